Background: an optimization exercise with open tools, aiming at small area, a short achievable clock period and few clock cycles. Do not read the settings as production practice.
The RTL was checked by simulation tests, not by an equivalence proof against the original design.
The runs stand in the order in which they began. Some may have run side by side, so a run need not build on the results above it, and the first need not be the original design.
The series may have gaps, and a smaller design here may also do less where the tests do not look.

## flow/constraint.sdc

```tcl
create_clock -name core_clock -period 7.0 [get_ports {clk}]
set_input_delay 1.4000 -clock core_clock [delete_from_list [all_inputs] [get_ports {clk}]]
set_output_delay 1.4000 -clock core_clock [all_outputs]
set_load 0.01 [all_outputs]
```

## flow/design.v

```verilog
module rbot_solver (
    input clk,
    input reset,
    input start,
    input [161:0] cube_in,
    output moves_valid,
    output [199:0] moves,
    output done
);
    localparam IDLE = 2'd0;
    localparam FIND_SOLUTION = 2'd1;
    localparam CALCULATE_NEW_STATE = 2'd2;
    localparam DONE_PLANNING_SOLUTION = 2'd3;
    reg [1:0] state;
    reg [161:0] cubestate_for_solving_algorithm;
    wire [161:0] cubestate_updated;
    wire state_updated;
    wire cube_solution_finished;
    wire new_moves_ready;
    wire [199:0] next_moves;
    wire load = start && (state == IDLE || state == DONE_PLANNING_SOLUTION);
    always @(posedge clk) begin
        if (reset) begin
            state <= IDLE;
        end else begin
            case (state)
                IDLE, DONE_PLANNING_SOLUTION: begin
                    if (start) begin
                        cubestate_for_solving_algorithm <= cube_in;
                        state <= FIND_SOLUTION;
                    end
                end
                FIND_SOLUTION: begin
                    if (cube_solution_finished) state <= DONE_PLANNING_SOLUTION;
                    else if (new_moves_ready) state <= CALCULATE_NEW_STATE;
                end
                CALCULATE_NEW_STATE: begin
                    cubestate_for_solving_algorithm <= cubestate_updated;
                    if (state_updated) state <= FIND_SOLUTION;
                end
            endcase
        end
    end
    solving_algorithm sa (
        .start(state == FIND_SOLUTION),
        .clock(clk),
        .reset(reset | load),
        .cubestate(cubestate_for_solving_algorithm),
        .state_updated(state_updated),
        .next_moves(next_moves),
        .cube_solved(cube_solution_finished),
        .new_moves_ready(new_moves_ready),
        .step_stuff(),
        .state_stuff(),
        .fucked(),
        .piece_counter_stuff()
    );
    update_state us (
        .clock(clk),
        .reset(reset),
        .moves_input(next_moves),
        .new_moves_ready(new_moves_ready),
        .cubestate_input(cubestate_for_solving_algorithm),
        .cubestate_updated(cubestate_updated),
        .state_updated(state_updated),
        .state_stuff()
    );
    assign moves_valid = new_moves_ready;
    assign moves = next_moves;
    assign done = (state == DONE_PLANNING_SOLUTION);
endmodule
module solving_algorithm(input start, input clock, input reset, input [161:0] cubestate, input state_updated,
                        output reg [199:0] next_moves, output reg cube_solved, output reg new_moves_ready, output [2:0] step_stuff, output [1:0] state_stuff, output reg fucked, output [1:0] piece_counter_stuff);
    parameter W = 3'd0;
    parameter O = 3'd1;
    parameter G = 3'd2;
    parameter Red = 3'd3;
    parameter Blue = 3'd4;
    parameter Y = 3'd5;
    parameter R = 4'd2;
    parameter Ri = 4'd3;
    parameter U = 4'd4;
    parameter Ui = 4'd5;
    parameter F = 4'd6;
    parameter Fi = 4'd7;
    parameter L = 4'd8;
    parameter Li = 4'd9;
    parameter B = 4'd10;
    parameter Bi = 4'd11;
    parameter D = 4'd12;
    parameter Di = 4'd13;
    parameter CROSS = 0;
    parameter BOTTOM_CORNERS = 1;
    parameter MIDDLE_LAYER = 2;
    parameter OLL_EDGES = 3;
    parameter OLL_CORNERS = 4;
    parameter PLL_EDGES = 5;
    parameter PLL_CORNERS = 6;
    parameter SOLVED = 7;
    parameter MOVE = 0;  
    parameter UPDATE_STATE = 1;  
    parameter WAIT = 2;
    parameter SETUP = 3;
    reg[2:0] step;
    assign step_stuff = step;
    reg [1:0] state;
    assign state_stuff = state;
    reg [5:0] counter;
    reg[1:0] piece_counter;
    assign piece_counter_stuff = piece_counter;
    always @(posedge clock) begin
        if(reset)begin
            state <= SETUP;
            step <= CROSS;  
            piece_counter <= 0;
            cube_solved <= 0;
            next_moves <= 0;
            new_moves_ready <= 0;
            fucked <= 0;
        end else begin
            case (state)
                SETUP:begin
                    if(start)begin
                        state <= MOVE;
                    end
                end
                MOVE:begin
                    case (step)
                        CROSS: begin
                            case (piece_counter)
                                0: begin
                                    if (cubestate[101:99] == G && cubestate[140:138] == Y) piece_counter <= 1;
                                    else if (cubestate[101:99] == Y && cubestate[140:138] == G) begin
                                        next_moves <= next_moves | {Fi,Ri,Di};
                                        new_moves_ready <= 1;
                                        state <= UPDATE_STATE;
                                        piece_counter <= 0;
                                    end
                                    else if (cubestate[137:135] == Y && cubestate[86:84] == G) begin
                                        next_moves <= next_moves | {D};
                                        new_moves_ready <= 1;
                                        state <= UPDATE_STATE;
                                        piece_counter <= 0;
                                    end
                                    else if (cubestate[137:135] == G && cubestate[86:84] == Y) begin
                                        next_moves <= next_moves | {Li,Fi};
                                        new_moves_ready <= 1;
                                        state <= UPDATE_STATE;
                                        piece_counter <= 0;
                                    end
                                    else if (cubestate[134:132] == Y && cubestate[125:123] == G) begin
                                        next_moves <= next_moves | {D,D};
                                        new_moves_ready <= 1;
                                        state <= UPDATE_STATE;
                                        piece_counter <= 0;
                                    end
                                    else if (cubestate[134:132] == G && cubestate[125:123] == Y) begin
                                        next_moves <= next_moves | {B,R,Di};
                                        new_moves_ready <= 1;
                                        state <= UPDATE_STATE;
                                        piece_counter <= 0;
                                    end
                                    else if (cubestate[143:141] == Y && cubestate[116:114] == G) begin
                                        next_moves <= next_moves | {Di};
                                        new_moves_ready <= 1;
                                        state <= UPDATE_STATE;
                                        piece_counter <= 0;
                                    end
                                    else if (cubestate[143:141] == G && cubestate[116:114] == Y) begin
                                        next_moves <= next_moves | {R,F};
                                        new_moves_ready <= 1;
                                        state <= UPDATE_STATE;
                                        piece_counter <= 0;
                                    end
                                    else if (cubestate[98:96] == Y && cubestate[113:111] == G) begin
                                        next_moves <= next_moves | {Ri,Di};
                                        new_moves_ready <= 1;
                                        state <= UPDATE_STATE;
                                        piece_counter <= 0;
                                    end
                                    else if (cubestate[98:96] == G && cubestate[113:111] == Y) begin
                                        next_moves <= next_moves | {F};
                                        new_moves_ready <= 1;
                                        state <= UPDATE_STATE;
                                        piece_counter <= 0;
                                    end
                                    else if (cubestate[104:102] == Y && cubestate[89:87] == G) begin
                                        next_moves <= next_moves | {L,D};
                                        new_moves_ready <= 1;
                                        state <= UPDATE_STATE;
                                        piece_counter <= 0;
                                    end
                                    else if (cubestate[104:102] == G && cubestate[89:87] == Y) begin
                                        next_moves <= next_moves | {Fi};
                                        new_moves_ready <= 1;
                                        state <= UPDATE_STATE;
                                        piece_counter <= 0;
                                    end
                                    else if (cubestate[128:126] == Y && cubestate[119:117] == G) begin
                                        next_moves <= next_moves | {R,Di};
                                        new_moves_ready <= 1;
                                        state <= UPDATE_STATE;
                                        piece_counter <= 0;
                                    end
                                    else if (cubestate[128:126] == G && cubestate[119:117] == Y) begin
                                        next_moves <= next_moves | {Bi,D,D};
                                        new_moves_ready <= 1;
                                        state <= UPDATE_STATE;
                                        piece_counter <= 0;
                                    end
                                    else if (cubestate[122:120] == Y && cubestate[95:93] == G) begin
                                        next_moves <= next_moves | {Li,D};
                                        new_moves_ready <= 1;
                                        state <= UPDATE_STATE;
                                        piece_counter <= 0;
                                    end
                                    else if (cubestate[122:120] == G && cubestate[95:93] == Y) begin
                                        next_moves <= next_moves | {B,D,D};
                                        new_moves_ready <= 1;
                                        state <= UPDATE_STATE;
                                        piece_counter <= 0;
                                    end
                                    else if (cubestate[80:78] == Y && cubestate[107:105] == G) begin
                                        next_moves <= next_moves | {F,F};
                                        new_moves_ready <= 1;
                                        state <= UPDATE_STATE;
                                        piece_counter <= 0;
                                    end
                                    else if (cubestate[80:78] == G && cubestate[107:105] == Y) begin
                                        next_moves <= next_moves | {U,L,Fi};
                                        new_moves_ready <= 1;
                                        state <= UPDATE_STATE;
                                        piece_counter <= 0;
                                    end
                                    else begin
                                        next_moves <= next_moves | {U};
                                        new_moves_ready <= 1;
                                        state <= UPDATE_STATE;
                                        piece_counter <= 0;
                                    end
                                end
                                1: begin
                                    if (cubestate[137:135] == Y && cubestate[86:84] == O) piece_counter <= 2;       
                                    else if (cubestate[137:135] == O && cubestate[86:84] == Y) begin
                                        next_moves <= next_moves | {Li,D,Fi,Di};
                                        new_moves_ready <= 1;
                                        state <= UPDATE_STATE;
                                        piece_counter <= 1;
                                    end
                                    else if (cubestate[134:132] == Y && cubestate[125:123] == O) begin
                                        next_moves <= next_moves | {F,D,Fi};
                                        new_moves_ready <= 1;
                                        state <= UPDATE_STATE;
                                        piece_counter <= 1;
                                    end
                                    else if (cubestate[134:132] == O && cubestate[125:123] == Y) begin
                                        next_moves <= next_moves | {Bi,Li};
                                        new_moves_ready <= 1;
                                        state <= UPDATE_STATE;
                                        piece_counter <= 1;
                                    end
                                    else if (cubestate[143:141] == Y && cubestate[116:114] == O) begin
                                        next_moves <= next_moves | {R,D,D,Ri,D,D};
                                        new_moves_ready <= 1;
                                        state <= UPDATE_STATE;
                                        piece_counter <= 1;
                                    end
                                    else if (cubestate[143:141] == O && cubestate[116:114] == Y) begin
                                        next_moves <= next_moves | {Ri,Di,Bi,D};
                                        new_moves_ready <= 1;
                                        state <= UPDATE_STATE;
                                        piece_counter <= 1;
                                    end
                                    else if (cubestate[98:96] == Y && cubestate[113:111] == O) begin
                                        next_moves <= next_moves | {D,D,Ri,D,D};
                                        new_moves_ready <= 1;
                                        state <= UPDATE_STATE;
                                        piece_counter <= 1;
                                    end
                                    else if (cubestate[98:96] == O && cubestate[113:111] == Y) begin
                                        next_moves <= next_moves | {D,F,Di};
                                        new_moves_ready <= 1;
                                        state <= UPDATE_STATE;
                                        piece_counter <= 1;
                                    end
                                    else if (cubestate[104:102] == Y && cubestate[89:87] == O) begin
                                        next_moves <= next_moves | {L};
                                        new_moves_ready <= 1;
                                        state <= UPDATE_STATE;
                                        piece_counter <= 1;
                                    end
                                    else if (cubestate[104:102] == O && cubestate[89:87] == Y) begin
                                        next_moves <= next_moves | {D,Fi,Di};
                                        new_moves_ready <= 1;
                                        state <= UPDATE_STATE;
                                        piece_counter <= 1;
                                    end
                                    else if (cubestate[128:126] == Y && cubestate[119:117] == O) begin
                                        next_moves <= next_moves | {D,D,R,D,D};
                                        new_moves_ready <= 1;
                                        state <= UPDATE_STATE;
                                        piece_counter <= 1;
                                    end
                                    else if (cubestate[128:126] == O && cubestate[119:117] == Y) begin
                                        next_moves <= next_moves | {Di,Bi,D};
                                        new_moves_ready <= 1;
                                        state <= UPDATE_STATE;
                                        piece_counter <= 1;
                                    end
                                    else if (cubestate[122:120] == Y && cubestate[95:93] == O) begin
                                        next_moves <= next_moves | {Li};
                                        new_moves_ready <= 1;
                                        state <= UPDATE_STATE;
                                        piece_counter <= 1;
                                    end
                                    else if (cubestate[122:120] == O && cubestate[95:93] == Y) begin
                                        next_moves <= next_moves | {Di,B,D};
                                        new_moves_ready <= 1;
                                        state <= UPDATE_STATE;
                                        piece_counter <= 1;
                                    end
                                    else if (cubestate[80:78] == Y && cubestate[107:105] == O) begin
                                        next_moves <= next_moves | {U,L,L};
                                        new_moves_ready <= 1;
                                        state <= UPDATE_STATE;
                                        piece_counter <= 1;
                                    end
                                    else if (cubestate[80:78] == O && cubestate[107:105] == Y) begin
                                        next_moves <= next_moves | {Fi,L,F};
                                        new_moves_ready <= 1;
                                        state <= UPDATE_STATE;
                                        piece_counter <= 1;
                                    end
                                    else begin
                                        next_moves <= next_moves | {U};
                                        new_moves_ready <= 1;
                                        state <= UPDATE_STATE;
                                        piece_counter <= 1;
                                    end              
                                end
                                2: begin
                                    if (cubestate[134:132] == Y && cubestate[125:123] == Blue) piece_counter <= 3;
                                    else if (cubestate[134:132] == Blue && cubestate[125:123] == Y) begin
                                        next_moves <= next_moves | {B,Di,R,D};
                                        new_moves_ready <= 1;
                                        state <= UPDATE_STATE;
                                        piece_counter <= 2;
                                    end
                                    else if (cubestate[143:141] == Y && cubestate[116:114] == Blue) begin
                                        next_moves <= next_moves | {R,Di,Ri,D};
                                        new_moves_ready <= 1;
                                        state <= UPDATE_STATE;
                                        piece_counter <= 2;
                                    end
                                    else if (cubestate[143:141] == Blue && cubestate[116:114] == Y) begin
                                        next_moves <= next_moves | {Ri,Bi};
                                        new_moves_ready <= 1;
                                        state <= UPDATE_STATE;
                                        piece_counter <= 2;
                                    end 
                                    else if (cubestate[98:96] == Y && cubestate[113:111] == Blue) begin
                                        next_moves <= next_moves | {Di,Ri,D};
                                        new_moves_ready <= 1;
                                        state <= UPDATE_STATE;
                                        piece_counter <= 2;
                                    end
                                    else if (cubestate[98:96] == Blue && cubestate[113:111] == Y) begin
                                        next_moves <= next_moves | {D,D,F,D,D};
                                        new_moves_ready <= 1;
                                        state <= UPDATE_STATE;
                                        piece_counter <= 2;
                                    end
                                    else if (cubestate[104:102] == Y && cubestate[89:87] == Blue) begin
                                        next_moves <= next_moves | {D,L,Di};
                                        new_moves_ready <= 1;
                                        state <= UPDATE_STATE;
                                        piece_counter <= 2;
                                    end
                                    else if (cubestate[104:102] == Blue && cubestate[89:87] == Y) begin
                                        next_moves <= next_moves | {D,D,Fi,D,D};
                                        new_moves_ready <= 1;
                                        state <= UPDATE_STATE;
                                        piece_counter <= 2;
                                    end
                                    else if (cubestate[128:126] == Y && cubestate[119:117] == Blue) begin
                                        next_moves <= next_moves | {Di,R,D};
                                        new_moves_ready <= 1;
                                        state <= UPDATE_STATE;
                                        piece_counter <= 2;
                                    end
                                    else if (cubestate[128:126] == Blue && cubestate[119:117] == Y) begin
                                        next_moves <= next_moves | {Bi};
                                        new_moves_ready <= 1;
                                        state <= UPDATE_STATE;
                                        piece_counter <= 2;
                                    end
                                    else if (cubestate[122:120] == Y && cubestate[95:93] == Blue) begin
                                        next_moves <= next_moves | {D,Li,Di};
                                        new_moves_ready <= 1;
                                        state <= UPDATE_STATE;
                                        piece_counter <= 2;
                                    end
                                    else if (cubestate[122:120] == Blue && cubestate[95:93] == Y) begin
                                        next_moves <= next_moves | {B};
                                        new_moves_ready <= 1;
                                        state <= UPDATE_STATE;
                                        piece_counter <= 2;
                                    end
                                    else if (cubestate[80:78] == Y && cubestate[107:105] == Blue) begin
                                        next_moves <= next_moves | {U,U,B,B};
                                        new_moves_ready <= 1;
                                        state <= UPDATE_STATE;
                                        piece_counter <= 2;
                                    end
                                    else if (cubestate[80:78] == Blue && cubestate[107:105] == Y) begin
                                        next_moves <= next_moves | {Ui,R,Bi};
                                        new_moves_ready <= 1;
                                        state <= UPDATE_STATE;
                                        piece_counter <= 2;
                                    end
                                    else begin
                                        next_moves <= next_moves | {U};
                                        new_moves_ready <= 1;
                                        state <= UPDATE_STATE;
                                        piece_counter <= 2;
                                    end             
                                end
                                3: begin
                                    if (cubestate[116:114] == Red && cubestate[143:141] == Y) begin
                                        piece_counter <= 0;
                                        step <= BOTTOM_CORNERS;
                                    end
                                    else if (cubestate[116:114] == Y && cubestate[143:141] == Red) begin
                                        next_moves <= next_moves | {R,Di,F,D};
                                        new_moves_ready <= 1;
                                        state <= UPDATE_STATE;
                                        piece_counter <= 3;
                                    end
                                    else if (cubestate[98:96] == Y && cubestate[113:111] == Red) begin
                                        next_moves <= next_moves | {Ri};
                                        new_moves_ready <= 1;
                                        state <= UPDATE_STATE;
                                        piece_counter <= 3;
                                    end
                                    else if (cubestate[98:96] == Red && cubestate[113:111] == Y) begin
                                        next_moves <= next_moves | {Di,F,D};
                                        new_moves_ready <= 1;
                                        state <= UPDATE_STATE;
                                        piece_counter <= 3;
                                    end
                                    else if (cubestate[104:102] == Y && cubestate[89:87] == Red) begin
                                        next_moves <= next_moves | {D,D,L,D,D};
                                        new_moves_ready <= 1;
                                        state <= UPDATE_STATE;
                                        piece_counter <= 3;
                                    end
                                    else if (cubestate[104:102] == Red && cubestate[89:87] == Y) begin
                                        next_moves <= next_moves | {Di,Fi,D};
                                        new_moves_ready <= 1;
                                        state <= UPDATE_STATE;
                                        piece_counter <= 3;
                                    end
                                    else if (cubestate[128:126] == Y && cubestate[119:117] == Red) begin
                                        next_moves <= next_moves | {R};
                                        new_moves_ready <= 1;
                                        state <= UPDATE_STATE;
                                        piece_counter <= 3;
                                    end
                                    else if (cubestate[128:126] == Red && cubestate[119:117] == Y) begin
                                        next_moves <= next_moves | {D,Bi,Di};
                                        new_moves_ready <= 1;
                                        state <= UPDATE_STATE;
                                        piece_counter <= 3;
                                    end
                                    else if (cubestate[122:120] == Y && cubestate[95:93] == Red) begin
                                        next_moves <= next_moves | {D,D,Li,D,D};
                                        new_moves_ready <= 1;
                                        state <= UPDATE_STATE;
                                        piece_counter <= 3;
                                    end
                                    else if (cubestate[122:120] == Red && cubestate[95:93] == Y) begin
                                        next_moves <= next_moves | {D,B,Di};
                                        new_moves_ready <= 1;
                                        state <= UPDATE_STATE;
                                        piece_counter <= 3;
                                    end
                                    else if (cubestate[80:78] == Y && cubestate[107:105] == Red) begin
                                        next_moves <= next_moves | {Ui,R,R};
                                        new_moves_ready <= 1;
                                        state <= UPDATE_STATE;
                                        piece_counter <= 3;
                                    end
                                    else if (cubestate[80:78] == Red && cubestate[107:105] == Y) begin
                                        next_moves <= next_moves | {F,Ri,Fi};
                                        new_moves_ready <= 1;
                                        state <= UPDATE_STATE;
                                        piece_counter <= 3;
                                    end
                                    else begin
                                        next_moves <= next_moves | {U};
                                        new_moves_ready <= 1;
                                        state <= UPDATE_STATE;
                                        piece_counter <= 3;
                                    end
                                end
                                default : piece_counter <= 0;
                            endcase
                        end
                        BOTTOM_CORNERS: begin
                            case (piece_counter)
                                0: begin
                                    if (cubestate[17:15] == O && cubestate[29:27] == G && cubestate[62:60] == Y) piece_counter <= 1;
                                    else if (cubestate[17:15] == Y && cubestate[29:27] == O && cubestate[62:60] == G) begin
                                        next_moves <= next_moves | {Li,Ui,L,U,Li,Ui,L};
                                        new_moves_ready <= 1;
                                        state <= UPDATE_STATE;
                                        piece_counter <= 0;
                                    end
                                    else if (cubestate[17:15] == G && cubestate[29:27] == Y && cubestate[62:60] == O) begin
                                        next_moves <= next_moves | {Li,U,L,Ui,Li,U,L};
                                        new_moves_ready <= 1;
                                        state <= UPDATE_STATE;
                                        piece_counter <= 0;
                                    end
                                    else if (cubestate[32:30] == G && cubestate[44:42] == Y && cubestate[71:69] == O) begin
                                        next_moves <= next_moves | {R,Li,U,L,Ri};
                                        new_moves_ready <= 1;
                                        state <= UPDATE_STATE;
                                        piece_counter <= 0;
                                    end
                                    else if (cubestate[32:30] == O && cubestate[44:42] == G && cubestate[71:69] == Y) begin
                                        next_moves <= next_moves | {R,U,Ri,Li,Ui,L};
                                        new_moves_ready <= 1;
                                        state <= UPDATE_STATE;
                                        piece_counter <= 0;
                                    end
                                    else if (cubestate[32:30] == Y && cubestate[44:42] == O && cubestate[71:69] == G) begin
                                        next_moves <= next_moves | {Fi,Ui,F,F,U,U,Fi};
                                        new_moves_ready <= 1;
                                        state <= UPDATE_STATE;
                                        piece_counter <= 0;
                                    end
                                    else if (cubestate[14:12] == G && cubestate[50:48] == O && cubestate[65:63] == Y) begin
                                        next_moves <= next_moves | {L,U,U,Li,U,Li,Ui,L};
                                        new_moves_ready <= 1;
                                        state <= UPDATE_STATE;
                                        piece_counter <= 0;
                                    end
                                    else if (cubestate[14:12] == Y && cubestate[50:48] == G && cubestate[65:63] == O) begin
                                        next_moves <= next_moves | {L,U,U,Li,Li,U,L};
                                        new_moves_ready <= 1;
                                        state <= UPDATE_STATE;
                                        piece_counter <= 0;
                                    end
                                    else if (cubestate[14:12] == O && cubestate[50:48] == Y && cubestate[65:63] == G) begin
                                        next_moves <= next_moves | {F,Bi,Ui,Fi,B};
                                        new_moves_ready <= 1;
                                        state <= UPDATE_STATE;
                                        piece_counter <= 0;
                                    end
                                    else if (cubestate[47:45] == G && cubestate[59:57] == Y && cubestate[68:66] == O) begin
                                        next_moves <= next_moves | {B,Li,U,U,L,Bi};
                                        new_moves_ready <= 1;
                                        state <= UPDATE_STATE;
                                        piece_counter <= 0;
                                    end
                                    else if (cubestate[47:45] == O && cubestate[59:57] == G && cubestate[68:66] == Y) begin
                                        next_moves <= next_moves | {Ri,Li,U,U,L,R};
                                        new_moves_ready <= 1;
                                        state <= UPDATE_STATE;
                                        piece_counter <= 0;
                                    end
                                    else if (cubestate[47:45] == Y && cubestate[59:57] == O && cubestate[68:66] == G) begin
                                        next_moves <= next_moves | {Ri,F,U,U,Fi,R};
                                        new_moves_ready <= 1;
                                        state <= UPDATE_STATE;
                                        piece_counter <= 0;
                                    end
                                    else if (cubestate[5:3] == G && cubestate[26:24] == Y && cubestate[20:18] == O) begin
                                        next_moves <= next_moves | {Ui,Li,U,L};
                                        new_moves_ready <= 1;
                                        state <= UPDATE_STATE;
                                        piece_counter <= 0;
                                    end
                                    else if (cubestate[5:3] == O && cubestate[26:24] == G && cubestate[20:18] == Y) begin
                                        next_moves <= next_moves | {Li,Ui,L};
                                        new_moves_ready <= 1;
                                        state <= UPDATE_STATE;
                                        piece_counter <= 0;
                                    end
                                    else if (cubestate[5:3] == Y && cubestate[26:24] == O && cubestate[20:18] == G) begin
                                        next_moves <= next_moves | {Li,U,U,L,U,Li,Ui,L};
                                        new_moves_ready <= 1;
                                        state <= UPDATE_STATE;
                                        piece_counter <= 0;
                                    end
                                    else begin
                                        next_moves <= next_moves | {U};
                                        new_moves_ready <= 1;
                                        state <= UPDATE_STATE;
                                        piece_counter <= 0;
                                    end
                                end
                                1: begin
                                    if (cubestate[32:30] == G && cubestate[44:42] == Red && cubestate[71:69] == Y) piece_counter <= 2;
                                    else if (cubestate[32:30] == Y && cubestate[44:42] == G && cubestate[71:69] == Red) begin
                                        next_moves <= next_moves | {R,Ui,Ri,U,R,Ui,Ri};
                                        new_moves_ready <= 1;
                                        state <= UPDATE_STATE;
                                        piece_counter <= 1;
                                    end
                                    else if (cubestate[32:30] == Red && cubestate[44:42] == Y && cubestate[71:69] == G) begin
                                        next_moves <= next_moves | {R,U,Ri,Ui,R,U,Ri};
                                        new_moves_ready <= 1;
                                        state <= UPDATE_STATE;
                                        piece_counter <= 1;
                                    end
                                    else if (cubestate[14:12] == G && cubestate[50:48] == Y && cubestate[65:63] == Red) begin
                                        next_moves <= next_moves | {Bi,R,U,U,Ri,B};
                                        new_moves_ready <= 1;
                                        state <= UPDATE_STATE;
                                        piece_counter <= 1;
                                    end
                                    else if (cubestate[14:12] == Red && cubestate[50:48] == G && cubestate[65:63] == Y) begin
                                        next_moves <= next_moves | {L,U,U,Li,U,R,Ui,Ri};
                                        new_moves_ready <= 1;
                                        state <= UPDATE_STATE;
                                        piece_counter <= 1;
                                    end
                                    else if (cubestate[14:12] == Y && cubestate[50:48] == Red && cubestate[65:63] == G) begin
                                        next_moves <= next_moves | {L,U,U,R,U,Ri,Li};
                                        new_moves_ready <= 1;
                                        state <= UPDATE_STATE;
                                        piece_counter <= 1;
                                    end
                                    else if (cubestate[47:45] == G && cubestate[59:57] == Red && cubestate[68:66] == Y) begin
                                        next_moves <= next_moves | {Ri,U,U,R,Ui,R,U,Ri};
                                        new_moves_ready <= 1;
                                        state <= UPDATE_STATE;
                                        piece_counter <= 1;
                                    end
                                    else if (cubestate[47:45] == Y && cubestate[59:57] == G && cubestate[68:66] == Red) begin
                                        next_moves <= next_moves | {Ri,U,U,R,R,Ui,Ri};
                                        new_moves_ready <= 1;
                                        state <= UPDATE_STATE;
                                        piece_counter <= 1;
                                    end
                                    else if (cubestate[47:45] == Red && cubestate[59:57] == Y && cubestate[68:66] == G) begin
                                        next_moves <= next_moves | {Fi,B,U,Bi,F};
                                        new_moves_ready <= 1;
                                        state <= UPDATE_STATE;
                                        piece_counter <= 1;
                                    end
                                    else if (cubestate[5:3] == G && cubestate[26:24] == Red && cubestate[20:18] == Y) begin
                                        next_moves <= next_moves | {R,Ui,Ri};
                                        new_moves_ready <= 1;
                                        state <= UPDATE_STATE;
                                        piece_counter <= 1;
                                    end
                                    else if (cubestate[5:3] == Y && cubestate[26:24] == G && cubestate[20:18] == Red) begin
                                        next_moves <= next_moves | {R,U,U,Ri,U,R,Ui,Ri};
                                        new_moves_ready <= 1;
                                        state <= UPDATE_STATE;
                                        piece_counter <= 1;
                                    end
                                    else if (cubestate[5:3] == Red && cubestate[26:24] == Y && cubestate[20:18] == G) begin
                                        next_moves <= next_moves | {Ui,R,U,Ri};
                                        new_moves_ready <= 1;
                                        state <= UPDATE_STATE;
                                        piece_counter <= 1;
                                    end
                                    else begin
                                        next_moves <= next_moves | {U};
                                        new_moves_ready <= 1;
                                        state <= UPDATE_STATE;
                                        piece_counter <= 1;
                                    end
                                end
                                2: begin
                                    if (cubestate[14:12] == O && cubestate[50:48] == Blue && cubestate[65:63] == Y) piece_counter <= 3;
                                    else if (cubestate[14:12] == Y && cubestate[50:48] == O && cubestate[65:63] == Blue) begin
                                        next_moves <= next_moves | {L,U,Li,Ui,L,U,Li};
                                        new_moves_ready <= 1;
                                        state <= UPDATE_STATE;
                                        piece_counter <= 2;
                                    end
                                    else if (cubestate[14:12] == Blue && cubestate[50:48] == Y && cubestate[65:63] == O) begin
                                        next_moves <= next_moves | {Bi,Ui,B,U,Bi,Ui,B};
                                        new_moves_ready <= 1;
                                        state <= UPDATE_STATE;
                                        piece_counter <= 2;
                                    end
                                    else if (cubestate[47:45] == Blue && cubestate[59:57] == O && cubestate[68:66] == Y) begin
                                        next_moves <= next_moves | {Ri,U,U,R,Bi,U,B};
                                        new_moves_ready <= 1;
                                        state <= UPDATE_STATE;
                                        piece_counter <= 2;
                                    end
                                    else if (cubestate[47:45] == Y && cubestate[59:57] == Blue && cubestate[68:66] == O) begin
                                        next_moves <= next_moves | {Ri,L,Ui,R,Li};
                                        new_moves_ready <= 1;
                                        state <= UPDATE_STATE;
                                        piece_counter <= 2;
                                    end
                                    else if (cubestate[47:45] == O && cubestate[59:57] == Y && cubestate[68:66] == Blue) begin
                                        next_moves <= next_moves | {B, U, Bi, U, Bi, U, B};
                                        new_moves_ready <= 1;
                                        state <= UPDATE_STATE;
                                        piece_counter <= 2;
                                    end
                                    else if (cubestate[5:3] == Blue && cubestate[26:24] == O && cubestate[20:18] == Y) begin
                                        next_moves <= next_moves | {U,U,L,Ui,Li};
                                        new_moves_ready <= 1;
                                        state <= UPDATE_STATE;
                                        piece_counter <= 2;
                                    end
                                    else if (cubestate[5:3] == Y && cubestate[26:24] == Blue && cubestate[20:18] == O) begin
                                        next_moves <= next_moves | {U,L,U,U,Li,Ui,Li,U,L};
                                        new_moves_ready <= 1;
                                        state <= UPDATE_STATE;
                                        piece_counter <= 2;
                                    end
                                    else if (cubestate[5:3] == O && cubestate[26:24] == Y && cubestate[20:18] == Blue) begin
                                        next_moves <= next_moves | {Bi,U,B};
                                        new_moves_ready <= 1;
                                        state <= UPDATE_STATE;
                                        piece_counter <= 2;
                                    end
                                    else begin
                                        next_moves <= next_moves | {U};
                                        new_moves_ready <= 1;
                                        state <= UPDATE_STATE;
                                        piece_counter <= 2;
                                    end
                                end
                                3: begin
                                    if (cubestate[47:45] == Red && cubestate[59:57] == Blue && cubestate[68:66] == Y) begin
                                        piece_counter <= 0;
                                        step <= MIDDLE_LAYER;
                                    end
                                    else if (cubestate[47:45] == Blue && cubestate[59:57] == Y && cubestate[68:66] == Red) begin
                                        next_moves <= next_moves | {Ri,U,R,Ui,Ri,U,R};
                                        new_moves_ready <= 1;
                                        state <= UPDATE_STATE;
                                        piece_counter <= 3;
                                    end
                                    else if (cubestate[47:45] == Y && cubestate[59:57] == Red && cubestate[68:66] == Blue) begin
                                        next_moves <= next_moves | {Ri,Ui,R,U,Ri,Ui,R};
                                        new_moves_ready <= 1;
                                        state <= UPDATE_STATE;
                                        piece_counter <= 3;
                                    end
                                    else if (cubestate[5:3] == Blue && cubestate[26:24] == Y && cubestate[20:18] == Red) begin
                                        next_moves <= next_moves | {Ri,U,U,R};
                                        new_moves_ready <= 1;
                                        state <= UPDATE_STATE;
                                        piece_counter <= 3;
                                    end
                                    else if (cubestate[5:3] == Red && cubestate[26:24] == Blue && cubestate[20:18] == Y) begin
                                        next_moves <= next_moves | {B,U,U,Bi};
                                        new_moves_ready <= 1;
                                        state <= UPDATE_STATE;
                                        piece_counter <= 3;
                                    end
                                    else if (cubestate[5:3] == Y && cubestate[26:24] == Red && cubestate[20:18] == Blue) begin
                                        next_moves <= next_moves | {Ri,Ui,R,Ui,Ri,U,R};
                                        new_moves_ready <= 1;
                                        state <= UPDATE_STATE;
                                        piece_counter <= 3;
                                    end
                                    else begin
                                        next_moves <= next_moves | {U};
                                        new_moves_ready <= 1;
                                        state <= UPDATE_STATE;
                                        piece_counter <= 3;
                                    end
                                end
                                default : piece_counter <= 0;
                            endcase
                        end
                        MIDDLE_LAYER: begin
                            case (piece_counter)
                                0: begin
                                    if (cubestate[89:87] == O && cubestate[104:102] == G) piece_counter <= 1;
                                    else if (cubestate[89:87] == G && cubestate[104:102] == O) begin
                                        next_moves <= next_moves | {Li,U,L,Ui,F,U,U,Fi,U,U,F,Ui,Fi};
                                        new_moves_ready <= 1;
                                        state <= UPDATE_STATE;
                                        piece_counter <= 0;
                                    end
                                    else if (cubestate[98:96] == G && cubestate[113:111] == O) begin
                                        next_moves <= next_moves | {B,B,D,D,F,F,D,D,B,B};
                                        new_moves_ready <= 1;
                                        state <= UPDATE_STATE;
                                        piece_counter <= 0;
                                    end
                                    else if( cubestate[98:96] == O && cubestate[113:111] == G) begin
                                        next_moves <= next_moves | {D,R,U,Ri,Di,U,F,Ui,Fi};
                                        new_moves_ready <= 1;
                                        state <= UPDATE_STATE;
                                        piece_counter <= 0;
                                    end
                                    else if (cubestate[128:126] == G && cubestate[119:117] == O) begin
                                        next_moves <= next_moves | {D,D,Ri,U,R,D,D,U,U,Li,Ui,L};
                                        new_moves_ready <= 1;
                                        state <= UPDATE_STATE;
                                        piece_counter <= 0;
                                    end
                                    else if( cubestate[128:126] == O && cubestate[119:117] == G) begin
                                        next_moves <= next_moves | {Ri,U,R,Ui,Li,U,L,U,F,Ui,Fi,U,Ri,Ui,R};
                                        new_moves_ready <= 1;
                                        state <= UPDATE_STATE;
                                        piece_counter <= 0;
                                    end
                                    else if (cubestate[95:93] == G && cubestate[122:120] == O) begin
                                        next_moves <= next_moves | {Di,L,U,Li,D,Ui,F,Ui,Fi};
                                        new_moves_ready <= 1;
                                        state <= UPDATE_STATE;
                                        piece_counter <= 0;
                                    end
                                    else if( cubestate[95:93] == O && cubestate[122:120] == G) begin
                                        next_moves <= next_moves | {R,R,D,D,L,L,D,D,R,R};
                                        new_moves_ready <= 1;
                                        state <= UPDATE_STATE;
                                        piece_counter <= 0;
                                    end
                                    else if (cubestate[80:78] == G && cubestate[107:105] == O) begin
                                        next_moves <= next_moves | {U,U,F,Ui,Fi,Ui,Li,U,L};
                                        new_moves_ready <= 1;
                                        state <= UPDATE_STATE;
                                        piece_counter <= 0;
                                    end
                                    else if(cubestate[80:78] == O && cubestate[107:105] == G) begin
                                        next_moves <= next_moves | {Ui,Li,U,L,U,F,Ui,Fi};
                                        new_moves_ready <= 1;
                                        state <= UPDATE_STATE;
                                        piece_counter <= 0;
                                    end
                                    else begin
                                        next_moves <= next_moves | {U};
                                        new_moves_ready <= 1;
                                        state <= UPDATE_STATE;
                                        piece_counter <= 0;
                                    end
                                end
                                1: begin
                                    if (cubestate[98:96] == G && cubestate[113:111] == Red) piece_counter <= 2;
                                    else if (cubestate[98:96] == Red && cubestate[113:111] == G) begin
                                        next_moves <= next_moves | {R,Ui,Ri,U,Fi,U,U,F,U,U,Fi,U,F};
                                        new_moves_ready <= 1;
                                        state <= UPDATE_STATE;
                                        piece_counter <= 1;
                                    end
                                    else if (cubestate[128:126] == G && cubestate[119:117] == Red) begin
                                        next_moves <= next_moves | {L,L,D,D,R,R,D,D,L,L};
                                        new_moves_ready <= 1;
                                        state <= UPDATE_STATE;
                                        piece_counter <= 1;
                                    end
                                    else if (cubestate[128:126] == Red && cubestate[119:117] == G) begin
                                        next_moves <= next_moves | {D,Ri,Ui,R,Di,Fi,U,U,F};
                                        new_moves_ready <= 1;
                                        state <= UPDATE_STATE;
                                        piece_counter <= 1;
                                    end
                                    else if (cubestate[122:120] == G && cubestate[95:93] == Red) begin
                                        next_moves <= next_moves | {D,D,L,U,Li,D,D,U,U,R,Ui,Ri};
                                        new_moves_ready <= 1;
                                        state <= UPDATE_STATE;
                                        piece_counter <= 1;
                                    end
                                    else if (cubestate[122:120] == Red && cubestate[95:93] == G) begin
                                        next_moves <= next_moves | {L,U,Li,Ui,Bi,Ui,B,U,R,Ui,Ri,Ui,Fi,U,F};
                                        new_moves_ready <= 1;
                                        state <= UPDATE_STATE;
                                        piece_counter <= 1;
                                    end
                                    else if (cubestate[80:78] == G && cubestate[107:105] == Red) begin
                                        next_moves <= next_moves | {U,U,Fi,U,F,U,R,Ui,Ri};
                                        new_moves_ready <= 1;
                                        state <= UPDATE_STATE;
                                        piece_counter <= 1;
                                    end
                                    else if (cubestate[80:78] == Red && cubestate[107:105] == G) begin
                                        next_moves <= next_moves | {U,R,Ui,Ri,Ui,Fi,U,F};
                                        new_moves_ready <= 1;
                                        state <= UPDATE_STATE;
                                        piece_counter <= 1;
                                    end
                                    else begin
                                        next_moves <= next_moves | {U};
                                        new_moves_ready <= 1;
                                        state <= UPDATE_STATE;
                                        piece_counter <= 1;
                                    end
                                end
                                2: begin
                                    if (cubestate[119:117] == Red && cubestate[128:126] == Blue) piece_counter <= 3;
                                    else if (cubestate[119:117] == Blue && cubestate[128:126] == Red) begin
                                        next_moves <= next_moves | {Ri,U,R,Ui,B,U,U,Bi,U,U,B,Ui,Bi};
                                        new_moves_ready <= 1;
                                        state <= UPDATE_STATE;
                                        piece_counter <= 2;
                                    end
                                    else if (cubestate[95:93] == Blue && cubestate[122:120] == Red) begin
                                        next_moves <= next_moves | {D,L,U,Li,Di,U,B,Ui,Bi};
                                        new_moves_ready <= 1;
                                        state <= UPDATE_STATE;
                                        piece_counter <= 2;
                                    end
                                    else if (cubestate[95:93] == Red && cubestate[122:120] == Blue) begin
                                        next_moves <= next_moves | {F,F,D,D,B,B,D,D,F,F};
                                        new_moves_ready <= 1;
                                        state <= UPDATE_STATE;
                                        piece_counter <= 2;
                                    end
                                    else if (cubestate[80:78] == Blue && cubestate[107:105] == Red) begin
                                        next_moves <= next_moves | {B,Ui,Bi,Ui,Ri,U,R};
                                        new_moves_ready <= 1;
                                        state <= UPDATE_STATE;
                                        piece_counter <= 2;
                                    end
                                    else if (cubestate[80:78] == Red && cubestate[107:105] == Blue) begin
                                        next_moves <= next_moves | {U,Ri,U,R,U,B,Ui,Bi};
                                        new_moves_ready <= 1;
                                        state <= UPDATE_STATE;
                                        piece_counter <= 2;
                                    end
                                    else begin
                                        next_moves <= next_moves | {U};
                                        new_moves_ready <= 1;
                                        state <= UPDATE_STATE;
                                        piece_counter <= 2;
                                    end
                                end
                                3: begin
                                    if (cubestate[95:93] == O && cubestate[122:120] == Blue) begin
                                        piece_counter <= 0;
                                        step <= OLL_EDGES;
                                    end
                                    else if (cubestate[95:93] == Blue && cubestate[122:120] == O) begin
                                        next_moves <= next_moves | {L,Ui,Li,U,Bi,U,U,B,U,U,Bi,U,B};
                                        new_moves_ready <= 1;
                                        state <= UPDATE_STATE;
                                        piece_counter <= 3;
                                    end
                                    else if (cubestate[80:78] == Blue && cubestate[107:105] == O) begin
                                        next_moves <= next_moves | {Bi,U,B,U,L,Ui,Li};
                                        new_moves_ready <= 1;
                                        state <= UPDATE_STATE;
                                        piece_counter <= 3;
                                    end
                                    else if (cubestate[80:78] == O && cubestate[107:105] == Blue) begin
                                        next_moves <= next_moves | {Ui,L,Ui,Li,Ui,Bi,U,B};
                                        new_moves_ready <= 1;
                                        state <= UPDATE_STATE;
                                        piece_counter <= 3;
                                    end
                                    else begin
                                        next_moves <= next_moves | {U};
                                        new_moves_ready <= 1;
                                        state <= UPDATE_STATE;
                                        piece_counter <= 3;
                                    end
                                end
                                default: piece_counter <= 0;
                            endcase
                        end
                        OLL_EDGES: begin
                            if(cubestate[83:81] == W && cubestate[80:78] == W && cubestate[77:75] == W && cubestate[74:72] == W) step <= OLL_CORNERS;
                            else if(cubestate[92:90] == W && cubestate[107:105] == W && cubestate[110:108] == W && cubestate[131:129] == W) begin
                                next_moves <= next_moves | {F,U,R,Ui,Ri,Fi,U,F,R,U,Ri,Ui,Fi};
                                new_moves_ready <= 1;
                                state <= UPDATE_STATE;
                            end
                            else if(cubestate[77:75] == W && cubestate[74:72] == W) begin
                                next_moves <= next_moves | {F,U,R,Ui,Ri,Fi};
                                new_moves_ready <= 1;
                                state <= UPDATE_STATE;
                            end
                            else if(cubestate[77:75] == W && cubestate[83:81] == W) begin
                                next_moves <= next_moves | {F,R,U,Ri,Ui,Fi};
                                new_moves_ready <= 1;
                                state <= UPDATE_STATE;
                            end
                            else begin
                                next_moves <= next_moves | {U};
                                new_moves_ready <= 1;
                                state <= UPDATE_STATE;
                            end
                        end
                        OLL_CORNERS: begin
                            if (cubestate[11:9] == W && cubestate[8:6] == W && cubestate[5:3] == W && cubestate[2:0] == W) step <= PLL_EDGES;
                            else if (cubestate[41:39] == W && cubestate[38:36] == W && cubestate[20:18] == W && cubestate[23:21] == W) begin
                                next_moves <= next_moves | {R,U,Ri,U,R,Ui,Ri,U,R,U,U,Ri};
                                new_moves_ready <= 1;
                                step <= OLL_CORNERS;
                                state <= UPDATE_STATE;
                            end
                            else if (cubestate[26:24] == W && cubestate[35:33] == W && cubestate[11:9] == W && cubestate[2:0] == W) begin
                                next_moves <= next_moves | {R,R,D,Ri,U,U,R,Di,Ri,U,U,Ri};
                                new_moves_ready <= 1;
                                step <= OLL_CORNERS;
                                state <= UPDATE_STATE;
                            end
                            else if (cubestate[26:24] == W && cubestate[53:51] == W && cubestate[11:9] == W && cubestate[8:6] == W) begin
                                next_moves <= next_moves | {L,F,Ri,Fi,Li,F,R,Fi};
                                new_moves_ready <= 1;
                                step <= OLL_CORNERS;
                                state <= UPDATE_STATE;
                            end
                            else if (cubestate[41:39] == W && cubestate[53:51] == W && cubestate[11:9] == W && cubestate[5:3] == W) begin
                                next_moves <= next_moves | {R,U,Ri,Ui,Ri,F,R,U,R,Ui,Ri,Fi};
                                new_moves_ready <= 1;
                                step <= OLL_CORNERS;
                                state <= UPDATE_STATE;
                            end
                            else if (cubestate[35:33] == W && cubestate[57:54] == W && cubestate[20:18] == W && cubestate[23:21] == W) begin
                                next_moves <= next_moves | {R,U,U,R,R,Ui,R,R,Ui,R,R,U,U,R};
                                new_moves_ready <= 1;
                                step <= OLL_CORNERS;
                                state <= UPDATE_STATE;
                            end
                            else if (cubestate[35:33] == W && cubestate[38:36] == W && cubestate[53:51] == W && cubestate[5:3] == W) begin
                                next_moves <= next_moves | {R,U,Ri,U,R,U,U,Ri};
                                new_moves_ready <= 1;
                                step <= OLL_CORNERS;
                                state <= UPDATE_STATE;
                            end
                            else if (cubestate[41:39] == W && cubestate[26:24] == W && cubestate[23:21] == W && cubestate[11:9] == W) begin
                                next_moves <= next_moves | {R,U,U,Ri,Ui,R,Ui,Ri};
                                new_moves_ready <= 1;
                                step <= OLL_CORNERS;
                                state <= UPDATE_STATE;
                            end
                            else begin
                                next_moves <= next_moves | {U};
                                new_moves_ready <= 1;
                                state <= UPDATE_STATE;
                            end
                        end
                        PLL_EDGES: begin
                            if (cubestate[92:90] == O && cubestate[107:105] == G && cubestate[110:108] == Red && cubestate[131:129] == Blue) step <= PLL_CORNERS;
                            else if (cubestate[92:90] == Red && cubestate[107:105] == O && cubestate[110:108] == G) begin
                                next_moves <= next_moves | {R,R,U,R,U,Ri,Ui,Ri,Ui,Ri,U,Ri};
                                new_moves_ready <= 1;
                                step <= PLL_CORNERS;
                                state <= UPDATE_STATE;
                            end
                            else if (cubestate[92:90] == G && cubestate[107:105] == Red && cubestate[110:108] == O) begin
                                next_moves <= next_moves | {R,Ui,R,U,R,U,R,Ui,Ri,Ui,R,R};
                                new_moves_ready <= 1;
                                step <= PLL_CORNERS;
                                state <= UPDATE_STATE;
                            end
                            else if (cubestate[131:129] == G && cubestate[107:105] == Red && cubestate[110:108] == Blue) begin
                                next_moves <= next_moves | {U,R,Ui,R,U,R,U,R,Ui,Ri,Ui,R,R,Ui};
                                new_moves_ready <= 1;
                                step <= PLL_CORNERS;
                                state <= UPDATE_STATE;
                            end
                            else if (cubestate[131:129] == Red && cubestate[107:105] == Blue && cubestate[110:108] == G) begin
                                next_moves <= next_moves | {U,R,R,U,R,U,Ri,Ui,Ri,Ui,Ri,U,Ri,Ui};
                                new_moves_ready <= 1;
                                step <= PLL_CORNERS;
                                state <= UPDATE_STATE;
                            end
                            else if (cubestate[131:129] == Red && cubestate[92:90] == Blue && cubestate[110:108] == O) begin
                                next_moves <= next_moves | {U,U,R,R,U,R,U,Ri,Ui,Ri,Ui,Ri,U,Ri,U,U};
                                new_moves_ready <= 1;
                                step <= PLL_CORNERS;
                                state <= UPDATE_STATE;
                            end
                            else if (cubestate[131:129] == O && cubestate[92:90] == Red && cubestate[110:108] == Blue) begin
                                next_moves <= next_moves | {U,U,R,Ui,R,U,R,U,R,Ui,Ri,Ui,R,R,U,U};
                                new_moves_ready <= 1;
                                step <= PLL_CORNERS;
                                state <= UPDATE_STATE;
                            end
                            else if (cubestate[131:129] == G && cubestate[107:105] == O && cubestate[92:90] == Blue) begin
                                next_moves <= next_moves | {Ui,R,R,U,R,U,Ri,Ui,Ri,Ui,Ri,U,Ri,U};
                                new_moves_ready <= 1;
                                step <= PLL_CORNERS;
                                state <= UPDATE_STATE;
                            end
                            else if (cubestate[131:129] == O && cubestate[107:105] == Blue && cubestate[92:90] == G) begin
                                next_moves <= next_moves | {Ui,R,Ui,R,U,R,U,R,Ui,Ri,Ui,R,R,U};
                                new_moves_ready <= 1;
                                step <= PLL_CORNERS;
                                state <= UPDATE_STATE;
                            end
                            else if (cubestate[107:105] == Red && cubestate[110:108] == G && cubestate[92:90] == Blue && cubestate[131:129] == O) begin
                                next_moves <= next_moves | {R,R,U,R,U,Ri,Ui,Ri,Ui,Ri,U,Ri};
                                new_moves_ready <= 1;
                                state <= UPDATE_STATE;
                            end
                            else if (cubestate[107:105] == O && cubestate[110:108] == Blue && cubestate[92:90] == G && cubestate[131:129] == Red) begin
                                next_moves <= next_moves | {R,R,U,R,U,Ri,Ui,Ri,Ui,Ri,U,Ri};
                                new_moves_ready <= 1;
                                state <= UPDATE_STATE;
                            end
                            else if (cubestate[92:90] == O && cubestate[110:108] == Red && cubestate[107:105] == Blue && cubestate[131:129] == G) begin
                                next_moves <= next_moves | {Ui,R,U,Ri,Ui,Ri,F,R,R,Ui,Ri,Ui,R,U,Ri,Fi,U};
                                new_moves_ready <= 1;
                                state <= UPDATE_STATE;
                            end
                            else if (cubestate[92:90] == Red && cubestate[110:108] == O && cubestate[107:105] == G && cubestate[131:129] == Blue) begin
                                next_moves <= next_moves | {Ui,R,U,Ri,Ui,Ri,F,R,R,Ui,Ri,Ui,R,U,Ri,Fi,U};
                                new_moves_ready <= 1;
                                state <= UPDATE_STATE;
                            end
                            else begin
                                next_moves <= next_moves | {U};
                                new_moves_ready <= 1;
                                state <= UPDATE_STATE;
                            end
                        end
                        PLL_CORNERS: begin
                            if (cubestate[26:24] == G && cubestate[35:33] == G && cubestate[56:54] == Blue && cubestate[53:51] == Blue) step <= SOLVED;
                            else if (cubestate[35:33] == Blue && cubestate[38:36] == G && cubestate[53:51] == Red) begin
                                next_moves <= next_moves | {Ri,F,Ri,B,B,R,Fi,Ri,B,B,R,R};
                                new_moves_ready <= 1;
                                state <= UPDATE_STATE;
                                step <= SOLVED;
                            end
                            else if (cubestate[35:33] == Red && cubestate[38:36] == Blue && cubestate[53:51] == G) begin
                                next_moves <= next_moves | {R,R,B,B,R,F,Ri,B,B,R,Fi,R};
                                new_moves_ready <= 1;
                                state <= UPDATE_STATE;
                                step <= SOLVED;
                            end
                            else if (cubestate[38:36] == O && cubestate[53:51] == Red && cubestate[20:18] == Blue) begin
                                next_moves <= next_moves | {U,Ri,F,Ri,B,B,R,Fi,Ri,B,B,R,R,Ui};
                                new_moves_ready <= 1;
                                state <= UPDATE_STATE;
                                step <= SOLVED;
                            end
                            else if (cubestate[38:36] == Blue && cubestate[53:51] == O && cubestate[20:18] == Red) begin
                                next_moves <= next_moves | {U,R,R,B,B,R,F,Ri,B,B,R,Fi,R,Ui};
                                new_moves_ready <= 1;
                                state <= UPDATE_STATE;
                                step <= SOLVED;
                            end
                            else if (cubestate[35:33] == Blue && cubestate[53:51] == O && cubestate[20:18] == G) begin
                                next_moves <= next_moves | {U,U,R,R,B,B,R,F,Ri,B,B,R,Fi,R,Ui,Ui};
                                new_moves_ready <= 1;
                                state <= UPDATE_STATE;
                                step <= SOLVED;
                            end
                            else if (cubestate[35:33] == O && cubestate[53:51] == G && cubestate[20:18] == Blue) begin
                                next_moves <= next_moves | {U,U,Ri,F,Ri,B,B,R,Fi,Ri,B,B,R,R,Ui,Ui};
                                new_moves_ready <= 1;
                                state <= UPDATE_STATE;
                                step <= SOLVED;
                            end
                            else if (cubestate[35:33] == Red && cubestate[38:36] == O && cubestate[20:18] == G) begin
                                next_moves <= next_moves | {Ui,R,R,B,B,R,F,Ri,B,B,R,Fi,R,U};
                                new_moves_ready <= 1;
                                state <= UPDATE_STATE;
                                step <= SOLVED;
                            end
                            else if (cubestate[35:33] == O && cubestate[38:36] == G && cubestate[20:18] == Red) begin
                                next_moves <= next_moves | {Ui,Ri,F,Ri,B,B,R,Fi,Ri,B,B,R,R,U};
                                new_moves_ready <= 1;
                                state <= UPDATE_STATE;
                                step <= SOLVED;
                            end
                            else if (cubestate[26:24] == O && cubestate[35:33] == Red && cubestate[23:21] == G && cubestate[38:36] == G) begin
                                next_moves <= next_moves | {R,Bi,Ri,F,R,B,Ri,Fi,R,B,Ri,F,R,Bi,Ri,Fi};
                                new_moves_ready <= 1;
                                state <= UPDATE_STATE;
                                step <= SOLVED;
                            end
                            else if (cubestate[26:24] == Red && cubestate[35:33] == O && cubestate[23:21] == Blue && cubestate[38:36] == Blue) begin
                                next_moves <= next_moves | {U,R,Bi,Ri,F,R,B,Ri,Fi,R,B,Ri,F,R,Bi,Ri,Fi,Ui};
                                new_moves_ready <= 1;
                                state <= UPDATE_STATE;
                                step <= SOLVED;
                            end
                            else if (cubestate[26:24] == Blue && cubestate[35:33] == Blue && cubestate[56:54] == G && cubestate[53:51] == G) begin
                                next_moves <= next_moves | {R,R,U,U,R,R,U,U,R,R,U,R,R,U,U,R,R,U,U,R,R,U};
                                new_moves_ready <= 1;
                                state <= UPDATE_STATE;
                                step <= SOLVED;
                            end
                            else begin
                                next_moves <= next_moves | U;
                                new_moves_ready <= 1;
                                state <= UPDATE_STATE;
                                fucked <= 1;
                            end
                        end
                        SOLVED: cube_solved <= 1;
                        default : step <= CROSS;
                    endcase
                end
                WAIT: begin
                    counter <= counter + 1;
                    state <= (counter == 60) ? MOVE : WAIT;
                end
                UPDATE_STATE:begin
                    next_moves <= 0;
                    new_moves_ready <= 0;
                    counter <= 0;
                    if (state_updated) begin
                        state <= WAIT;
                    end
                end
                default : state <= UPDATE_STATE;  
            endcase
        end
    end
endmodule
module update_state (
    input clock, input reset, input [199:0] moves_input, input new_moves_ready, input [161:0] cubestate_input,
    output reg [161:0] cubestate_updated, output reg state_updated, output [1:0] state_stuff
);
    parameter R = 4'd2;
    parameter Ri = 4'd3;
    parameter U = 4'd4;
    parameter Ui = 4'd5;
    parameter F = 4'd6;
    parameter Fi = 4'd7;
    parameter L = 4'd8;
    parameter Li = 4'd9;
    parameter B = 4'd10;
    parameter Bi = 4'd11;
    parameter D = 4'd12;
    parameter Di = 4'd13;
    parameter IDLE = 0;
    parameter MOVING = 1;
    parameter DONE = 2;
    reg [1:0] state;
    assign state_stuff = state;
    reg [5:0] counter;
    reg [161:0] cubestate;
    reg [199:0] moves;
    reg [3:0] next_move;
    always @(posedge clock) begin
        if (reset) begin
            state <= IDLE;
            state_updated <= 0;
        end else
        case (state)
            MOVING: begin
                case (next_move)
                    R: begin  
                        cubestate[8:6] <= cubestate[32:30];
                        cubestate[11:9] <= cubestate[35:33];
                        cubestate[56:54] <= cubestate[8:6];
                        cubestate[59:57] <= cubestate[11:9];
                        cubestate[68:66] <= cubestate[56:54];
                        cubestate[71:69] <= cubestate[59:57];
                        cubestate[32:30] <= cubestate[68:66];
                        cubestate[35:33] <= cubestate[71:69];
                        cubestate[83:81] <= cubestate[98:96];
                        cubestate[128:126] <= cubestate[83:81];
                        cubestate[143:141] <= cubestate[128:126];
                        cubestate[98:96] <= cubestate[143:141];
                        cubestate[38:36] <= cubestate[41:39];
                        cubestate[47:45] <= cubestate[38:36];
                        cubestate[44:42] <= cubestate[47:45]; 
                        cubestate[41:39] <= cubestate[44:42]; 
                        cubestate[110:108] <= cubestate[113:111];
                        cubestate[119:117] <= cubestate[110:108];
                        cubestate[116:114] <= cubestate[119:117];
                        cubestate[113:111] <= cubestate[116:114];
                    end
                    Ri: begin  
                        cubestate[32:30] <= cubestate[8:6];
                        cubestate[35:33] <= cubestate[11:9];
                        cubestate[8:6] <= cubestate[56:54];
                        cubestate[11:9] <= cubestate[59:57];
                        cubestate[56:54] <= cubestate[68:66];
                        cubestate[59:57] <= cubestate[71:69];
                        cubestate[68:66] <= cubestate[32:30];
                        cubestate[71:69] <= cubestate[35:33];
                        cubestate[98:96] <= cubestate[83:81];
                        cubestate[83:81] <= cubestate[128:126];
                        cubestate[128:126] <= cubestate[143:141];
                        cubestate[143:141] <= cubestate[98:96];
                        cubestate[41:39] <= cubestate[38:36];
                        cubestate[38:36] <= cubestate[47:45];
                        cubestate[47:45] <= cubestate[44:42];
                        cubestate[44:42] <= cubestate[41:39];
                        cubestate[113:111] <= cubestate[110:108];
                        cubestate[110:108] <= cubestate[119:117];
                        cubestate[119:117] <= cubestate[116:114];
                        cubestate[116:114] <= cubestate[113:111];
                    end
                    U: begin  
                        cubestate[26:24] <= cubestate[41:39];
                        cubestate[41:39] <= cubestate[56:54];
                        cubestate[56:54] <= cubestate[23:21];
                        cubestate[23:21] <= cubestate[26:24];
                        cubestate[35:33] <= cubestate[38:36];
                        cubestate[38:36] <= cubestate[53:51];
                        cubestate[53:51] <= cubestate[20:18];
                        cubestate[20:18] <= cubestate[35:33];
                        cubestate[107:105] <= cubestate[110:108];
                        cubestate[110:108] <= cubestate[131:129];
                        cubestate[131:129] <= cubestate[92:90];
                        cubestate[92:90] <= cubestate[107:105];
                        cubestate[2:0] <= cubestate[5:3];
                        cubestate[5:3] <= cubestate[8:6];
                        cubestate[8:6] <= cubestate[11:9];
                        cubestate[11:9] <= cubestate[2:0];
                        cubestate[77:75] <= cubestate[80:78];
                        cubestate[80:78] <= cubestate[83:81];
                        cubestate[83:81] <= cubestate[74:72];
                        cubestate[74:72] <= cubestate[77:75];
                    end
                    Ui: begin  
                        cubestate[41:39] <= cubestate[26:24];
                        cubestate[56:54] <= cubestate[41:39];
                        cubestate[23:21] <= cubestate[56:54];
                        cubestate[26:24] <= cubestate[23:21];
                        cubestate[38:36] <= cubestate[35:33];
                        cubestate[53:51] <= cubestate[38:36];
                        cubestate[20:18] <= cubestate[53:51];
                        cubestate[35:33] <= cubestate[20:18];
                        cubestate[110:108] <= cubestate[107:105];
                        cubestate[131:129] <= cubestate[110:108];
                        cubestate[92:90] <= cubestate[131:129];
                        cubestate[107:105] <= cubestate[92:90];
                        cubestate[5:3] <= cubestate[2:0];
                        cubestate[8:6] <= cubestate[5:3];
                        cubestate[11:9] <= cubestate[8:6];
                        cubestate[2:0] <= cubestate[11:9];
                        cubestate[80:78] <= cubestate[77:75];
                        cubestate[83:81] <= cubestate[80:78];
                        cubestate[74:72] <= cubestate[83:81];
                        cubestate[77:75] <= cubestate[74:72];
                    end
                    F: begin  
                        cubestate[41:39] <= cubestate[5:3];
                        cubestate[71:69] <= cubestate[41:39];
                        cubestate[17:15] <= cubestate[71:69];
                        cubestate[5:3] <= cubestate[17:15]; 
                        cubestate[44:42] <= cubestate[8:6];
                        cubestate[62:60] <= cubestate[44:42];
                        cubestate[20:18] <= cubestate[62:60];
                        cubestate[8:6] <= cubestate[20:18];
                        cubestate[80:78] <= cubestate[89:87];
                        cubestate[113:111] <= cubestate[80:78];
                        cubestate[140:138] <= cubestate[113:111];
                        cubestate[89:87] <= cubestate[140:138];
                        cubestate[35:33] <= cubestate[26:24];
                        cubestate[32:30] <= cubestate[35:33];
                        cubestate[29:27] <= cubestate[32:30];
                        cubestate[26:24] <= cubestate[29:27];
                        cubestate[107:105] <= cubestate[104:102];
                        cubestate[98:96] <= cubestate[107:105];
                        cubestate[101:99] <= cubestate[98:96];
                        cubestate[104:102] <= cubestate[101:99];
                    end
                    Fi: begin  
                        cubestate[5:3] <= cubestate[41:39];
                        cubestate[41:39] <= cubestate[71:69];
                        cubestate[71:69] <= cubestate[17:15];
                        cubestate[17:15] <= cubestate[5:3];
                        cubestate[8:6] <= cubestate[44:42];
                        cubestate[44:42] <= cubestate[62:60];
                        cubestate[62:60] <= cubestate[20:18];
                        cubestate[20:18] <= cubestate[8:6];
                        cubestate[89:87] <= cubestate[80:78];
                        cubestate[80:78] <= cubestate[113:111];
                        cubestate[113:111] <= cubestate[140:138];
                        cubestate[140:138] <= cubestate[89:87];
                        cubestate[26:24] <= cubestate[35:33];
                        cubestate[35:33] <= cubestate[32:30];
                        cubestate[32:30] <= cubestate[29:27];
                        cubestate[29:27] <= cubestate[26:24];
                        cubestate[104:102] <= cubestate[107:105];
                        cubestate[107:105] <= cubestate[98:96];
                        cubestate[98:96] <= cubestate[101:99];
                        cubestate[101:99] <= cubestate[104:102];
                    end
                    L: begin  
                        cubestate[2:0] <= cubestate[50:48];
                        cubestate[50:48] <= cubestate[62:60];
                        cubestate[62:60] <= cubestate[26:24];
                        cubestate[26:24] <= cubestate[2:0];
                        cubestate[5:3] <= cubestate[53:51];
                        cubestate[53:51] <= cubestate[65:63];
                        cubestate[65:63] <= cubestate[29:27];
                        cubestate[29:27] <= cubestate[5:3];
                        cubestate[104:102] <= cubestate[77:75];
                        cubestate[77:75] <= cubestate[122:120];
                        cubestate[122:120] <= cubestate[137:135];
                        cubestate[137:135] <= cubestate[104:102];
                        cubestate[23:21] <= cubestate[14:12];
                        cubestate[14:12] <= cubestate[17:15];
                        cubestate[17:15] <= cubestate[20:18];
                        cubestate[20:18] <= cubestate[23:21];
                        cubestate[95:93] <= cubestate[86:84];
                        cubestate[86:84] <= cubestate[89:87];
                        cubestate[89:87] <= cubestate[92:90];
                        cubestate[92:90] <= cubestate[95:93];
                    end
                    Li: begin  
                        cubestate[50:48] <= cubestate[2:0];
                        cubestate[62:60] <= cubestate[50:48];
                        cubestate[26:24] <= cubestate[62:60];
                        cubestate[2:0] <= cubestate[26:24];
                        cubestate[53:51] <= cubestate[5:3];
                        cubestate[65:63] <= cubestate[53:51];
                        cubestate[29:27] <= cubestate[65:63];
                        cubestate[5:3] <= cubestate[29:27];
                        cubestate[77:75] <= cubestate[104:102];
                        cubestate[122:120] <= cubestate[77:75];
                        cubestate[137:135] <= cubestate[122:120];
                        cubestate[104:102] <= cubestate[137:135];
                        cubestate[14:12] <= cubestate[23:21];
                        cubestate[17:15] <= cubestate[14:12];
                        cubestate[20:18] <= cubestate[17:15];
                        cubestate[23:21] <= cubestate[20:18];
                        cubestate[86:84] <= cubestate[95:93];
                        cubestate[89:87] <= cubestate[86:84];
                        cubestate[92:90] <= cubestate[89:87];
                        cubestate[95:93] <= cubestate[92:90];
                    end
                    B: begin  
                        cubestate[2:0] <= cubestate[38:36];
                        cubestate[38:36] <= cubestate[68:66];
                        cubestate[68:66] <= cubestate[14:12];
                        cubestate[14:12] <= cubestate[2:0];
                        cubestate[11:9] <= cubestate[47:45];
                        cubestate[47:45] <= cubestate[65:63];
                        cubestate[65:63] <= cubestate[23:21];
                        cubestate[23:21] <= cubestate[11:9];
                        cubestate[74:72] <= cubestate[119:117];
                        cubestate[119:117] <= cubestate[134:132];
                        cubestate[134:132] <= cubestate[95:93];
                        cubestate[95:93] <= cubestate[74:72];
                        cubestate[56:54] <= cubestate[59:57];
                        cubestate[59:57] <= cubestate[50:48];
                        cubestate[50:48] <= cubestate[53:51];
                        cubestate[53:51] <= cubestate[56:54];
                        cubestate[128:126] <= cubestate[125:123];
                        cubestate[125:123] <= cubestate[122:120];
                        cubestate[122:120] <= cubestate[131:129];
                        cubestate[131:129] <= cubestate[128:126];
                    end
                    Bi: begin  
                        cubestate[38:36] <= cubestate[2:0];
                        cubestate[68:66] <= cubestate[38:36];
                        cubestate[14:12] <= cubestate[68:66];
                        cubestate[2:0] <= cubestate[14:12];
                        cubestate[47:45] <= cubestate[11:9];
                        cubestate[65:63] <= cubestate[47:45];
                        cubestate[23:21] <= cubestate[65:63];
                        cubestate[11:9] <= cubestate[23:21];
                        cubestate[119:117] <= cubestate[74:72];
                        cubestate[134:132] <= cubestate[119:117];
                        cubestate[95:93] <= cubestate[134:132];
                        cubestate[74:72] <= cubestate[95:93];
                        cubestate[59:57] <= cubestate[56:54];
                        cubestate[50:48] <= cubestate[59:57];
                        cubestate[53:51] <= cubestate[50:48];
                        cubestate[56:54] <= cubestate[53:51];
                        cubestate[125:123] <= cubestate[128:126];
                        cubestate[122:120] <= cubestate[125:123];
                        cubestate[131:129] <= cubestate[122:120];
                        cubestate[128:126] <= cubestate[131:129];
                    end
                    D: begin  
                        cubestate[29:27] <= cubestate[14:12];
                        cubestate[14:12] <= cubestate[59:57];
                        cubestate[59:57] <= cubestate[44:42];
                        cubestate[44:42] <= cubestate[29:27];
                        cubestate[32:30] <= cubestate[17:15];
                        cubestate[17:15] <= cubestate[50:48];
                        cubestate[50:48] <= cubestate[47:45];
                        cubestate[47:45] <= cubestate[32:30];
                        cubestate[101:99] <= cubestate[86:84];
                        cubestate[86:84] <= cubestate[125:123];
                        cubestate[125:123] <= cubestate[116:114];
                        cubestate[116:114] <= cubestate[101:99];
                        cubestate[62:60] <= cubestate[65:63];
                        cubestate[65:63] <= cubestate[68:66];
                        cubestate[68:66] <= cubestate[71:69];
                        cubestate[71:69] <= cubestate[62:60];
                        cubestate[140:138] <= cubestate[137:135];
                        cubestate[137:135] <= cubestate[134:132];
                        cubestate[134:132] <= cubestate[143:141];
                        cubestate[143:141] <= cubestate[140:138];
                    end
                    Di: begin  
                        cubestate[14:12] <= cubestate[29:27];
                        cubestate[59:57] <= cubestate[14:12];
                        cubestate[44:42] <= cubestate[59:57];
                        cubestate[29:27] <= cubestate[44:42];
                        cubestate[17:15] <= cubestate[32:30];
                        cubestate[50:48] <= cubestate[17:15];
                        cubestate[47:45] <= cubestate[50:48];
                        cubestate[32:30] <= cubestate[47:45];
                        cubestate[101:99] <= cubestate[116:114];
                        cubestate[116:114] <= cubestate[125:123];
                        cubestate[125:123] <= cubestate[86:84];
                        cubestate[86:84] <= cubestate[101:99];
                        cubestate[65:63] <= cubestate[62:60];
                        cubestate[68:66] <= cubestate[65:63];
                        cubestate[71:69] <= cubestate[68:66];
                        cubestate[62:60] <= cubestate[71:69];
                        cubestate[137:135] <= cubestate[140:138];
                        cubestate[134:132] <= cubestate[137:135];
                        cubestate[143:141] <= cubestate[134:132];
                        cubestate[140:138] <= cubestate[143:141];
                    end
                endcase
                counter <= counter + 1;
                moves <= moves << 4;
                next_move <= moves[195:192];
                state <= (counter < 49) ? MOVING : DONE;
            end
            DONE: begin
                state_updated <= 1;
                cubestate_updated <= cubestate;
                state <= IDLE;
            end
            IDLE: begin
                counter <= 0;  
                state_updated <= 0;
                if (new_moves_ready) begin
                    cubestate <= cubestate_input;
                    moves <= moves_input;
                    next_move <= moves_input[199:196];
                    state <= MOVING;
                end
            end
            default : state <= IDLE;
        endcase
    end
endmodule
```

## flow/config.mk

```make
export PLATFORM = sky130hd
export DESIGN_NAME = rbot_solver
export DESIGN_NICKNAME = rbot_solver
export VERILOG_FILES = /design/flow/design.v
export SDC_FILE = /design/flow/constraint.sdc
export NUM_CORES = 4
export LEC_CHECK = 0
export CAP_MARGIN = 20
export CORE_MARGIN = 2
export CORE_UTILIZATION = 30
export PLACE_DENSITY = 0.5
export SLEW_MARGIN = 20
```

## flow/run.sh

```bash
#!/bin/bash
# synth_recipe.tcl (not shown) runs the flow's synth.tcl, then flattens the netlist and writes it again
# the make line also repeats each setting of config.mk as NAME=value (left out here)
make -C /OpenROAD-flow-scripts/flow DESIGN_CONFIG=/design/flow/config.mk WORK_HOME=/design/flow/orfs CLKGATE_MAP_FILE= SYNTH_SCRIPT=/design/flow/synth_recipe.tcl finish
```

==> results of run 1 <==
## cell usage in the layout (no fill, tap or decap), types with 30 or more instances in the layout
cell type | netlist | final
dfxtp_1 | 78 | 75
a31oi_1 | 115 | 111
or3_1 | 30 | 30
nand4_1 | 146 | 146
nand2_1 | 618 | 617
a21oi_1 | 325 | 318
o21ai_0 | 260 | 253
nand3_1 | 209 | 208
nor4bb_1 | 33 | 32
nand4b_1 | 34 | 34
a22o_1 | 43 | 43
diode_2 | 0 | 31
and2_1 | 168 | 167
a222oi_1 | 40 | 40
clkdlybuf4s50_1 | 0 | 220
buf_4 | 139 | 355
nor3_1 | 152 | 141
conb_1 | 1 | 128
nand2b_1 | 60 | 60
nor2_1 | 514 | 499
mux2i_1 | 72 | 72
nor2b_1 | 54 | 52
edfxtp_1 | 644 | 644
nor4_1 | 103 | 91
a41oi_1 | 31 | 30
clkbuf_16 | 0 | 82
or4_1 | 48 | 48
a22oi_1 | 99 | 99
mux2_2 | 155 | 155
o211ai_1 | 58 | 58
nor3b_1 | 34 | 32
o22ai_1 | 43 | 41
a211oi_1 | 59 | 48
a221oi_1 | 76 | 75
and3_1 | 40 | 38
## state kept, by name (all words and copies together) (netlist names), 3 cells and up
signal / flops
us.cubestate_updated: 144
us.cubestate: 144
us.counter: 6
us.moves: 196
us.next_move: 4
sa.step: 3
sa.next_moves: 64
sa.counter: 6
cubestate_for_solving_algorithm: 144
## stage by stage
step	cell area (um^2)	utilization, %	setup WS (ns)	hold WS (ns)
finish	58810	35.68	0.8963	0.4677
global route	58740	35.64	1.312	0.5093
CTS	58530	35.51	1.582	0.4720
detailed placement	55850	33.89	1.623	0.4634
global placement	55820	33.87	1.420	0.4504
floorplan	50200	-	1.040	0.4363
## metal layers
layer | up-vias | wire length (um) | global-route usage (%)
met5 | - | 133 | 0.05653
met4 | 22 | 45280 | 41.46
met3 | 1451 | 42120 | 14.35
met2 | 4719 | 164200 | 66.26
met1 | 27730 | 150800 | 55.85
li1 | 21700 | - | -
## cell type report
class / count / area [um^2]
Inverter: 32 / 123.9
Sequential cell: 722 / 20910
Tap cell: 2189 / 2739
Clock inverter: 46 / 554.3
Fill cell: 16990 / 106000
Multi-Input combinational cell: 4330 / 27190
Clock buffer: 97 / 2128
Timing Repair Buffer: 589 / 5084
Antenna cell: 31 / 77.57
## worst register-to-register path: stages (launching register included)
cell and delay (ns):
edfxtp_1 0.36, buf_4 0.21, nor4_1 0.72, nand4_1 0.87, buf_4 0.44, o211ai_1 0.33, buf_4 0.34, nor4b_1 1.01
o211ai_1 0.18, a2111oi_0 0.75, nand3_1 0.50, mux2i_1 0.23
## logic make-up after synthesis
| kind of cell | share of synthesized area [%] |
|---|---|
| AO/OA/AOI/OAI | 20.45 |
| XOR/XNOR | 0.2996 |
| adder cells (fa/ha/maj) | 0.3776 |
| buffers and inverters | 5.503 |
| flip-flops | 42.05 |
| multiplexers | 4.962 |
| other | 0.007545 |
| AND/OR/NAND/NOR | 26.35 |
## cells in the mapped netlist, types with 33 or more instances
master / instances
and2_1: 168
or4_1: 48
nor2b_1: 54
a221oi_1: 76
nand4_1: 146
a22o_1: 43
clkbuf_1: 312
o21ai_0: 260
nor3_1: 152
buf_2: 43
nand3_1: 209
a222oi_1: 40
nand2_1: 618
nor2_1: 514
mux2i_1: 72
nor4bb_1: 33
buf_4: 139
nor4_1: 103
o22ai_1: 43
mux2_2: 155
edfxtp_1: 644
dfxtp_1: 78
a22oi_1: 99
a31oi_1: 115
a21oi_1: 325
and3_1: 40
nor3b_1: 34
o211ai_1: 58
nand2b_1: 60
a211oi_1: 59
nand4b_1: 34
## final timing paths
| check | end | start | slack, ns |
|---|---|---|---|
| max reg2reg | sa.next_moves[17] | cubestate_for_solving_algorithm[129] | 0.90 |
| max | sa.next_moves[17] | cubestate_for_solving_algorithm[129] | 0.90 |
| min reg2reg | us.state_updated | us.state_updated | 0.47 |
| min | us.state_updated | us.state_updated | 0.47 |
==> key figures, run 1 <==
Critical path
  • Most used cell, CP: buf_4
  • Max incr delay on CP: 1.01 ns
  • Worst Path Required: approximately 7.6 ns
  • Worst path cell trace: buf_4, nor4_1, nand4_1, buf_4, o211ai_1, buf_4, nor4b_1, o211ai_1, a2111oi_0, nand3_1, mux2i_1
  • CP top delay family: simple AND/OR/NAND/NOR gates
  • WS Path Type: register to register
  • Critical path's slowest cell: nor4b_1
  • Critical Path AT: 6.66 ns
  • Cells on worst reg2reg path: 11
  • Crit path buffers/inverters: 3
  • Crit path launch type: register
  • Kind of end point of the critical path: register
  • Crit path depth: 11
  • Crit Path Max Fanout: 8

CTS
  • Clock Path Buffers: 3
  • TritonCTS clock tree: yes
  • Post-CTS Setup Inserts: 0
  • PostCTS Resize Cnt: 0
  • CTS H-tree depth: 3
  • Insertion delay to the later sink of the worst-skew pair: 0.75 ns
  • Hold-fix buffers, CTS: 0
  • Root Driver: clkbuf_16
  • TritonCTS buffer count: between 80 and 90
  • Clock-pin slew on the worst setup and hold paths: 0.06 ns
  • Total clock sinks: ~720

Timing
  • Least-Margin Pin Slew: about 1.5 ns
  • RSZ-0062 raised after global routing: false
  • Period utilization: 87.20%
  • Setup TNS: 0 ns
  • Fmax: ~160 MHz
  • Period minus WS final: ~6.1 ns
  • Final Max Slew Viols: 0
  • Clk_skew: ~0.051 ns
  • Final hold violation count: 0
  • Setup-failing EPs final: 0
  • Relative slew slack: between 2 and 3%

Synthesis
  • Top cell type's share of synthesized area: between 30 and 40%
  • Ys flop type: edfxtp_1
  • #FFs+latches synth: 722
  • Syn Std Cell Area: roughly 0.05 mm^2
  • FFs w/ async S/R, synth: 0%
  • Synth area leaders: edfxtp_1 39%, nand2_1 4.7%, nor2_1 3.9%, mux2_2 3.5%, a21oi_1 3.3%
  • Post-synth EDFFs: about 640
  • Area leader, netlist: edfxtp_1
  • Avg Cell Area, Syn: 9.057 um^2
  • Distinct cells, synth: 110
  • Cells after Synth: 5488
  • Register area share after synthesis: about 42%
  • Synth warn: 3

GRT
  • Total GRT Usage: a little under half
  • GRT overflow: 0
  • Pin count of the biggest net entering global routing: ~180
  • First-pass GRT wire length: 518800 um
  • Initial antenna violation count: 54
  • Vias in the first global route: just over 50000

Floorplan
  • Die area: 0.1690 mm^2
  • Die H: between 400 and 500 um
  • Initial Util: 30.16%
  • Placeable Area: around 0.16 mm^2
  • Num ports: ~370
  • FP Rows: 149
  • Die X: about 410 um

Status
  • Run status: no timing/DRC/antenna violations

Route
  • Iteration-0 DRC Markers: between 9000 and 10000
  • Vias/cell: ~6.9
  • DRT Pass-1 Iters: 10
  • WL/cell: 50.10 um
  • Post-DRT Antenna Nets: 0
  • DRC: 0
  • Post-Route WL: between 400000 and 500000 um
  • Via count: ~56000

Place
  • Placed cell count: around 7900
  • Detail Placement HPWL: about 320000 um
  • Final Wtd Congestion: around 1.1
  • PortBufs: 220

Cells and area
  • Final cell count without fillers: roughly 8000
  • Fraction of final layout cells sized beyond drive strength 1: ~15%
  • Layout Nets: 5937
  • Area Overhead vs Synth: 18.31%

Worst hold path
  • Min-Delay Path Class: register to register
  • Hold Path Depth: 2

Job
  • MaxCap Viol Count: 0
Testbench counts, summed over its fixed seeds: cycles 404,394.
Power of run 1 is not shown: the default activity estimate is doubtful for this run.
## Run 2: large edit since run 1, in outline
flow/design.v: 1535 -> 1973 lines; modules unchanged: 0
  rbot_solver: edited, 71 -> 1973 lines, shown in part
  removed: solving_algorithm, update_state
==> module rbot_solver, changes in run 2, first 29 of 2031 lines <==
@@ -3,69 +3,1971 @@
     input reset,
     input start,
     input [161:0] cube_in,
-    output moves_valid,
-    output [199:0] moves,
-    output done
+    output reg moves_valid,
+    output reg [199:0] moves,
+    output reg done
 );
-    localparam IDLE = 2'd0;
-    localparam FIND_SOLUTION = 2'd1;
-    localparam CALCULATE_NEW_STATE = 2'd2;
-    localparam DONE_PLANNING_SOLUTION = 2'd3;
-    reg [1:0] state;
-    reg [161:0] cubestate_for_solving_algorithm;
-    wire [161:0] cubestate_updated;
-    wire state_updated;
-    wire cube_solution_finished;
-    wire new_moves_ready;
-    wire [199:0] next_moves;
-    wire load = start && (state == IDLE || state == DONE_PLANNING_SOLUTION);
+    reg busy;
+    reg [143:0] s;           
+    reg [16:0] key;           
+    reg [7:0] seq;           
+    reg [2:0] nu;            
+    wire [143:0] s0 = {s[143:141], s[140:138], s[137:135], s[134:132], s[131:129], s[128:126], s[125:123], s[122:120], s[119:117], s[116:114], s[113:111], s[110:108], s[107:105], s[104:102], s[101:99], s[98:96], s[95:93], s[92:90], s[89:87], s[86:84], s[83:81], s[80:78], s[77:75], s[74:72], s[71:69], s[68:66], s[65:63], s[62:60], s[59:57], s[56:54], s[53:51], s[50:48], s[47:45], s[44:42], s[41:39], s[38:36], s[35:33], s[32:30], s[29:27], s[26:24], s[23:21], s[20:18], s[17:15], s[14:12], s[11:9], s[8:6], s[5:3], s[2:0]};
--- a/flow/config.mk
+++ b/flow/config.mk
@@ -9,4 +9,6 @@
 export CORE_MARGIN = 2
 export CORE_UTILIZATION = 30
 export PLACE_DENSITY = 0.5
+export SETUP_SLACK_MARGIN = 2.5
 export SLEW_MARGIN = 20
+export SYNTH_MEMORY_MAX_BITS = 65536
==> key figures, run 2 <==
Synthesis
  • Distinct cells, synth: 130
  • Top cells by count, synth: 823 x nand2_1, 676 x nor2_1, 520 x clkbuf_1, 312 x nand3_1, 310 x a21oi_1
  • Avg Cell Area, Syn: approximately 6.4 um^2
  • Register area share after synthesis: 8.098%
  • Top cell type's share of synthesized area: between 8 and 9%
  • Area leader, netlist: dfxtp_1
  • #FFs+latches synth: between 150 and 200
  • Synth warn: 1
  • Post-synth EDFFs: 0
  • Synth area leaders: dfxtp_1 8.1%, nand2_1 7.1%, nor2_1 5.9%, a221oi_1 5.7%, a22oi_1 5.1%
  • Count leader, synth: nand2_1
  • Ys flop type: dfxtp_1
  • Syn Std Cell Area: 0.04326 mm^2
  • FFs w/ async S/R, synth: 0%
  • Cells after Synth: about 6800

CTS
  • Root Driver: clkbuf_16
  • Total clock sinks: roughly 180
  • Clock Path Buffers: 2
  • CTS H-tree depth: 4
  • TritonCTS buffer count: 17

Status
  • Run status: aborted with a tool error
  • Stop err: [ERROR GRT-0232] Routing congestion too high. Check the congestion heatmap in the GUI.
  • Fail Step: global routing (5_1_grt)

Place
  • PortBufs: approximately 220
  • Detail Placement HPWL: between 300000 and 400000 um
  • Final Wtd Congestion: roughly 1.3
  • Placement Setup Slack: -0.001160 ns

Floorplan
  • Die X: approximately 380 um
  • Num ports: 367
  • Die H: approximately 380 um
  • Initial Util: 30.19%
  • FP Rows: roughly 140

GRT
  • Pin count of the biggest net entering global routing: a little over 60
run 2: changes by cell type after synthesis, moves of 103 or more:
cell | before | now
nand3_1 | 209 | 312
nand2_1 | 618 | 823
edfxtp_1 | 644 | 0
mux2_2 | 155 | 1
nor3_1 | 152 | 260
clkbuf_1 | 312 | 520
a22oi_1 | 99 | 292
nor2_1 | 514 | 676
a221o_1 | 23 | 210
a221oi_1 | 76 | 281
and2_1 | 168 | 61
run 2: timing repair:
action	in CTS
resized for setup	515
hold buffers	0
endpoints found under the setup margin	246
pin swaps	101
gates cloned	2
buffers inserted	122
run 2: cell families after synthesis:
family	count (synthesis)	share of synthesized area, %
mux	4	0.09544
other cells	1	0.008668
flops	175	8.098
simple gates	3266	39.69
compound gates	2366	41.75
xor+xnor	20	0.4049
buf+inv	929	9.952
run 2: how the worst max path moves through the flow:
stage              to  slack, ns  cells after the start
4_1_cts        s[129]       1.20                     19
3_5_place_dp    s[56]     -0.001                     19
3_3_place_gp    s[56]      -0.15                     19
2_1_floorplan  s[129]       2.13                     18
run 2: stage by stage:
| step | cells | hold slack, ns | TNS [ns] | instance area (um^2) |
|---|---|---|---|---|
| 2_1_floorplan | 6884 | 0.4700 | 0 | 44740 |
| 3_3_place_gp | 9418 | 0.4909 | -0.1461 | 55640 |
| 3_5_place_dp | 9421 | 0.4846 | -0.001160 | 55700 |
| 4_1_cts | 9577 | 0.4950 | 0 | 59560 |
Testbench counts for the RTL of run 2, summed over its fixed seeds: cycles 2,054.
==> run 3: too many edits to list; what changed since run 2 <==
flow/design.v: 1973 -> 1973 lines; modules unchanged: 0
  rbot_solver: edited, 1973 -> 1973 lines, shown in part
==> module rbot_solver, changes in run 3, first 44 of 1644 lines <==
@@ -75,22 +75,22 @@
     assign c0_0[16] = (s0[80:78] == 3'd2) & (s0[107:105] == 3'd5);
     assign any0[0] = |c0_0;
     assign hit0[0] = c0_0[0];
-    assign hit0[1] = c0_0[1] & ~(|c0_0[0:0]);
-    assign hit0[2] = c0_0[2] & ~(|c0_0[1:0]);
-    assign hit0[3] = c0_0[3] & ~(|c0_0[2:0]);
-    assign hit0[4] = c0_0[4] & ~(|c0_0[3:0]);
-    assign hit0[5] = c0_0[5] & ~(|c0_0[4:0]);
-    assign hit0[6] = c0_0[6] & ~(|c0_0[5:0]);
-    assign hit0[7] = c0_0[7] & ~(|c0_0[6:0]);
-    assign hit0[8] = c0_0[8] & ~(|c0_0[7:0]);
-    assign hit0[9] = c0_0[9] & ~(|c0_0[8:0]);
-    assign hit0[10] = c0_0[10] & ~(|c0_0[9:0]);
-    assign hit0[11] = c0_0[11] & ~(|c0_0[10:0]);
-    assign hit0[12] = c0_0[12] & ~(|c0_0[11:0]);
-    assign hit0[13] = c0_0[13] & ~(|c0_0[12:0]);
-    assign hit0[14] = c0_0[14] & ~(|c0_0[13:0]);
-    assign hit0[15] = c0_0[15] & ~(|c0_0[14:0]);
-    assign hit0[16] = c0_0[16] & ~(|c0_0[15:0]);
+    assign hit0[1] = c0_0[1];
+    assign hit0[2] = c0_0[2];
+    assign hit0[3] = c0_0[3];
+    assign hit0[4] = c0_0[4];
+    assign hit0[5] = c0_0[5];
+    assign hit0[6] = c0_0[6];
+    assign hit0[7] = c0_0[7];
+    assign hit0[8] = c0_0[8];
+    assign hit0[9] = c0_0[9];
+    assign hit0[10] = c0_0[10];
+    assign hit0[11] = c0_0[11];
+    assign hit0[12] = c0_0[12];
+    assign hit0[13] = c0_0[13];
+    assign hit0[14] = c0_0[14];
+    assign hit0[15] = c0_0[15];
+    assign hit0[16] = c0_0[16];
     wire [14:0] c0_1;
     assign c0_1[0] = (s0[137:135] == 3'd1) & (s0[86:84] == 3'd5);
     assign c0_1[1] = (s0[134:132] == 3'd5) & (s0[125:123] == 3'd1);
@@ -109,20 +109,20 @@
     assign c0_1[14] = (s0[80:78] == 3'd1) & (s0[107:105] == 3'd5);
     assign any0[1] = |c0_1;
     assign hit0[17] = c0_1[0];
-    assign hit0[18] = c0_1[1] & ~(|c0_1[0:0]);
--- a/flow/config.mk
+++ b/flow/config.mk
@@ -8,7 +8,7 @@
 export CAP_MARGIN = 20
 export CORE_MARGIN = 2
 export CORE_UTILIZATION = 30
+export GPL_TIMING_DRIVEN = 0
 export PLACE_DENSITY = 0.5
-export SETUP_SLACK_MARGIN = 2.5
+export SETUP_SLACK_MARGIN = 1.5
 export SLEW_MARGIN = 20
-export SYNTH_MEMORY_MAX_BITS = 65536
==> key figures, run 3 <==
Place
  • PortBufs: between 300 and 400
  • Final Wtd Congestion: around 1.3
  • Post-placement cell area: about 0.05 mm^2
  • Detail Placement HPWL: about 450000 um

Synthesis
  • Distinct cells, synth: roughly 120
  • Post-synth EDFFs: 0
  • FFs w/ async S/R, synth: 0%
  • Avg Cell Area, Syn: 6.318 um^2
  • Synth warn: 1
  • Top cells by count, synth: 834 x nand2_1, 722 x nor2_1, 562 x clkbuf_1, 346 x a21oi_1, 323 x nand3_1
  • Ys flop type: dfxtp_1
  • Syn Std Cell Area: between 0.04 and 0.05 mm^2
  • Count leader, synth: nand2_1
  • Top cell type's share of synthesized area: 8.154%
  • #FFs+latches synth: about 180
  • Cells after Synth: slightly below 7000
  • Register area share after synthesis: roughly 8.2%
  • Area leader, netlist: dfxtp_1
  • Synth area leaders: dfxtp_1 8.2%, nand2_1 7.3%, nor2_1 6.3%, a22oi_1 4.9%, clkbuf_1 4.9%

CTS
  • Clock Path Buffers: 2
  • Total clock sinks: 175
  • TritonCTS buffer count: 17
  • CTS H-tree depth: 4
  • Root Driver: clkbuf_16

Floorplan
  • Die X: 382.4 um
  • Num ports: approximately 370
  • Initial Util: slightly above 30%
  • Die H: approximately 380 um
  • FP Rows: 138

Status
  • Stop err: [ERROR GRT-0116] Global routing finished with congestion. Check the congestion regions in the DRC Viewer.
  • Run status: aborted with a tool error
  • Fail Step: global routing (5_1_grt)

GRT
  • Pin count of the biggest net entering global routing: 20
## run 3: worst min path at each step
stage               endpoint  slack, ns  cells past startpoint
detailed placement      busy       0.55                      2
CTS                     busy       0.56                      2
floorplan               busy       0.48                      2
global placement        busy       0.53                      2
## run 3: cells by family after synthesis
logic type	count (synthesis)	synth area share, %
AO/OA/AOI/OAI	2549	44.34
XOR/XNOR	10	0.2039
buffers and inverters	799	7.782
flip-flops	175	8.154
multiplexers	6	0.1456
other	1	0.008729
AND/OR/NAND/NOR	3260	39.36
## run 3: per-stage QoR
step                hold WS, ns  util (%)  setup slack, ns  instances  setup TNS, ns
detailed placement       0.5468     35.99           -3.535       9156        -435.97
CTS                      0.5611     40.44           0.3868       9409              0
global placement         0.5318     34.30           -6.638       9037        -823.54
floorplan                0.4801         -            1.839       6819              0
## run 3: repair_timing
item,CTS
hold buffers,0
buffers inserted,219
cloned,2
resized for setup,934
setup endpoints to repair,326
pin swaps,124
Testbench counts for the RTL of run 3, summed over its fixed seeds: cycles 2,054.
--- run 4: outline of the changes from run 3 ---
flow/design.v: 1973 -> 828 lines; modules unchanged: 0
  rbot_solver: edited, 1973 -> 828 lines, shown in part
==> module rbot_solver as of run 4, first 36 of 828 lines <==
module rbot_solver (
    input clk,
    input reset,
    input start,
    input [161:0] cube_in,
    output reg moves_valid,
    output reg [199:0] moves,
    output reg done
);
    reg busy;
    reg [143:0] s;           
    reg [16:0] key;           
    reg [7:0] seq;
    wire [16:0] skip;
    assign skip[0] = (s[101:99] == 3'd2) & (s[140:138] == 3'd5);
    assign skip[1] = (s[137:135] == 3'd5) & (s[86:84] == 3'd1);
    assign skip[2] = (s[134:132] == 3'd5) & (s[125:123] == 3'd4);
    assign skip[3] = (s[116:114] == 3'd3) & (s[143:141] == 3'd5);
    assign skip[4] = (s[17:15] == 3'd1) & (s[29:27] == 3'd2) & (s[62:60] == 3'd5);
    assign skip[5] = (s[32:30] == 3'd2) & (s[44:42] == 3'd3) & (s[71:69] == 3'd5);
    assign skip[6] = (s[14:12] == 3'd1) & (s[50:48] == 3'd4) & (s[65:63] == 3'd5);
    assign skip[7] = (s[47:45] == 3'd3) & (s[59:57] == 3'd4) & (s[68:66] == 3'd5);
    assign skip[8] = (s[89:87] == 3'd1) & (s[104:102] == 3'd2);
    assign skip[9] = (s[98:96] == 3'd2) & (s[113:111] == 3'd3);
    assign skip[10] = (s[119:117] == 3'd3) & (s[128:126] == 3'd4);
    assign skip[11] = (s[95:93] == 3'd1) & (s[122:120] == 3'd4);
    assign skip[12] = (s[83:81] == 3'd0) & (s[80:78] == 3'd0) & (s[77:75] == 3'd0) & (s[74:72] == 3'd0);
    assign skip[13] = (s[11:9] == 3'd0) & (s[8:6] == 3'd0) & (s[5:3] == 3'd0) & (s[2:0] == 3'd0);
    assign skip[14] = (s[92:90] == 3'd1) & (s[107:105] == 3'd2) & (s[110:108] == 3'd3) & (s[131:129] == 3'd4);
    assign skip[15] = (s[26:24] == 3'd2) & (s[35:33] == 3'd2) & (s[56:54] == 3'd4) & (s[53:51] == 3'd4);
    assign skip[16] = 1'b0;
    wire [16:0] act, eff;
    assign act[0] = key[0];
    assign act[1] = key[1] | (act[0] & skip[0]);
    assign act[2] = key[2] | (act[1] & skip[1]);
    assign act[3] = key[3] | (act[2] & skip[2]);
--- a/flow/config.mk
+++ b/flow/config.mk
@@ -8,7 +8,6 @@
 export CAP_MARGIN = 20
 export CORE_MARGIN = 2
 export CORE_UTILIZATION = 30
-export GPL_TIMING_DRIVEN = 0
 export PLACE_DENSITY = 0.5
-export SETUP_SLACK_MARGIN = 1.5
 export SLEW_MARGIN = 20
+export SYNTH_MEMORY_MAX_BITS = 65536
==> key figures, run 4 <==
Status
  • Run status: no timing/DRC/antenna violations

Timing
  • Final Max Slew Viols: 0
  • Final hold violation count: 0
  • Fmax: 163.1 MHz
  • Setup TNS: 0 ns
  • Relative slew slack: a little under a tenth
  • Least-Margin Pin Slew: about 1.4 ns
  • Clk_skew: 0.03093 ns
  • Period minus WS final: 6.133 ns
  • Period utilization: just under 90%
  • Setup-failing EPs final: 0
  • RSZ-0062 raised after global routing: false

Cells and area
  • Area Overhead vs Synth: 16.86%
  • Commonest non-fill, non-tap cell in the layout: nand2_1
  • Layout Nets: 5931
  • Biggest regs: s (144), key (17), seq (8)
  • Filler instances: roughly 14000
  • Max reg flops: 144
  • Fraction of final layout cells sized beyond drive strength 1: between 10% and 20%
  • Largest register by flop count: s
  • Most frequent cells in the layout: 666 x nand2_1, 535 x buf_4, 445 x nor2_1

Worst hold path
  • Min-Delay Path Class: register to register

Route
  • WL/cell: approximately 47 um
  • Via count: 58960
  • Post-DRT Antenna Nets: 0
  • Vias/cell: 7.944
  • Post-Route WL: ~350000 um
  • Iteration-0 DRC Markers: around 15000
  • DRT Pass-1 Iters: 16
  • DRC: 0

Synthesis
  • Synth warn: 1
  • #FFs+latches synth: roughly 170
  • Register area share after synthesis: 12.81%
  • Syn Std Cell Area: between 0.03 and 0.04 mm^2
  • Cells after Synth: roughly 5600
  • Post-synth EDFFs: between 100 and 150
  • FFs w/ async S/R, synth: 0%
  • Ys flop type: edfxtp_1
  • Distinct cells, synth: between 100 and 150
  • Top cell type's share of synthesized area: 11.34%
  • Synth area leaders: edfxtp_1 11%, a22oi_1 7.6%, nand2_1 6.6%, a221oi_1 6.2%, clkbuf_1 5.4%
  • Count leader, synth: nand2_1
  • Top cells by count, synth: 666 x nand2_1, 548 x clkbuf_1, 453 x nor2_1, 386 x a22oi_1, 271 x a221oi_1
  • Area leader, netlist: edfxtp_1
  • Avg Cell Area, Syn: between 6 and 7 um^2

Floorplan
  • Die area: between 0.1 and 0.15 mm^2
  • Initial Util: between 30% and 40%
  • Die X: about 360 um
  • Placeable Area: 0.1259 mm^2
  • Die H: roughly 360 um
  • FP Rows: 130
  • Num ports: 367

GRT
  • Vias in the first global route: 52910
  • Initial antenna violation count: 38
  • Total GRT Usage: between 50% and 60%
  • First-pass GRT wire length: 469900 um
  • Pin count of the biggest net entering global routing: 76
  • GRT overflow: 0

Critical path
  • Max incr delay on CP: ~0.72 ns
  • WS Path Type: register to output pin
  • Crit Path Max Fanout: 11
  • Critical Path AT: ~4.7 ns
  • Kind of end point of the critical path: output pin
  • Crit path launch type: register
  • Worst Path Required: about 5.6 ns
  • Worst path cell trace: inv_1, ha_1, inv_1, nand2_1, a21oi_1, a21oi_1, mux4_2, a211oi_1, clkdlybuf4s50_1
  • Critical path's slowest cell: dfxtp_1

CTS
  • Root Driver: clkbuf_16
  • Insertion delay to the later sink of the worst-skew pair: around 0.57 ns
  • Clock-pin slew on the worst setup and hold paths: roughly 0.090 ns
  • Hold-fix buffers, CTS: 0
  • Post-CTS Setup Inserts: 0
  • PostCTS Resize Cnt: 0
  • TritonCTS buffer count: 17
  • TritonCTS clock tree: yes
  • Clock Path Buffers: 2
  • Total clock sinks: between 150 and 200
  • CTS H-tree depth: 4

Place
  • Detail Placement HPWL: between 200000 and 300000 um
  • PortBufs: 220
  • Final Wtd Congestion: between 1 and 1.5

Job
  • MaxCap Viol Count: 0
==> run 4: cell types whose count changed after synthesis, sizes merged, moves of 103 or more <==
cell	delta
o22ai	-130
nand2	-167
edfxtp	+144
nor2	-270
a22oi	+103
dfxtp	-147
o21ai	-125
a21oi	-127
==> run 4: critical path: cells and delay by family (launching register included) <==
family | cells | cell delay [ns]
buffers and inverters | 3 | 1.09
AOI/OAI and AO/OA | 3 | 1.02
adders and majority gates | 1 | 0.54
and+or+nand+nor | 1 | 0.32
muxes | 1 | 0.51
DFF | 1 | 0.72
==> run 4: worst paths after layout <==
check,slack [ns],depth (start not counted),end,startpoint
worst max-delay path,0.87,9,moves[199],seq[1]
worst max register to register,0.92,14,s[73],s[42]
worst min-delay path,0.50,2,done,done
worst min register to register,0.50,2,done,done
==> run 4: logic make-up (layout without fill, tap and decap cells) <==
logic type | after synthesis | in the layout | share of synthesized area (%)
AOI/OAI and AO/OA | 2038 | 2038 | 40.81
xor gates and xnor gates | 13 | 13 | 0.2986
adders and majority gates | 24 | 24 | 0.8204
buffers and inverters | 825 | 843 | 9.713
DFF | 172 | 172 | 12.81
muxes | 5 | 5 | 0.1641
other | 1 | 144 | 0.009835
and+or+nand+nor | 2533 | 2533 | 35.37
==> run 4: final cells by class <==
class | count | area (um^2) | share of cell area (%)
diodes | 16 | 40.04 | 0.08986
clock buffers | 17 | 425.4 | 0.9548
well taps | 1650 | 2064 | 4.633
flip-flops and latches | 172 | 4896 | 10.99
repair buffers | 766 | 6422 | 14.41
inverters | 45 | 173.9 | 0.3903
multi-input cells | 4741 | 30380 | 68.19
clock inverters | 15 | 150.1 | 0.3370
==> run 4: metal layers <==
metal / track usage, % / vias to the layer above / wire length [um]
li1: - / 22600 / -
met3: 21.03 / 1653 / 53730
met2: 71.78 / 6280 / 136700
met1: 65.05 / 28410 / 131300
met5: 0.07399 / - / 188
met4: 31.52 / 26 / 30010
==> run 4: per-stage QoR <==
| stage | util, % | hold slack [ns] | setup slack [ns] | std cells | cell area, um^2 |
|---|---|---|---|---|---|
| finish | 35.39 | 0.4980 | 0.8674 | 7422 | 44560 |
| global route | 35.38 | 0.5171 | 0.8418 | 7414 | 44540 |
| CTS | 35.33 | 0.4991 | 0.9887 | 7402 | 44470 |
| detailed placement | 34.87 | 0.4673 | 1.067 | 7370 | 43900 |
| global placement | 34.85 | 0.4705 | 1.147 | 7370 | 43870 |
| floorplan | - | 0.4494 | 2.070 | 5738 | 38600 |
Testbench counts for the RTL of run 4, summed over its fixed seeds: cycles 3,635.
Power of run 4 is not shown: the default activity estimate is doubtful for this run.
## Run 5: large edit since run 4, in outline
flow/design.v: 828 -> 1451 lines; modules unchanged: 0
  rbot_solver: edited, 828 -> 1451 lines, shown in part
==> module rbot_solver, changes in run 5, first 10 of 2195 lines <==
@@ -10,24 +10,29 @@
     reg busy;
     reg [143:0] s;           
     reg [16:0] key;           
-    reg [7:0] seq;
+    reg [15:0] sqh, sql;     
+    reg [2:0] nu;            
+    wire [143:0] s0 = {s[143:141], s[140:138], s[137:135], s[134:132], s[131:129], s[128:126], s[125:123], s[122:120], s[119:117], s[116:114], s[113:111], s[110:108], s[107:105], s[104:102], s[101:99], s[98:96], s[95:93], s[92:90], s[89:87], s[86:84], s[83:81], s[80:78], s[77:75], s[74:72], s[71:69], s[68:66], s[65:63], s[62:60], s[59:57], s[56:54], s[53:51], s[50:48], s[47:45], s[44:42], s[41:39], s[38:36], s[35:33], s[32:30], s[29:27], s[26:24], s[23:21], s[20:18], s[17:15], s[14:12], s[11:9], s[8:6], s[5:3], s[2:0]};
+    wire [143:0] s1 = {s[143:141], s[140:138], s[137:135], s[134:132], s[92:90], s[128:126], s[125:123], s[122:120], s[119:117], s[116:114], s[113:111], s[131:129], s[110:108], s[104:102], s[101:99], s[98:96], s[95:93], s[107:105], s[89:87], s[86:84], s[74:72], s[83:81], s[80:78], s[77:75], s[71:69], s[68:66], s[65:63], s[62:60], s[59:57], s[23:21], s[20:18], s[50:48], s[47:45], s[44:42], s[56:54], s[53:51], s[38:36], s[32:30], s[29:27], s[41:39], s[26:24], s[35:33], s[17:15], s[14:12], s[2:0], s[11:9], s[8:6], s[5:3]};
+    wire [143:0] s2 = {s[143:141], s[140:138], s[137:135], s[134:132], s[107:105], s[128:126], s[125:123], s[122:120], s[119:117], s[116:114], s[113:111], s[92:90], s[131:129], s[104:102], s[101:99], s[98:96], s[95:93], s[110:108], s[89:87], s[86:84], s[77:75], s[74:72], s[83:81], s[80:78], s[71:69], s[68:66], s[65:63], s[62:60], s[59:57], s[26:24], s[35:33], s[50:48], s[47:45], s[44:42], s[23:21], s[20:18], s[53:51], s[32:30], s[29:27], s[56:54], s[41:39], s[38:36], s[17:15], s[14:12], s[5:3], s[2:0], s[11:9], s[8:6]};
--- a/flow/config.mk
+++ b/flow/config.mk
@@ -6,8 +6,9 @@
 export NUM_CORES = 4
 export LEC_CHECK = 0
 export CAP_MARGIN = 20
+export CELL_PAD_IN_SITES_DETAIL_PLACEMENT = 1
 export CORE_MARGIN = 2
 export CORE_UTILIZATION = 30
 export PLACE_DENSITY = 0.5
+export SETUP_SLACK_MARGIN = 1.5
 export SLEW_MARGIN = 20
-export SYNTH_MEMORY_MAX_BITS = 65536
==> key figures, run 5 <==
Status
  • Run status: no timing/DRC/antenna violations

Synthesis
  • Cells after Synth: ~6100
  • Top cells by count, synth: 558 x nand2_1, 546 x clkbuf_1, 533 x nor2_1, 334 x o22ai_1, 323 x nand3_1
  • Syn Std Cell Area: 0.03977 mm^2
  • Distinct cells, synth: 123
  • Area leader, netlist: dfxtp_1
  • Synth warn: 1
  • Count leader, synth: nand2_1
  • #FFs+latches synth: ~190
  • FFs w/ async S/R, synth: 0%
  • Ys flop type: dfxtp_1
  • Register area share after synthesis: 9.716%
  • Synth area leaders: dfxtp_1 9.7%, nand2_1 5.3%, o22ai_1 5.3%, clkbuf_1 5.2%, nor2_1 5.0%
  • Avg Cell Area, Syn: 6.489 um^2
  • Top cell type's share of synthesized area: a little under 10%
  • Post-synth EDFFs: 0

CTS
  • Total clock sinks: slightly below 200
  • TritonCTS buffer count: 17
  • Clock-pin slew on the worst setup and hold paths: 0.10 ns
  • Root Driver: clkbuf_16
  • TritonCTS clock tree: yes
  • Clock Path Buffers: 2
  • Insertion delay to the later sink of the worst-skew pair: ~0.6 ns
  • Hold-fix buffers, CTS: 0
  • CTS H-tree depth: 4

GRT
  • First-pass GRT wire length: 509800 um
  • GRT overflow: 0
  • Pin count of the biggest net entering global routing: 73
  • Total GRT Usage: between 50% and 60%
  • Vias in the first global route: 62040
  • Initial antenna violation count: 25

Floorplan
  • Die X: 368.1 um
  • Num ports: around 370
  • FP Rows: ~130
  • Die H: between 300 and 400 um
  • Placeable Area: 0.1315 mm^2
  • Initial Util: ~30%
  • Die area: between 0.1 and 0.15 mm^2

Cells and area
  • Commonest non-fill, non-tap cell in the layout: buf_4
  • Biggest regs: s (144), key (17), sql (16)
  • Area Overhead vs Synth: 27.12%
  • Most frequent cells in the layout: 732 x buf_4, 556 x nand2_1, 524 x nor2_1
  • Fraction of final layout cells sized beyond drive strength 1: roughly 19%
  • Largest register by flop count: s
  • Max reg flops: 144
  • Layout Nets: approximately 6700

Place
  • Detail Placement HPWL: 289500 um
  • Final Wtd Congestion: between 1 and 1.5
  • PortBufs: 328

Critical path
  • Crit Path Max Fanout: 10
  • WS Path Type: register to register
  • Worst Path Required: 7.47 ns
  • Crit path launch type: register
  • Critical Path AT: between 6 and 7 ns
  • Kind of end point of the critical path: register

Route
  • Vias/cell: 7.922
  • DRC: 0
  • WL/cell: ~45 um
  • Metal3 WL: around 54000 um
  • Metal2 WL: around 150000 um
  • DRT Pass-1 Iters: 17
  • Metal-1 WL: 137700 um
  • Post-Route WL: around 370000 um
  • Iteration-0 DRC Markers: approximately 13000
  • Post-DRT Antenna Nets: 0
  • Via count: between 60000 and 70000
  • Top layer reached by signal wires: met5

Timing
  • Relative slew slack: under 10%
  • Final hold violation count: 0
  • Setup TNS: 0 ns
  • Setup-failing EPs final: 0
  • Period utilization: 79.67%
  • Clk_skew: between 0.02 and 0.03 ns
  • Final Max Slew Viols: 0
  • Least-Margin Pin Slew: 1.356 ns
  • RSZ-0062 raised after global routing: true
  • Period minus WS final: between 5 and 6 ns
  • Fmax: 179.3 MHz

Job
  • MaxCap Viol Count: 0

Worst hold path
  • Min-Delay Path Class: register to register
==> run 5: changes by cell type after synthesis, sizes merged, moves of 60 or more <==
cell,delta
a22o,-69
a22oi,-151
dfxtp,+165
edfxtp,-144
nand2,-110
nand3,+60
nand4,+77
nor2,+89
nor4,+99
o221ai,+92
o22ai,+292
==> run 5: timing repair <==
| action | 4_1_cts | 5_1_grt |
|---|---|---|
| setup endpoints to repair | 191 | 134 |
| gates resized for setup | 89 | 94 |
| pin swaps | 8 | 16 |
| setup buffers | 11 | 23 |
| cloned | 1 | 0 |
==> run 5: logic make-up (layout without fill, tap and decap cells) <==
family | after synthesis | in the layout | synth area share, %
muxes | 2 | 2 | 0.05349
xor gates and xnor gates | 9 | 9 | 0.1982
AOI/OAI and AO/OA | 2192 | 2192 | 41.54
buffers and inverters | 837 | 1219 | 8.728
DFF | 193 | 193 | 9.716
and+or+nand+nor | 2895 | 2895 | 39.76
other | 1 | 35 | 0.009430
==> run 5: area by class of cell <==
class	count	area (um^2)
well taps	1755	2196
multi-input cells	5118	33600
flip-flops and latches	193	3913
clock buffers	19	452.9
fillers	16590	80910
clock inverters	11	96.34
diodes	15	37.54
repair buffers	1127	10020
inverters	62	232.7
==> run 5: layer usage <==
metal,vias up,track usage (%)
li1,25480,-
met1,32090,64.00
met2,6330,74.99
met3,1830,20.16
met4,24,35.33
met5,-,0.6766
==> run 5: worst paths after layout <==
path         startpoint    end  slack [ns]  cells after the start
min                done   done        0.48                      1
max reg2reg      s[101]  s[67]        1.42                     15
min reg2reg        done   done        0.48                      1
max              s[101]  s[67]        1.42                     15
==> run 5: worst max-delay path: stages (launching register included) <==
cell,delay (ns)
dfxtp_1,0.35
nor4bb_4,0.36
buf_6,0.21
a311o_1,0.27
and3_1,0.71
nand2_1,0.72
o21ai_0,0.53
nor3_1,0.23
nand2_1,0.13
nor3_1,0.06
buf_4,0.17
a221oi_1,0.54
buf_4,0.21
o221ai_1,0.09
or4_1,0.54
o32a_1,0.30
==> run 5: stage by stage <==
| stage | util (%) | setup WS (ns) | hold WS, ns | instances | instance area, um^2 |
|---|---|---|---|---|---|
| finish | 38.45 | 1.423 | 0.4782 | 8300 | 50550 |
| global route | 38.43 | 1.475 | 0.5125 | 8286 | 50520 |
| CTS | 37.93 | 1.405 | 0.4802 | 8262 | 49860 |
| detailed placement | 37.18 | 0.2924 | 0.4566 | 8220 | 48880 |
| global placement | 37.12 | 0.3553 | 0.4520 | 8215 | 48800 |
| floorplan | - | 2.583 | 0.4847 | 6148 | 39840 |
Testbench counts for the RTL of run 5, summed over its fixed seeds: cycles 2,054.
Power of run 5 is not shown: the default activity estimate is doubtful for this run.
==> run 6: changes to the inputs <==
--- a/flow/design.v
+++ b/flow/design.v
@@ -1068,15 +1068,39 @@
     assign nkey[14] = (eff[14] & ~chg) | (tany & eff[13]);
     assign nkey[15] = (eff[15] & ~chg) | g[128] | g[129] | g[130] | g[131] | g[132] | g[133] | g[134] | g[135] | (tany & eff[14]);
     assign nkey[16] = (eff[16] & ~chg) | g[140] | g[141] | g[142] | g[143] | g[144] | g[145] | g[146] | g[147] | g[148] | g[149] | g[150] | (tany & eff[15]);
-    wire [7:0] nseq;
-    assign nseq[0] = g[0] | g[1] | g[2] | g[6] | g[8] | g[9] | g[12] | g[13] | g[16] | g[19] | g[20] | g[22] | g[23] | g[24] | g[27] | g[30] | g[32] | g[35] | g[36] | g[39] | g[40] | g[43] | g[44] | g[46] | g[48] | g[49] | g[53] | g[55] | g[56] | g[58] | g[60] | g[61] | g[62] | g[64] | g[66] | g[67] | g[70] | g[73] | g[76] | g[77] | g[78] | g[79] | g[82] | g[85] | g[86] | g[87] | g[90] | g[91] | g[94] | g[95] | g[99] | g[104] | g[105] | g[106] | g[107] | g[109] | g[110] | g[113] | g[118] | g[119] | g[122] | g[124] | g[126] | g[129] | g[130] | g[133] | g[134] | g[138] | g[139] | g[141] | g[143] | g[144] | g[147] | g[148] | g[150];
-    assign nseq[1] = g[0] | g[1] | g[3] | g[6] | g[10] | g[11] | g[13] | g[14] | g[16] | g[20] | g[21] | g[22] | g[24] | g[25] | g[27] | g[31] | g[32] | g[34] | g[35] | g[38] | g[41] | g[42] | g[44] | g[45] | g[46] | g[48] | g[51] | g[53] | g[57] | g[60] | g[62] | g[63] | g[65] | g[66] | g[67] | g[68] | g[69] | g[71] | g[73] | g[77] | g[78] | g[81] | g[82] | g[89] | g[90] | g[92] | g[94] | g[96] | g[98] | g[99] | g[100] | g[104] | g[107] | g[108] | g[114] | g[115] | g[116] | g[117] | g[118] | g[120] | g[121] | g[122] | g[126] | g[128] | g[129] | g[131] | g[134] | g[136] | g[137] | g[138] | g[139] | g[140] | g[141] | g[142] | g[143] | g[144] | g[149];
-    assign nseq[2] = g[0] | g[5] | g[7] | g[8] | g[9] | g[10] | g[11] | g[13] | g[17] | g[18] | g[21] | g[23] | g[24] | g[25] | g[26] | g[27] | g[32] | g[36] | g[37] | g[38] | g[39] | g[41] | g[44] | g[48] | g[50] | g[54] | g[55] | g[59] | g[60] | g[61] | g[64] | g[65] | g[66] | g[68] | g[69] | g[73] | g[75] | g[78] | g[79] | g[80] | g[83] | g[84] | g[85] | g[86] | g[89] | g[90] | g[91] | g[92] | g[95] | g[98] | g[100] | g[101] | g[103] | g[104] | g[105] | g[107] | g[108] | g[110] | g[111] | g[114] | g[115] | g[118] | g[126] | g[131] | g[132] | g[133] | g[134] | g[140] | g[141] | g[145] | g[146] | g[147] | g[148];
-    assign nseq[3] = g[1] | g[4] | g[5] | g[8] | g[10] | g[12] | g[14] | g[15] | g[16] | g[18] | g[19] | g[20] | g[21] | g[23] | g[24] | g[25] | g[27] | g[32] | g[34] | g[47] | g[49] | g[51] | g[52] | g[53] | g[54] | g[55] | g[58] | g[59] | g[60] | g[61] | g[63] | g[64] | g[65] | g[66] | g[68] | g[69] | g[73] | g[75] | g[77] | g[78] | g[79] | g[84] | g[86] | g[87] | g[93] | g[96] | g[97] | g[99] | g[101] | g[105] | g[106] | g[108] | g[111] | g[112] | g[113] | g[114] | g[116] | g[121] | g[122] | g[124] | g[125] | g[126] | g[128] | g[129] | g[130] | g[135] | g[136] | g[137] | g[140] | g[141] | g[142] | g[143] | g[146] | g[147];
-    assign nseq[4] = g[17] | g[21] | g[22] | g[26] | g[28] | g[29] | g[30] | g[31] | g[32] | g[35] | g[36] | g[37] | g[38] | g[39] | g[40] | g[41] | g[42] | g[44] | g[46] | g[47] | g[48] | g[49] | g[50] | g[51] | g[52] | g[53] | g[54] | g[55] | g[56] | g[57] | g[58] | g[60] | g[62] | g[63] | g[68] | g[70] | g[71] | g[72] | g[77] | g[78] | g[84] | g[86] | g[87] | g[95] | g[96] | g[98] | g[99] | g[100] | g[101] | g[104] | g[105] | g[107] | g[108] | g[112] | g[119] | g[120] | g[123] | g[125] | g[127] | g[130] | g[140] | g[141] | g[142] | g[143] | g[144] | g[145] | g[146] | g[147] | g[148];
-    assign nseq[5] = g[0] | g[4] | g[12] | g[14] | g[16] | g[17] | g[18] | g[23] | g[25] | g[27] | g[29] | g[30] | g[31] | g[33] | g[35] | g[37] | g[39] | g[41] | g[43] | g[44] | g[45] | g[47] | g[49] | g[51] | g[53] | g[54] | g[55] | g[56] | g[57] | g[60] | g[61] | g[62] | g[67] | g[68] | g[69] | g[73] | g[78] | g[80] | g[87] | g[91] | g[92] | g[94] | g[95] | g[96] | g[97] | g[99] | g[100] | g[101] | g[102] | g[103] | g[104] | g[105] | g[106] | g[108] | g[109] | g[110] | g[111] | g[112] | g[115] | g[117] | g[118] | g[121] | g[122] | g[123];
-    assign nseq[6] = g[0] | g[4] | g[12] | g[14] | g[16] | g[18] | g[20] | g[21] | g[22] | g[23] | g[25] | g[26] | g[27] | g[29] | g[30] | g[31] | g[32] | g[33] | g[35] | g[36] | g[37] | g[38] | g[39] | g[41] | g[43] | g[44] | g[45] | g[47] | g[48] | g[49] | g[51] | g[52] | g[53] | g[54] | g[55] | g[58] | g[59] | g[63] | g[64] | g[65] | g[66] | g[67] | g[68] | g[72] | g[74] | g[76] | g[77] | g[78] | g[80] | g[81] | g[82] | g[83] | g[84] | g[85] | g[86] | g[89] | g[90] | g[91] | g[92] | g[93] | g[113] | g[116] | g[119] | g[120];
-    assign nseq[7] = g[1] | g[2] | g[3] | g[5] | g[6] | g[7] | g[8] | g[9] | g[10] | g[11] | g[13] | g[15] | g[19] | g[24] | g[28] | g[34] | g[40] | g[42] | g[46] | g[50] | g[88];
+    wire [15:0] nsqh, nsql;
+    assign nsqh[0] = g[75] | g[79] | g[114] | g[124] | g[126] | g[128] | g[129] | g[131] | g[132] | g[133] | g[134] | g[135] | g[136] | g[137] | g[138] | g[139] | g[149] | g[150];
+    assign nsqh[1] = g[70] | g[71] | g[98] | g[107] | g[125] | g[127] | g[130] | g[140] | g[141] | g[142] | g[143] | g[144] | g[145] | g[146] | g[147] | g[148];
+    assign nsqh[2] = g[61] | g[69] | g[73] | g[94] | g[97] | g[102] | g[103] | g[106] | g[109] | g[110] | g[111] | g[115] | g[117] | g[118] | g[121] | g[122];
+    assign nsqh[3] = g[17] | g[56] | g[57] | g[60] | g[62] | g[87] | g[95] | g[96] | g[99] | g[100] | g[101] | g[104] | g[105] | g[108] | g[112] | g[123];
+    assign nsqh[4] = g[20] | g[59] | g[64] | g[65] | g[66] | g[74] | g[76] | g[81] | g[82] | g[83] | g[85] | g[89] | g[90] | g[93] | g[113] | g[116];
+    assign nsqh[5] = g[21] | g[22] | g[26] | g[32] | g[36] | g[38] | g[48] | g[52] | g[58] | g[63] | g[72] | g[77] | g[84] | g[86] | g[119] | g[120];
+    assign nsqh[6] = g[0] | g[4] | g[12] | g[14] | g[16] | g[18] | g[23] | g[25] | g[27] | g[33] | g[43] | g[45] | g[67] | g[80] | g[91] | g[92];
+    assign nsqh[7] = g[29] | g[30] | g[31] | g[35] | g[37] | g[39] | g[41] | g[44] | g[47] | g[49] | g[51] | g[53] | g[54] | g[55] | g[68] | g[78];
+    assign nsqh[8] = g[1] | g[2] | g[3] | g[5] | g[6] | g[7] | g[8] | g[9] | g[10] | g[11] | g[13] | g[15] | g[19] | g[24] | g[34] | g[88];
+    assign nsqh[9] = g[28] | g[40] | g[42] | g[46] | g[50];
+    assign nsqh[10] = 1'b0;
+    assign nsqh[11] = 1'b0;
+    assign nsqh[12] = 1'b0;
+    assign nsqh[13] = 1'b0;
+    assign nsqh[14] = 1'b0;
+    assign nsqh[15] = 1'b0;
+    assign nsql[0] = g[28] | g[29] | g[33] | g[72] | g[74] | g[88] | g[102] | g[123] | g[127];
+    assign nsql[1] = g[2] | g[30] | g[40] | g[43] | g[56] | g[70] | g[76] | g[109] | g[119] | g[150];
+    assign nsql[2] = g[3] | g[31] | g[42] | g[45] | g[57] | g[71] | g[81] | g[117] | g[120] | g[149];
+    assign nsql[3] = g[6] | g[22] | g[35] | g[46] | g[62] | g[67] | g[82] | g[94] | g[138] | g[139] | g[144];
+    assign nsql[4] = g[7] | g[17] | g[26] | g[37] | g[50] | g[80] | g[83] | g[103] | g[132] | g[145];
+    assign nsql[5] = g[9] | g[36] | g[39] | g[85] | g[91] | g[95] | g[110] | g[133] | g[148];
+    assign nsql[6] = g[11] | g[38] | g[41] | g[89] | g[92] | g[98] | g[100] | g[115] | g[131];
+    assign nsql[7] = g[0] | g[13] | g[44] | g[48] | g[90] | g[104] | g[107] | g[118] | g[134];
+    assign nsql[8] = g[4] | g[15] | g[47] | g[52] | g[93] | g[97] | g[112] | g[125] | g[135];
+    assign nsql[9] = g[12] | g[19] | g[49] | g[58] | g[87] | g[106] | g[113] | g[124] | g[130];
+    assign nsql[10] = g[14] | g[34] | g[51] | g[63] | g[96] | g[116] | g[121] | g[128] | g[136] | g[137] | g[142];
+    assign nsql[11] = g[1] | g[16] | g[20] | g[53] | g[77] | g[99] | g[122] | g[129] | g[143];
+    assign nsql[12] = g[5] | g[18] | g[54] | g[59] | g[75] | g[84] | g[101] | g[111] | g[146];
+    assign nsql[13] = g[8] | g[23] | g[55] | g[61] | g[64] | g[79] | g[86] | g[105] | g[147];
+    assign nsql[14] = g[10] | g[21] | g[25] | g[65] | g[68] | g[69] | g[108] | g[114] | g[140];
+    assign nsql[15] = g[24] | g[27] | g[32] | g[60] | g[66] | g[73] | g[78] | g[126] | g[141];
     wire fin = busy & (eff[16] | g[140] | g[141] | g[142] | g[143] | g[144] | g[145] | g[146] | g[147] | g[148] | g[149] | g[150]);
     wire [2:0] nnu = {ksel[4], ksel[2] | ksel[3], ksel[1] | ksel[3]};
     always @(posedge clk) begin
@@ -1096,7 +1120,6 @@
             end
         end
     end
-    integer i;
     always @(posedge clk) begin
         if (start & ~busy) begin
             s <= cube_in[143:0];
@@ -1105,10 +1128,8 @@
             s <= ns;
             key <= nkey;
         end
-        for (i = 0; i < 16; i = i + 1) begin
-            sqh[i] <= nseq[7:4] == i;
-            sql[i] <= nseq[3:0] == i;
-        end
+        sqh <= nsqh;
+        sql <= nsql;
         nu <= nnu;
     end
     wire [148:1] sd;
==> key figures, run 6 <==
Floorplan
  • Initial Util: between 30% and 40%
  • Placeable Area: around 0.13 mm^2
  • FP Rows: 131
  • Num ports: about 370
  • Die X: between 300 and 400 um
  • Die H: between 300 and 400 um
  • Die area: between 0.1 and 0.15 mm^2

Timing
  • Relative slew slack: around an eighth
  • Least-Margin Pin Slew: roughly 1.3 ns
  • RSZ-0062 raised after global routing: true
  • Period minus WS final: 5.809 ns
  • Setup-failing EPs final: 0
  • Final Max Slew Viols: 0
  • Period utilization: roughly 83%
  • Setup TNS: 0 ns
  • Fmax: 172.1 MHz
  • Clk_skew: about 0.035 ns
  • Final hold violation count: 0

CTS
  • CTS H-tree depth: 4
  • TritonCTS buffer count: 17
  • Total clock sinks: a little under 200
  • Clock-pin slew on the worst setup and hold paths: 0.10 ns
  • Insertion delay to the later sink of the worst-skew pair: ~0.60 ns
  • Root Driver: clkbuf_16
  • Clock Path Buffers: 2
  • TritonCTS clock tree: yes

Place
  • PortBufs: between 300 and 400
  • Final Wtd Congestion: approximately 1.1
  • Detail Placement HPWL: approximately 300000 um
  • Placed cell count: 8107

Synthesis
  • Ys flop type: dfxtp_1
  • Top cells by count, synth: 646 x nand2_1, 570 x clkbuf_1, 413 x a22oi_1, 403 x nand3_1, 337 x nor2_1
  • Post-synth EDFFs: 0
  • Distinct cells, synth: ~110
  • Area leader, netlist: dfxtp_1
  • FFs w/ async S/R, synth: 0%
  • Syn Std Cell Area: ~0.039 mm^2
  • Synth warn: 1
  • Cells after Synth: about 5900
  • Synth area leaders: dfxtp_1 10%, a22oi_1 8.0%, nand2_1 6.3%, a221oi_1 5.7%, clkbuf_1 5.5%
  • Register area share after synthesis: 9.999%
  • #FFs+latches synth: approximately 190
  • Avg Cell Area, Syn: approximately 6.5 um^2
  • Count leader, synth: nand2_1
  • Top cell type's share of synthesized area: 9.999%

Cells and area
  • Fin util: 39.65%
  • Register area: ~0.004 mm^2
  • Filler instances: approximately 16000
  • Largest register by flop count: s
  • Fraction of final layout cells sized beyond drive strength 1: 20.61%
  • Layout Nets: 6670
  • Biggest regs: s (144), key (17), sql (16)
  • Multi-input logic area: approximately 0.033 mm^2
  • Area Overhead vs Synth: 31.02%
  • Commonest non-fill, non-tap cell in the layout: buf_4
  • Max reg flops: around 140
  • Most frequent cells in the layout: 893 x buf_4, 643 x nand2_1, 413 x a22oi_1
  • Final cell count without fillers: roughly 8200

Critical path
  • Kind of end point of the critical path: register
  • Critical Path AT: 6.33 ns
  • Crit path buffers/inverters: 5
  • Most used cell, CP: buf_4
  • CP top delay family: simple AND/OR/NAND/NOR gates
  • Crit Path Max Fanout: 15
  • Worst Path Required: about 7.5 ns
  • Worst path cell trace: nand2b_1, or4_4, nor4_4, buf_6, buf_4, buf_4, o21ai_4, buf_8, or2_2, nand3_1, or4_1, nor4_1, buf_4, a221o_1, a21oi_1, nand4_1, o22a_1
  • Crit path launch type: register
  • Critical path's slowest cell: nor4_1
  • Max incr delay on CP: between 0.8 and 0.9 ns
  • WS Path Type: register to register

Route
  • WL/cell: 47.13 um
  • Vias/cell: 8.159
  • Post-DRT Antenna Nets: 0
  • Via count: ~67000
  • Post-Route WL: about 390000 um
  • DRT Pass-1 Iters: 15
  • DRC: 0
  • Iteration-0 DRC Markers: roughly 15000

Worst hold path
  • Min-Delay Path Class: register to register

GRT
  • First-pass GRT wire length: 519800 um
  • Pin count of the biggest net entering global routing: 63
  • Total GRT Usage: between 50% and 60%
  • Vias in the first global route: around 63000
  • Initial antenna violation count: 46
  • GRT overflow: 0

Job
  • MaxCap Viol Count: 0

Status
  • Run status: no timing/DRC/antenna violations
==> run 6: path summary, 6_finish.rpt <==
check,cells past startpoint,startpoint,slack (ns),end
setup / recovery,17,s[61],1.19,s[69]
setup reg to reg,17,s[61],1.19,s[69]
hold / removal,2,done,0.48,done
hold reg to reg,2,done,0.48,done
==> run 6: cells by family after synthesis <==
logic type | after synthesis | synth area share [%]
simple gates | 2738 | 38.07
compound gates | 2156 | 42.91
buf+inv | 817 | 8.629
flops | 193 | 9.999
mux | 8 | 0.2234
xor+xnor | 7 | 0.1587
other cells | 1 | 0.009704
==> run 6: metrics by stage <==
stage / hold slack (ns) / worst slack (ns) / cell area (um^2)
2_1_floorplan: 0.4447 / 2.461 / 38710
3_3_place_gp: 0.4485 / 0.8503 / 48770
3_5_place_dp: 0.4543 / 0.8260 / 48790
4_1_cts: 0.4780 / 1.482 / 49870
5_1_grt: 0.5165 / 1.386 / 50590
6_report: 0.4833 / 1.191 / 50630
==> run 6: repair_timing <==
action,4_1_cts,5_1_grt
gates resized for setup,86,119
endpoints found under the setup margin,165,131
pin swaps,8,25
hold endpoints to repair,0,0
hold buffers,0,0
buffers inserted,11,28
==> run 6: layout make-up <==
class	instances	area share (%)
Multi-Input combinational cell	4929	64.40
Timing Repair Buffer	1281	21.95
Sequential cell	193	7.723
Tap cell	1662	4.107
Clock buffer	17	0.8402
Inverter	83	0.6153
Clock inverter	14	0.2817
Antenna cell	16	0.07908
==> run 6: worst reg2reg max path, cell delays in order (launching register included) <==
cell and delay (ns):
dfxtp_1 0.34, nand2b_1 0.47, or4_4 0.35, nor4_4 0.08, buf_6 0.15, buf_4 0.16
buf_4 0.18, o21ai_4 0.31, buf_8 0.24, or2_2 0.43, nand3_1 0.52, or4_1 0.58
nor4_1 0.85, buf_4 0.33, a221o_1 0.29, a21oi_1 0.09, nand4_1 0.18, o22a_1 0.20
==> run 6: metal layers <==
metal / wire (um) / global-route usage (%) / vias to the layer above
met5: 676 / 2.479 / -
met4: 35530 / 38.57 / 52
met3: 62860 / 25.98 / 2172
met2: 147100 / 76.10 / 7228
met1: 140000 / 67.31 / 32320
li1: - / - / 25090
Testbench counts for the RTL of run 6, summed over its fixed seeds: cycles 2,054.
Power of run 6 is not shown: the default activity estimate is doubtful for this run.
==> run 7: changes to the inputs <==
==> flow/design.v: back to that of run 5 <==
--- a/flow/config.mk
+++ b/flow/config.mk
@@ -10,5 +10,5 @@
 export CORE_MARGIN = 2
 export CORE_UTILIZATION = 30
 export PLACE_DENSITY = 0.5
-export SETUP_SLACK_MARGIN = 1.5
+export SETUP_SLACK_MARGIN = 1.75
 export SLEW_MARGIN = 20
==> key figures, run 7 <==
CTS
  • Clock-pin slew on the worst setup and hold paths: ~0.1 ns
  • Root Driver: clkbuf_16
  • CTS H-tree depth: 4
  • Insertion delay to the later sink of the worst-skew pair: 0.59 ns
  • Total clock sinks: ~190
  • TritonCTS clock tree: yes
  • TritonCTS buffer count: 17
  • Clock Path Buffers: 2

Timing
  • Final hold violation count: 0
  • Setup TNS: 0 ns
  • RSZ-0062 raised after global routing: true
  • Least-Margin Pin Slew: ~1.4 ns
  • Setup-failing EPs final: 0
  • Period minus WS final: roughly 5.5 ns
  • Fmax: 181.2 MHz
  • Clk_skew: 0.02619 ns
  • Final Max Slew Viols: 0
  • Period utilization: 78.85%
  • Relative slew slack: about 9%

GRT
  • M2 GR Usage: approximately 75%
  • GRT overflow: 0
  • GR Layer Usage met1: roughly 64%
  • Total GRT Usage: about 52%
  • Grt met3 use: 20.05%
  • Initial antenna violation count: 30
  • Vias in the first global route: between 60000 and 70000
  • GRT busiest layer: met2
  • First-pass GRT wire length: a little over 500000 um
  • Pin count of the biggest net entering global routing: between 70 and 80

Floorplan
  • Num ports: roughly 370
  • Placeable Area: approximately 0.13 mm^2
  • FP Rows: 133
  • Die X: ~370 um
  • Initial Util: roughly 30%
  • Die area: about 0.14 mm^2
  • Die H: approximately 370 um

Critical path
  • Kind of end point of the critical path: register
  • Worst Path Required: 7.46 ns
  • Crit Path Max Fanout: 16
  • Worst R2R Setup Slack: around 1.5 ns
  • WS Path Type: register to register
  • Crit path launch type: register
  • Critical Path AT: 5.98 ns

Route
  • DRT Pass-1 Iters: 14
  • Iteration-0 DRC Markers: 13150
  • Post-Route WL: roughly 380000 um
  • WL/cell: around 45 um
  • Vias/cell: between 7 and 8
  • DRC: 0
  • Via count: 66530
  • Post-DRT Antenna Nets: 0

Cells and area
  • Most frequent cells in the layout: 779 x buf_4, 546 x nand2_1, 515 x nor2_1
  • Biggest regs: s (144), key (17), sql (16)
  • Layout Nets: 6763
  • Final cell count without fillers: between 8000 and 9000
  • Fin util: about two fifths
  • Largest register by flop count: s
  • Max reg flops: ~140
  • Fraction of final layout cells sized beyond drive strength 1: 21.20%
  • Commonest non-fill, non-tap cell in the layout: buf_4
  • Area Overhead vs Synth: 31.14%

Synthesis
  • Count leader, synth: nand2_1
  • Synth warn: 1
  • Ys flop type: dfxtp_1
  • Top cells by count, synth: 558 x nand2_1, 546 x clkbuf_1, 533 x nor2_1, 334 x o22ai_1, 323 x nand3_1
  • Avg Cell Area, Syn: around 6.5 um^2
  • Post-synth EDFFs: 0
  • #FFs+latches synth: around 190
  • Area leader, netlist: dfxtp_1
  • Top cell type's share of synthesized area: around a tenth
  • FFs w/ async S/R, synth: 0%
  • Distinct cells, synth: 123
  • Synth area leaders: dfxtp_1 9.7%, nand2_1 5.3%, o22ai_1 5.3%, clkbuf_1 5.2%, nor2_1 5.0%
  • Cells after Synth: roughly 6000
  • Syn Std Cell Area: around 0.040 mm^2
  • Register area share after synthesis: under 10%

Place
  • PortBufs: 328
  • Final Wtd Congestion: about 1.1
  • Placed cell count: just over 8000
  • Detail Placement HPWL: 289500 um

Status
  • Run status: no timing/DRC/antenna violations

Job
  • MaxCap Viol Count: 0

Worst hold path
  • Min-Delay Path Class: register to register
-- run 7: cell types whose count changed in the layout (fill, tap and decap cells not counted), sizes merged, moves of 67 or more --
cell    change
o221ai     +67
nor2      +205
nor4       +69
nand2      -89
nand3      -80
buf        -81
o22ai     +198
a22oi     -178
-- run 7: final timing paths --
| kind | startpoint | endpoint | cells past startpoint |
|---|---|---|---|
| hold reg to reg | done | done | 1 |
| hold / removal | done | done | 1 |
| setup / recovery | s[86] | sql[2] | 15 |
| setup reg to reg | s[86] | sql[2] | 15 |
-- run 7: worst max-delay path, cell delays in order, from the launching register on --
cell and delay (ns):
dfxtp_1 0.37, and4bb_4 0.33, nand2_1 0.12, buf_4 0.25
o31a_2 0.36, buf_4 0.28, nor4_2 0.10, buf_4 0.27
nor3_1 0.76, nand3_1 0.19, nor3_1 0.55, nand4b_1 0.21
or4_1 0.50, or4_1 0.46, buf_4 0.22, nor4_4 0.33
-- run 7: what timing repair did --
item / CTS / global route
buffers inserted: 35 / 74
hold buffers: 0 / 0
pin swaps: 22 / 52
resized for setup: 164 / 212
setup endpoints to repair: 195 / 160
cloned: 2 / 3
-- run 7: through the flow --
stage                     hold WS, ns  cell area, um^2  worst slack [ns]
after floorplan                0.4847            39840             2.583
after global placement         0.4520            48800            0.3553
after detailed placement       0.4566            48880            0.2924
after CTS                      0.4802            50410             1.643
after global routing           0.5128            52100             1.584
final                          0.4795            52150             1.480
-- run 7: routing by layer --
metal	part of all wire, %	routed length (um)	vias to the layer above
met3	15	55230	1897
met4	9.1	34470	20
met5	0.059	224	-
met1	37	138100	32400
met2	40	149500	6527
li1	-	-	25680
-- run 7: final cells by class --
class | instances | area, um^2
diodes | 24 | 60.06
clock buffers | 19 | 452.9
clock inverters | 11 | 96.34
fillers | 16480 | 79310
inverters | 62 | 232.7
multi-input cells | 5118 | 34280
flip-flops and latches | 193 | 3955
well taps | 1755 | 2196
repair buffers | 1206 | 10880
-- run 7: cells by family after synthesis --
family / after synthesis / share of synthesized area [%]
AOI/OAI and AO/OA: 2192 / 41.54
xor gates and xnor gates: 9 / 0.1982
buffers and inverters: 837 / 8.728
DFF: 193 / 9.716
muxes: 2 / 0.05349
other: 1 / 0.009430
and+or+nand+nor: 2895 / 39.76
Testbench counts for the RTL of run 7, summed over its fixed seeds: cycles 2,054.
Power of run 7 is not shown: the default activity estimate is doubtful for this run.

[what the ideal ports hide]
The flow's constraints put no driver on any port. The routed layouts listed below were extracted and timed again, unchanged, in two steps.
Step 1 assumes that a clkbuf_16 drives the clock port and a buf_2 every other input.
Step 2 also shifts input and output timing later by t, the mid clock arrival at the registers, as if the neighbouring blocks saw the same clock.
Three values: no drivers, after step 1, after step 2; two values: the first two.
run	t, ns	setup WS [ns]	worst setup path at the end	slew at the worst register clock pin (ns)	worst slew at a driven data input, ns
run 1	0.816	0.896 / 0.896 / 0.896	register to register	0.07 / 0.07	0.11
run 4	0.645	0.867 / 0.776 / 0.925	register to register	0.11 / 0.11	0.14
run 5	0.661	1.423 / 1.423 / 1.423	register to register	0.10 / 0.10	0.10
run 6	0.661	1.191 / 1.191 / 1.191	register to register	0.11 / 0.11	0.22
run 7	0.664	1.480 / 1.480 / 1.480	register to register	0.10 / 0.10	0.10
After both steps setup and hold are still met in every run listed.
